This is an optimization exercise on Yosys and OpenROAD, whose aim is small area, not a production implementation.
RTL that was checked went through simulation tests only; none was proved equivalent to the original.
The runs stand in the order in which they began. Some may have run side by side, so a run need not build on the results above it, and the first need not be the original design.
Some runs may be left out. An edit can pass the tests and still lose a function that they never use.
Only the layout flow was run in run 3; the RTL was not checked for function there.

===== flow/design.v =====
`timescale 1ns/1ps
module VM(		i_clk, 
				i_rst_n,
				i_buy,
				i_product,
				i_money, 
				o_busy,
				o_no_change,
				o_not_enough, 
				o_other_product,
				o_change,
				o_strobe_ch,
				o_product, 
				o_strobe_pr,
				o_empty
				);
parameter   CASH_WIDTH = 10 ;				
parameter   [CASH_WIDTH-1:0]CASH_100   = 100 ;
parameter   [CASH_WIDTH-1:0]CASH_50    = 100 ;
parameter   [CASH_WIDTH-1:0]CASH_20    = 100 ;
parameter   [CASH_WIDTH-1:0]CASH_10    = 100 ;
parameter   [CASH_WIDTH-1:0]CASH_5     = 100 ;
parameter   [CASH_WIDTH-1:0]CASH_2     = 100 ;
parameter   [CASH_WIDTH-1:0]CASH_1     = 100 ;
parameter   [CASH_WIDTH-1:0]CASH_05    = 100 ;
parameter   [CASH_WIDTH-1:0]CASH_025   = 100 ;
parameter   [CASH_WIDTH-1:0]CASH_01    = 100 ;
parameter   [CASH_WIDTH-1:0]CASH_005   = 100 ;
parameter   [CASH_WIDTH-1:0]CASH_001   = 100 ;
parameter   AMOUNT_WIDTH = 6  ;
parameter   [AMOUNT_WIDTH-1:0]AMOUNT_ESPRESSO      = 6 ;
parameter   [AMOUNT_WIDTH-1:0]AMOUNT_AMERICANO     = 6 ;   
parameter   [AMOUNT_WIDTH-1:0]AMOUNT_LATTE         = 6 ;
parameter   [AMOUNT_WIDTH-1:0]AMOUNT_TEA           = 6 ;
parameter   [AMOUNT_WIDTH-1:0]AMOUNT_MILK          = 6 ;
parameter   [AMOUNT_WIDTH-1:0]AMOUNT_HOT_CHOCOLATE = 6 ;
parameter   [AMOUNT_WIDTH-1:0]AMOUNT_NUTS          = 6 ;
parameter   [AMOUNT_WIDTH-1:0]AMOUNT_SNICKERS      = 6 ;
parameter   [AMOUNT_WIDTH-1:0]AMOUNT_BOUNTY        = 6 ; 
parameter   [AMOUNT_WIDTH-1:0]AMOUNT_GUMS          = 8 ;
parameter   PRICE_ESPRESSO      = 1600 ;
parameter   PRICE_AMERICANO     = 1600 ;   
parameter   PRICE_LATTE         = 1600 ;
parameter   PRICE_TEA           = 1200 ;
parameter   PRICE_MILK          = 2100 ;
parameter   PRICE_HOT_CHOCOLATE = 1600 ;
parameter   PRICE_NUTS          = 1000 ;
parameter   PRICE_SNICKERS      = 2100 ;
parameter   PRICE_BOUNTY        = 2100 ; 
parameter   PRICE_GUMS          = 600 ;
localparam  ESPRESSO      = 1 ;
localparam  AMERICANO     = 2 ;   
localparam  LATTE         = 3 ;
localparam  TEA           = 4 ;
localparam  MILK          = 5 ;
localparam  HOT_CHOCOLATE = 6 ;
localparam  NUTS          = 7 ;
localparam  SNICKERS      = 8 ;
localparam  BOUNTY        = 9 ; 
localparam  GUMS          = 10;
localparam  START         = 1 ;
localparam  TAKE_ORDER    = 2 ;
localparam  TAKE_MONEY    = 3 ;
localparam  CHANGE_CALC   = 4 ;
localparam  CHANGE_SEL    = 5 ;
localparam  CASH_SEL      = 6 ;
localparam  GIVE_ORDER    = 7 ;
localparam  GIVE_MONEY    = 8 ;
localparam  EMPTY         = 9;
input			i_clk, i_rst_n, i_buy;
input	[3:0]	i_product;
input	[15:0]	i_money;
output reg			o_busy, o_no_change, o_not_enough, o_other_product,o_empty;
output reg	[3:0]	o_product;
output reg	[15:0]	o_change;
output reg			o_strobe_ch, o_strobe_pr;
reg [CASH_WIDTH-1:0] buf_add;
reg [CASH_WIDTH-1:0] cash_100,next_cash_100;
reg [CASH_WIDTH-1:0] cash_50,next_cash_50;
reg [CASH_WIDTH-1:0] cash_20,next_cash_20;
reg [CASH_WIDTH-1:0] cash_10,next_cash_10;
reg [CASH_WIDTH-1:0] cash_5,next_cash_5;
reg [CASH_WIDTH-1:0] cash_2,next_cash_2;
reg [CASH_WIDTH-1:0] cash_1,next_cash_1;
reg [CASH_WIDTH-1:0] cash_05,next_cash_05;
reg [CASH_WIDTH-1:0] cash_025,next_cash_025;
reg [CASH_WIDTH-1:0] cash_01,next_cash_01;
reg [CASH_WIDTH-1:0] cash_005,next_cash_005;
reg [CASH_WIDTH-1:0] cash_001,next_cash_001;
reg  [AMOUNT_WIDTH-1:0] buf_sub;  
reg  [AMOUNT_WIDTH-1:0] amount_espresso,espresso;
reg  [AMOUNT_WIDTH-1:0] amount_americano,americano;   
reg  [AMOUNT_WIDTH-1:0] amount_latte,latte;
reg  [AMOUNT_WIDTH-1:0] amount_tea,tea;
reg  [AMOUNT_WIDTH-1:0] amount_milk,milk;
reg  [AMOUNT_WIDTH-1:0] amount_hot_chokolate,hot_chokolate;
reg  [AMOUNT_WIDTH-1:0] amount_nuts,nuts;
reg  [AMOUNT_WIDTH-1:0] amount_snickers,snickers;
reg  [AMOUNT_WIDTH-1:0] amount_bounty,bounty; 
reg  [AMOUNT_WIDTH-1:0] amount_gums,gums;
reg	[5:0]	state;
reg			p_busy, p_no_change, p_not_enough, p_other_product,p_empty;
reg	[3:0]	p_product;
reg	[15:0]	p_change;
reg			p_strobe_ch, p_strobe_pr;
reg	[5:0]	next_state;
reg			next_p_busy, next_p_no_change, next_p_not_enough, next_p_other_product,next_p_empty;
reg	[3:0]	next_p_product;
reg	[15:0]	next_p_change;
reg			next_p_strobe_ch, next_p_strobe_pr;
reg	[15:0]    		payment,next_payment;
reg	[15:0]			change,next_change;
reg	[CASH_WIDTH-1:0]	amount, next_amount;
reg	[15:0]			price,next_price;
reg	[15:0]			try,next_try;
reg	[15:0]			change_sel,next_change_sel;
reg	[3:0]			r_product, next_r_product;  
reg	[9:0]			empty,next_empty;  
always @(posedge i_clk, negedge i_rst_n) begin
	if(!i_rst_n)begin
		cash_100	<= CASH_100;
		cash_50   <= CASH_50;
		cash_20   <= CASH_20;
		cash_10   <= CASH_10;
		cash_5    <= CASH_5;
		cash_2    <= CASH_2;
		cash_1    <= CASH_1;
		cash_05   <= CASH_05;
		cash_025  <= CASH_025;
		cash_01   <= CASH_01;
		cash_005  <= CASH_005;
		cash_001  <= CASH_001;
		amount_espresso      <= AMOUNT_ESPRESSO;
		amount_americano     <= AMOUNT_AMERICANO;   
		amount_latte         <= AMOUNT_LATTE;
		amount_tea           <= AMOUNT_TEA;
		amount_milk          <= AMOUNT_MILK;
		amount_hot_chokolate <= AMOUNT_HOT_CHOCOLATE;
		amount_nuts          <= AMOUNT_NUTS;
		amount_snickers      <= AMOUNT_SNICKERS;
		amount_bounty        <= AMOUNT_BOUNTY; 
		amount_gums          <= AMOUNT_GUMS;
		state           <= START;
		p_busy          <=  0;
		p_no_change     <=  0;
		p_not_enough    <=  0;
		p_other_product <=  0;
		p_product       <=  0;
		p_change        <=  0;
		p_strobe_ch     <=  0;
		p_strobe_pr     <=  0;
		p_empty         <=0 ;
		payment       <= 0;
		change        <= 0;
		amount        <= CASH_100;
		price         <= 0;
		try           <= 0;
		change_sel    <= 10000;
		r_product     <= 0;
		empty         <= 10'b11_1111_1111;
	end
	else	begin
		amount_espresso      <= espresso;
		amount_americano     <= americano;   
		amount_latte         <= latte;
		amount_tea           <= tea;
		amount_milk          <= milk;
		amount_hot_chokolate <= hot_chokolate;
		amount_nuts          <= nuts;
		amount_snickers      <= snickers;
		amount_bounty        <= bounty; 
		amount_gums          <= gums;
		cash_100  <= next_cash_100;
		cash_50   <= next_cash_50;
		cash_20   <= next_cash_20;
		cash_10   <= next_cash_10;
		cash_5    <= next_cash_5;
		cash_2    <= next_cash_2;
		cash_1    <= next_cash_1;
		cash_05   <= next_cash_05;
		cash_025  <= next_cash_025;
		cash_01   <= next_cash_01;
		cash_005  <= next_cash_005;
		cash_001  <= next_cash_001;
		state           <= next_state;
		p_busy          <= next_p_busy;
		p_no_change     <= next_p_no_change;
		p_not_enough    <= next_p_not_enough;
		p_other_product <= next_p_other_product;
		p_product       <= next_p_product;
		p_change        <= next_p_change;
		p_strobe_ch     <= next_p_strobe_ch;
		p_strobe_pr     <= next_p_strobe_pr;
		p_empty         <= next_p_empty;
		payment       <= next_payment;
		change        <= next_change;
		amount        <= next_amount;
		price         <= next_price;
		try           <= next_try;
		change_sel    <= next_change_sel;
		r_product     <= next_r_product;
		empty         <= next_empty;
	end
end
always@* begin
	espresso      = amount_espresso;
	americano     = amount_americano;   
	latte         = amount_latte;
	tea           = amount_tea;
	milk          = amount_milk;
	hot_chokolate = amount_hot_chokolate;
	nuts          = amount_nuts;
	snickers      = amount_snickers;
	bounty        = amount_bounty; 
	gums          = amount_gums;
	next_cash_100 = cash_100; 
	next_cash_50  = cash_50;
	next_cash_20  = cash_20;
	next_cash_10  = cash_10;
	next_cash_5   = cash_5;
	next_cash_2   = cash_2;
	next_cash_1   = cash_1;
	next_cash_05  = cash_05;
	next_cash_025 = cash_025;
	next_cash_01  = cash_01;
	next_cash_005 = cash_005;
	next_cash_001 = cash_001;
	next_state		= state;
	next_p_busy         = p_busy;
	next_p_no_change    = p_no_change;
	next_p_not_enough   = p_not_enough;
	next_p_other_product= p_other_product;
	next_p_product      = p_product;
	next_p_change       = p_change;
	next_p_strobe_ch    = p_strobe_ch;
	next_p_strobe_pr    = p_strobe_pr;
	next_p_empty        = p_empty;
	next_payment        = payment;
	next_change         = change;  
	next_amount         = amount;
	next_price          = price;
	next_try            = try;
	next_change_sel     = change_sel;
	next_r_product      = r_product;
	next_empty          = empty;
	buf_sub			=0;
	buf_add			=0;
	case(state)
		START       :	begin			                	       
						if(empty==0) begin 
							next_p_empty=~(|empty); 
							next_state = EMPTY; 
							next_p_busy= 1; 
						end 
						else begin 
							if( i_buy == 1) begin 
								next_state = TAKE_ORDER; 
								next_p_busy  = 1; 
								next_payment = 0; 
							end 
						end 
					end
		TAKE_ORDER  :	begin 
						next_r_product = i_product; 
						case (next_r_product) 
							ESPRESSO      : buf_sub = espresso; 
							AMERICANO     : buf_sub = americano; 
							LATTE         : buf_sub = latte; 
							TEA           : buf_sub = tea; 
							MILK          : buf_sub = milk; 
							HOT_CHOCOLATE : buf_sub = hot_chokolate; 
							NUTS          : buf_sub = nuts; 
							SNICKERS      : buf_sub = snickers; 
							BOUNTY        : buf_sub = bounty; 
							GUMS          : buf_sub = gums; 
							default       : buf_sub = 0; 
						endcase
						if( buf_sub != 0 )	begin 
							buf_sub = buf_sub - 1'b1; 
							next_empty     = empty;
							case (next_r_product) 
							ESPRESSO      :	begin 
												espresso       = buf_sub; 
												next_price     = PRICE_ESPRESSO; 
												next_empty[ESPRESSO-1]  =|buf_sub; 
											end
							AMERICANO     :	begin 
												americano      = buf_sub; 
												next_price     = PRICE_AMERICANO; 
												next_empty[AMERICANO-1]  =|buf_sub; 
											end 
							LATTE         :	begin 
												latte          = buf_sub; 
												next_price     = PRICE_LATTE; 
												next_empty[LATTE-1]  =|buf_sub; 
											end 
							TEA           :	begin 
												tea            = buf_sub; 
												next_price     = PRICE_TEA; 
												next_empty[TEA-1]  =|buf_sub; 
											end 
							MILK          :	begin 
												milk           = buf_sub; 
												next_price     = PRICE_MILK; 
												next_empty[MILK-1]  =|buf_sub; 
											end 
							HOT_CHOCOLATE :	begin 
												hot_chokolate  = buf_sub; 
												next_price     = PRICE_HOT_CHOCOLATE; 
												next_empty[HOT_CHOCOLATE-1]  =|buf_sub; 
											end 
							NUTS          :	begin 
												nuts           = buf_sub; 
												next_price     = PRICE_NUTS; 
												next_empty[NUTS-1]  =|buf_sub; 
											end 
							SNICKERS      :	begin 
												snickers       = buf_sub; 
												next_price     = PRICE_SNICKERS; 
												next_empty[SNICKERS-1]  =|buf_sub; 
											end 
							BOUNTY        :	begin 
												bounty         = buf_sub; 
												next_price     = PRICE_BOUNTY; 
												next_empty[BOUNTY-1]  =|buf_sub; 
												end  
							GUMS          :	begin 
												gums           = buf_sub; 
												next_price     = PRICE_GUMS; 
												next_empty[GUMS-1]  =|buf_sub; 
											end 
							default       :	begin 
												buf_sub        = 0; 
											end
							endcase
							next_state = TAKE_MONEY;
							next_p_other_product = 0;
						end
						else	begin
							next_p_other_product = 1; 
						end
					end
		TAKE_MONEY  :	begin
						next_payment = payment + i_money;
						if( next_payment >= price )	begin
							next_state = CHANGE_CALC;
							next_p_not_enough = 0;
						end
						else	begin
							next_p_not_enough = 1;
						end
						case(i_money)
							10000 :    buf_add = cash_100;
							5000  :    buf_add = cash_50;
							2000  :    buf_add = cash_20;
							1000  :    buf_add = cash_10;
							500   :    buf_add = cash_5;
							200   :    buf_add = cash_2;
							100   :    buf_add = cash_1;
							50    :    buf_add = cash_05;
							25    :    buf_add = cash_025;
							10    :    buf_add = cash_01;
							5     :    buf_add = cash_005;
							1     :    buf_add = cash_001;
							default:	 buf_add=0;
						endcase
						buf_add = buf_add + 1'b1;
						case(i_money)
							10000 :    next_cash_100  = buf_add;
							5000  :    next_cash_50   = buf_add;
							2000  :    next_cash_20   = buf_add;
							1000  :    next_cash_10   = buf_add;
							500   :    next_cash_5    = buf_add;
							200   :    next_cash_2    = buf_add;
							100   :    next_cash_1    = buf_add;
							50    :    next_cash_05   = buf_add;
							25    :    next_cash_025  = buf_add;
							10    :    next_cash_01   = buf_add;
							5     :    next_cash_05   = buf_add;
							1     :    next_cash_001  = buf_add;
							default:	 buf_add=0;						  
						endcase
					end
		CHANGE_CALC :	begin
						next_change = payment - price;
						next_state = CHANGE_SEL;
					end               
		CHANGE_SEL  :	begin
						next_try = change - change_sel; 
                    		if( ( change >= next_try ) && ( amount > 0 ) ) begin 
                    			next_p_change = change_sel; 
                    			next_change = next_try; 
                    			next_amount = amount - 1'b1 ; 
                    		end 
                    		else begin 
                    			next_p_change = 0; 
                    			next_change = change; 
                    			next_amount = amount; 
                    			next_state = CASH_SEL; 
                    		end 
                    	end
		CASH_SEL    :	begin 
                    		case(change_sel) 
                    		10000:	begin 
                    					next_change_sel = 5000; 
                    					if( p_strobe_ch == 1 ) next_cash_100   = amount; 
                    					next_amount     = cash_50; 
                    				end
						5000 :	begin 
                    					next_change_sel = 2000; 
                    					if( p_strobe_ch == 1 ) next_cash_50    = amount; 
                    					next_amount     = cash_20; 
                    				end 
                    		2000 :	begin 
                    					next_change_sel = 1000; 
                    					if( p_strobe_ch == 1 ) next_cash_20    = amount; 
                    					next_amount     = cash_10; 
                    			end
						1000 :	begin 
                    					next_change_sel = 500; 
                    					if( p_strobe_ch == 1 ) next_cash_10    = amount; 
                    					next_amount     = cash_5; 
                    				end
						500  :	begin 
                    					next_change_sel = 200; 
                    					if( p_strobe_ch == 1 ) next_cash_5     = amount; 
                    					next_amount     = cash_2; 
                    				end
						200  :	begin 
                    					next_change_sel = 100; 
                    					if( p_strobe_ch == 1 ) next_cash_2     = amount; 
                    					next_amount     = cash_1; 
                    				end
						100  :	begin 
                    					next_change_sel = 50; 
                    					if( p_strobe_ch == 1 ) next_cash_1     = amount; 
                    					next_amount     = cash_05; 
                    				end 
                    		50   :	begin 
                    					next_change_sel = 25; 
                    					if( p_strobe_ch == 1 ) next_cash_05    = amount; 
                    					next_amount     = cash_025; 
                    				end 
                    		25   :	begin 
                    					next_change_sel = 10; 
                    					if( p_strobe_ch == 1 ) next_cash_025   = amount; 
                    					next_amount     = cash_01; 
                    				end 
                    		10   :	begin 
                    					next_change_sel = 5; 
                    					if( p_strobe_ch == 1 ) next_cash_01    = amount; 
                    					next_amount     = cash_005; 
                    				end 
                    		5    :	begin 
                    					next_change_sel = 1; 
                    					if( p_strobe_ch == 1 ) next_cash_005   = amount; 
                    					next_amount     = cash_001; 
                    				end 
                    		1    :	begin 
                    					next_change_sel = 10000; 
                    					if( p_strobe_ch == 1 ) next_cash_001   = amount; 
                    					next_amount     = cash_100; 
                    				end 
                    		default: 	next_state = START; 
                    		endcase
						if( ( change_sel == 1 ) && ( change != 0 ) ) begin
							next_state = CHANGE_SEL;
							next_change = payment;
							next_p_strobe_ch = 1;
							next_p_no_change = 1;
						end                       
						else begin
							if ( change == 0 ) begin
								next_change_sel = 10000;
								next_amount     = cash_100;
								if( p_strobe_ch == 1 ) begin
									next_state = START;
									next_p_strobe_ch = 0;
									next_p_no_change = 0;
									next_p_busy = 0;
								end
								else	begin
									next_state = GIVE_ORDER;
									next_p_strobe_pr = 1;
									next_p_product = r_product;
								end
							end
							else	begin
								next_state = CHANGE_SEL;
							end
						end
					end
		GIVE_ORDER:	begin
						next_p_strobe_pr = 0;
						next_p_product = 0;                 
						next_state = CHANGE_CALC;
						next_p_strobe_ch = 1;
					end
		EMPTY     :	begin next_state = EMPTY;
					end
	endcase
end				
always@*	begin
	o_busy=p_busy;
	o_no_change=p_no_change;
	o_not_enough=p_not_enough; 
	o_other_product=p_other_product;
	o_change=p_change;
	o_strobe_ch=p_strobe_ch;
	o_product=p_product; 
	o_strobe_pr=p_strobe_pr;
	o_empty = p_empty;
end				
endmodule

===== flow/run.sh =====
#!/bin/bash
# synth_recipe.tcl (not shown) runs the flow's synth.tcl, then flattens the netlist and writes it again
# the make line also repeats each setting of config.mk as NAME=value (left out here)
make -C /OpenROAD-flow-scripts/flow DESIGN_CONFIG=/design/flow/config.mk WORK_HOME=/design/flow/orfs CLKGATE_MAP_FILE= SYNTH_SCRIPT=/design/flow/synth_recipe.tcl finish

===== flow/config.mk =====
export PLATFORM = sky130hd
export DESIGN_NAME = VM
export DESIGN_NICKNAME = VM
export VERILOG_FILES = /design/flow/design.v
export SDC_FILE = /design/flow/constraint.sdc
export NUM_CORES = 4
export LEC_CHECK = 0
export CAP_MARGIN = 20
export CORE_MARGIN = 2
export CORE_UTILIZATION = 40
export SLEW_MARGIN = 20

===== flow/constraint.sdc =====
create_clock -name core_clock -period 8.0 [get_ports {i_clk}]
set_input_delay 1.6000 -clock core_clock [delete_from_list [all_inputs] [get_ports {i_clk}]]
set_output_delay 1.6000 -clock core_clock [all_outputs]
set_load 0.01 [all_outputs]

==> summary.md, run 1 <==
| Metric | Value |
|---|---|
| Post-Synthesis Cells | 1921 |
| GP Congestion | 0.946 |
| Initial antenna violation count | 1 |
| Skew-Pair Late Insertion Delay | 0.56 ns |
| Clock root cell | clkbuf_16 |
| Multi-input gate area | 10100 µm² |
| Grt total ovfl | 0 |
| Main flop type after synthesis | dfrtp_1 |
| Simple-gate share of the synthesized area | 19.0% |
| DR vias | 16.0k |
| Total length of routed met2 wires | 28.6 mm |
| Crit path time final | 5.86 ns |
| FFs w/ async S/R, synth | 100% |
| Vias per Instance | 6.29 |
| Initial Utilization | 40.6% |
| DIE WIDTH | 216 µm |
| Worst setup EP type | flip-flop |
| Clk sinks | 291 |
| Largest family of logic cells by synthesized area | compound AO/OA/AOI/OAI gates |
| Initial DRC Count | 1905 |
| Final wirelength | 63.9 mm |
| Nets | 2022 |
| Worst path slowest cell | clkdlybuf4s50_1 |
| # setup viols final | 0 |
| EDFF count, synth | 0 |
| Max incr delay on CP | 0.74 ns |
| Post-Synth XOR/XNOR Area | 2.50% |
| Post-CTS sizing | 0 |
| Compound-Gate Fraction of Synth Area | 20.4% |
| Top cells by area, synth | dfrtp_1, dfstp_2, mux2_2 |
| Max Cap Viol | 0 |
| Vias in the first global route | 15.6k |
| Yosys Warn Count | 1 |
| H-tree levels | 2 |
| Final TNS setup | 0 ns |
| Cell taking the most area after synthesis | dfrtp_1 |
| First-pass GRT wire length | 97.6 mm |
| Final Hold Vio Count | 0 |
| WP data required | 8.38 ns |
| Count of state elements after synthesis | 291 |
| PortBufs | 49 |
| Initial DRT Pass Iterations | 7 |
| Commonest cells in the netlist | dfrtp_1, nand2_1, nor2_1, a21oi_1, mux2_2 |
| Antenna Nets Post-Route | 0 |
| DRC | 0 |
| DR top layer | met4 |
| Adder-Cell Fraction of Synth Area | 5.24% |
| Non-Filler Instances | 2545 |
| Synth unique cells | 88 |
| Die height | 216 µm |
| GRT Total Usage | 27.3% |
| Dpl cells | 2481 |
| # Post-CTS Setup Buffers | 0 |
| Largest net degree at the start of global routing | 154 |
| Part of the Yosys area used for sequential elements | 40.9% |
| Outcome | complete, no violations |
| Fmax | 171 MHz |
| Register cell area after layout | 7370 µm² |
| # hold bufs at CTS | 0 |
| Crit path max fanout | 11 |
| Synth Cell Area | 18100 µm² |
| Critical path cell sequence | clkdlybuf4s50_1 -> nor3b_1 -> buf_4 -> nand4bb_1 -> a21oi_1 -> a21oi_1 -> and3_1 -> o2111ai_1 -> ha_1 -> inv_1 -> nor4_2 -> buf_4 -> nand3_1 -> xor2_1 -> o221ai_1 |
| Crit Path Class | input port to flip-flop |
| Multiplexer area fraction after synthesis | 8.30% |
| Clock tree from TritonCTS | done |
| Clock transition at path regs | 0.06 ns |
| Layout filler cell count | 4272 |
| DP HPWL | 44.9 mm |
| Core area | 44400 µm² |
| Area share of the largest cell type after synthesis | 30.1% |
| Number of CTS-inserted buffers | 35 |
| Row count | 77 |
| RSZ-0062 raised after global routing | false |
| Area growth, synth to finish | 12.3% |
| I/O pin count | 50 |
| WP data arrival | 6.24 ns |
| Mapped Avg Cell Area | 9.40 µm² |
| Worst-case clock skew | 0.0199 ns |
| Mean routed wirelength per cell | 25.1 µm |
| Worst Tran Pin Value | 1.07 ns |
| Clk buf depth | 3 |
| Met3 routed WL | 5.63 mm |
| Startpoint Class | input port |
| HP Class | flip-flop to flip-flop |
| Top-count cell post-synth | dfrtp_1 |
| Die area | 46800 µm² |
| Headroom to the max-slew limit | 28.7% |
| Metal-1 WL | 27.4 mm |
| Final slew viol count | 0 |
| Layout cells sized above 1 | 16.4% |
| Antenna diode count | 0 |
| Period utilization | 73.2% |
-- layer usage --
metal / vias to the layer above / track usage, %
met1: 7908 / 37.1
met2: 781 / 43.1
met5: - / 0
met3: 147 / 5.49
met4: 0 / 9.95
li1: 7184 / -
-- worst max-delay path, delay by kind of cell --
kind / cells / cell delay (ns)
AO/OA/AOI/OAI: 4 / 0.93
XOR/XNOR: 1 / 0.74
adder cells (fa/ha/maj): 1 / 0.25
buffers and inverters: 4 / 1.25
AND/OR/NAND/NOR: 5 / 1.45
-- cells by family (layout without fill, tap and decap cells) --
group                      count (synthesis)  in the layout
AOI/OAI and AO/OA                        528            528
xor gates and xnor gates                  50             50
buffers and inverters                    172            204
adders and majority gates                 74             74
and+or+nand+nor                          674            674
muxes                                    132            132
DFF                                      291            291
-- path summary, 6_finish.rpt --
path                                   to     startpoint  slack (ns)  cells past startpoint
setup / recovery               cash_10[8]     i_money[2]        2.14                     15
hold / removal               p_change[11]   p_change[11]        0.47                      2
setup reg to reg                amount[1]  change_sel[1]        2.23                     20
hold reg to reg              p_change[11]   p_change[11]        0.47                      2
max in group asynchronous       cash_2[0]        i_rst_n        5.69                      2
min in group asynchronous  amount_milk[3]        i_rst_n        1.01                      1
-- state kept, by name, summed over array words and instances (netlist names), 16 cells and up --
register and flops:
payment 16, change 16, p_change 16, change_sel 16
-- metrics by stage --
stage / area (µm²) / utilization (%) / hold WS [ns] / worst slack [ns]
floorplan: 18100 / - / 0.450 / 3.30
global placement: 19200 / 43.2 / 0.462 / 1.75
detailed placement: 19200 / 43.2 / 0.466 / 1.69
CTS: 20300 / 45.6 / 0.479 / 2.20
global route: 20300 / 45.7 / 0.491 / 1.54
finish: 20300 / 45.7 / 0.472 / 2.14
-- final cells by class --
type / count / share of cell area [%]
multi-input combinational: 1458 / 49.7
sequential: 291 / 36.4
clock buffer: 52 / 4.99
timing repair buffer: 89 / 3.99
tap: 592 / 3.65
inverter: 51 / 0.944
clock inverter: 12 / 0.395
-- layout by cell type, fill, tap and decap left out, types with 17 or more instances in the layout --
cell type,count
nand2_1,202
mux2_2,110
a221oi_1,25
nor2_1,171
a22oi_1,25
o31ai_1,21
clkbuf_16,37
a22o_1,48
clkdlybuf4s50_1,48
and4_1,20
o221ai_1,30
and2_1,28
o21ai_0,83
xor2_1,21
mux2i_1,17
a21oi_1,121
nor3_1,38
dfrtp_1,217
inv_1,50
a31oi_1,28
ha_1,70
nor2b_1,24
xnor2_1,28
buf_4,39
dfstp_2,74
nand3_1,47
Power of run 1 is not shown: the default activity estimate is doubtful for this run.
==> run 2, diff against run 1 <==
==> flow/design.v (replaced) <==
`timescale 1ns/1ps
module VM(i_clk, i_rst_n, i_buy, i_product, i_money,
          o_busy, o_no_change, o_not_enough, o_other_product,
          o_change, o_strobe_ch, o_product, o_strobe_pr, o_empty);
input           i_clk, i_rst_n, i_buy;
input   [3:0]   i_product;
input   [15:0]  i_money;
output          o_busy, o_no_change, o_not_enough, o_other_product, o_empty;
output  [3:0]   o_product;
output  [15:0]  o_change;
output          o_strobe_ch, o_strobe_pr;
localparam [2:0] S_START = 3'd0,
                 S_ORDER = 3'd1,
                 S_MONEY = 3'd2,
                 S_CALC  = 3'd3,
                 S_SEL   = 3'd4,
                 S_CASH  = 3'd5,
                 S_GIVE  = 3'd6,
                 S_EMPTY = 3'd7;
reg [2:0]  st;
reg        ne, op, pcv, sc, nc;
reg [3:0]  idx;             
reg [9:0]  amount;
reg [15:0] x, y;            
reg [3:0]  rp;              
reg [9:0]  c0, c1, c2, c3, c4, c5, c6, c7, c8, c9, c11;
reg [6:0]  c10;             
reg [2:0]  a1, a2, a3, a4, a5, a6, a7, a8, a9;
reg [3:0]  a10;
wire st_start = st == S_START;
wire st_order = st == S_ORDER;
wire st_money = st == S_MONEY;
wire st_calc  = st == S_CALC;
wire st_sel   = st == S_SEL;
wire st_cash  = st == S_CASH;
wire st_give  = st == S_GIVE;
wire st_empty = st == S_EMPTY;
wire [10:1] nz = {|a10, |a9, |a8, |a7, |a6, |a5, |a4, |a3, |a2, |a1};
wire all_zero = ~|nz;
reg  avail;
always @* begin
    case (i_product)
        4'd1: avail = nz[1];
        4'd2: avail = nz[2];
        4'd3: avail = nz[3];
        4'd4: avail = nz[4];
        4'd5: avail = nz[5];
        4'd6: avail = nz[6];
        4'd7: avail = nz[7];
        4'd8: avail = nz[8];
        4'd9: avail = nz[9];
        4'd10: avail = nz[10];
        default: avail = 1'b0;
    endcase
end
wire take = st_order & avail;
reg [15:0] price;
always @* begin
    case (rp)
        4'd4:  price = 16'd1200;
        4'd5, 4'd8, 4'd9: price = 16'd2100;
        4'd7:  price = 16'd1000;
        4'd10: price = 16'd600;
        default: price = 16'd1600;
    endcase
end
reg [15:0] denom;
always @* begin
    case (idx)
        4'd0:  denom = 16'd10000;
        4'd1:  denom = 16'd5000;
        4'd2:  denom = 16'd2000;
        4'd3:  denom = 16'd1000;
        4'd4:  denom = 16'd500;
        4'd5:  denom = 16'd200;
        4'd6:  denom = 16'd100;
        4'd7:  denom = 16'd50;
        4'd8:  denom = 16'd25;
        4'd9:  denom = 16'd10;
        4'd10: denom = 16'd5;
        default: denom = 16'd1;
    endcase
end
wire [15:0] k  = st_calc ? price : denom;
wire [15:0] b  = st_money ? i_money : ~k;
wire [16:0] s  = {1'b0, x} + {1'b0, b} + {16'd0, ~st_money};
wire        ge_price = s[15:0] >= price;
wire        amt_nz = |amount;
wire        succ = s[16] & amt_nz;            
wire        z = ~|x;                          
wire [11:0] ihot;
genvar gi;
generate for (gi = 0; gi < 12; gi = gi + 1) begin : g_ih
    assign ihot[gi] = idx == gi;
end endgenerate
wire last = ihot[11];
wire [11:0] nhot = {ihot[10:0] & {11{~z}}, last | z};
wire [11:0] mhot;
assign mhot[0]  = i_money == 16'd10000;
assign mhot[1]  = i_money == 16'd5000;
assign mhot[2]  = i_money == 16'd2000;
assign mhot[3]  = i_money == 16'd1000;
assign mhot[4]  = i_money == 16'd500;
assign mhot[5]  = i_money == 16'd200;
assign mhot[6]  = i_money == 16'd100;
assign mhot[7]  = i_money == 16'd50;
assign mhot[8]  = i_money == 16'd25;
assign mhot[9]  = i_money == 16'd10;
assign mhot[10] = i_money == 16'd5;
assign mhot[11] = i_money == 16'd1;
wire [11:0] whot = {mhot[11], 1'b0, mhot[9:8], mhot[7] | mhot[10], mhot[6:0]};
wire [11:0] rs = st_money ? mhot : nhot;
wire [9:0] r = ({10{rs[0]}}  & c0)  | ({10{rs[1]}}  & c1)  | ({10{rs[2]}}  & c2)  |
               ({10{rs[3]}}  & c3)  | ({10{rs[4]}}  & c4)  | ({10{rs[5]}}  & c5)  |
               ({10{rs[6]}}  & c6)  | ({10{rs[7]}}  & c7)  | ({10{rs[8]}}  & c8)  |
               ({10{rs[9]}}  & c9)  | ({10{rs[10]}} & {3'd0, c10}) | ({10{rs[11]}} & c11);
wire [9:0] w = st_money ? r + 10'd1 : amount;
wire [11:0] we = ({12{st_money}} & whot) | ({12{st_cash & sc}} & ihot);
always @(posedge i_clk, negedge i_rst_n) begin
    if (!i_rst_n) begin
        c0 <= 10'd100; c1 <= 10'd100; c2 <= 10'd100; c3 <= 10'd100;
        c4 <= 10'd100; c5 <= 10'd100; c6 <= 10'd100; c7 <= 10'd100;
        c8 <= 10'd100; c9 <= 10'd100; c10 <= 7'd100; c11 <= 10'd100;
    end else begin
        if (we[0])  c0  <= w;
        if (we[1])  c1  <= w;
        if (we[2])  c2  <= w;
        if (we[3])  c3  <= w;
        if (we[4])  c4  <= w;
        if (we[5])  c5  <= w;
        if (we[6])  c6  <= w;
        if (we[7])  c7  <= w;
        if (we[8])  c8  <= w;
        if (we[9])  c9  <= w;
        if (we[10]) c10 <= w[6:0];
        if (we[11]) c11 <= w;
    end
end
always @(posedge i_clk, negedge i_rst_n) begin
    if (!i_rst_n) begin
        a1 <= 3'd6; a2 <= 3'd6; a3 <= 3'd6; a4 <= 3'd6; a5 <= 3'd6;
        a6 <= 3'd6; a7 <= 3'd6; a8 <= 3'd6; a9 <= 3'd6; a10 <= 4'd8;
    end else if (take) begin
        case (i_product)
            4'd1: a1 <= a1 - 3'd1;
            4'd2: a2 <= a2 - 3'd1;
            4'd3: a3 <= a3 - 3'd1;
            4'd4: a4 <= a4 - 3'd1;
            4'd5: a5 <= a5 - 3'd1;
            4'd6: a6 <= a6 - 3'd1;
            4'd7: a7 <= a7 - 3'd1;
            4'd8: a8 <= a8 - 3'd1;
            4'd9: a9 <= a9 - 3'd1;
            4'd10: a10 <= a10 - 4'd1;
            default: ;
        endcase
    end
end
always @(posedge i_clk, negedge i_rst_n) begin
    if (!i_rst_n) begin
        amount <= 10'd100;
        idx    <= 4'd0;
    end else begin
        if (st_cash) begin
            amount <= r;
            idx    <= (last | z) ? 4'd0 : idx + 4'd1;
        end else if (st_sel & succ)
            amount <= amount - 10'd1;
    end
end
always @(posedge i_clk) begin
    if (st_order) rp <= i_product;
    if (st_money) y <= s[15:0];
    if (st_order)
        x <= 16'd0;
    else if (st_money | st_calc | (st_sel & succ))
        x <= s[15:0];
    else if (st_cash & nhot[0])
        x <= y;
end
always @(posedge i_clk, negedge i_rst_n) begin
    if (!i_rst_n) begin
        st  <= S_START;
        ne  <= 1'b0;
        op  <= 1'b0;
        pcv <= 1'b0;
        sc  <= 1'b0;
        nc  <= 1'b0;
    end else begin
        ne  <= st_money & ~ge_price;
        op  <= st_order & ~avail;
        pcv <= st_sel & succ;
        case (st)
            S_START: if (all_zero) st <= S_EMPTY;
                     else if (i_buy) st <= S_ORDER;
            S_ORDER: if (avail) st <= S_MONEY;
            S_MONEY: if (ge_price) st <= S_CALC;
            S_CALC:  st <= S_SEL;
            S_SEL:   if (~succ) st <= S_CASH;
            S_CASH:  begin
                if (last & ~z) begin
                    st <= S_SEL; sc <= 1'b1; nc <= 1'b1;
                end else if (z) begin
                    if (sc) begin
                        st <= S_START; sc <= 1'b0; nc <= 1'b0;
                    end else
                        st <= S_GIVE;
                end else
                    st <= S_SEL;
            end
            S_GIVE:  begin st <= S_CALC; sc <= 1'b1; end
            default: ;
        endcase
    end
end
assign o_busy          = ~st_start;
assign o_empty         = st_empty;
assign o_strobe_pr     = st_give;
assign o_product       = {4{st_give}} & rp;
assign o_change        = {16{pcv}} & denom;
assign o_strobe_ch     = sc;
assign o_no_change     = nc;
assign o_not_enough    = ne;
assign o_other_product = op;
endmodule
==> summary.md, run 2 <==
| Metric | Value |
|---|---|
| HP Class | flip-flop to flip-flop (unchanged) |
| Flop2flop setup slack | 1.96 ns (was 2.23 ns) |
| Cell taking the most area after synthesis | dfrtp_1 (unchanged) |
| DR vias | 9559 (was 16.0k) |
| Commonest non-fill, non-tap cells in the layout | o21ai_0, nor2_1, dfrtp_1 (was dfrtp_1, nand2_1, nor2_1) |
| Top flop regs | x x16, y x16 |
| Multi-input gate area | 6010 µm² (was 10100 µm²) |
| Clock tree from TritonCTS | done (unchanged) |
| Row count | 62 (was 77) |
| Crit Path Class | flip-flop to flip-flop (was input port to flip-flop) |
| Post-Synthesis Cells | 1243 (was 1921) |
| Count of state elements after synthesis | 206 (was 291) |
| Largest net degree at the start of global routing | 96 (was 154) |
| EDFF count, synth | 20 (was 0) |
| Outcome | complete, no violations (unchanged) |
| Non-Filler Instances | 1674 (was 2545) |
| Startpoint Class | flip-flop (was input port) |
| Antenna Nets Post-Route | 0 (unchanged) |
| H-tree levels | 1 (was 2) |
| Layout filler cell count | 2654 (was 4272) |
| Die height | 175 µm (was 216 µm) |
| Setup slack at placement | 1.28 ns (was 1.69 ns) |
| Final TNS setup | 0 ns (unchanged) |
| Nets | 1351 (was 2022) |
| Worst Tran Pin Value | 1.14 ns (was 1.07 ns) |
| Vias per Instance | 5.71 (was 6.29) |
| Clock root cell | clkbuf_16 (unchanged) |
| Main flop type after synthesis | dfrtp_1 (unchanged) |
| Area share of the largest cell type after synthesis | 23.9% (was 30.1%) |
| Synth Cell Area | 11700 µm² (was 18100 µm²) |
| Clk sinks | 206 (was 291) |
| Commonest cells in the netlist | o21ai_0, nor2_1, dfrtp_1, nand2_1, a21oi_1 (was dfrtp_1, nand2_1, nor2_1, a21oi_1, mux2_2) |
| Worst setup EP type | flip-flop (unchanged) |
| # hold bufs at CTS | 0 (unchanged) |
| Initial DRC Count | 976 (was 1905) |
| DIE WIDTH | 175 µm (was 216 µm) |
| PortBufs | 46 (was 49) |
| Final slew viol count | 0 (unchanged) |
| DP HPWL | 23.5 mm (was 44.9 mm) |
| Max Cap Viol | 0 (unchanged) |
| Core area | 28800 µm² (was 44400 µm²) |
| Mapped Avg Cell Area | 9.43 µm² (was 9.40 µm²) |
| Clk buf depth | 3 (unchanged) |
| Crit path max fanout | 35 (was 11) |
| Dpl cells | 1628 (was 2481) |
| Number of CTS-inserted buffers | 25 (was 35) |
| Synth unique cells | 71 (was 88) |
| I/O pin count | 50 (unchanged) |
| Top cells by area, synth | dfrtp_1, dfstp_2, ha_1 (was dfrtp_1, dfstp_2, mux2_2) |
| GP Congestion | 0.905 (was 0.946) |
| Clock transition at path regs | 0.06 ns (about the same) |
| Initial antenna violation count | 0 (was 1) |
| # Post-CTS Setup Buffers | 0 (unchanged) |
| Post-CTS sizing | 0 (unchanged) |
| Yosys Warn Count | 1 (unchanged) |
| RSZ-0062 raised after global routing | false (unchanged) |
| Grt total ovfl | 0 (unchanged) |
| Commonest non-fill, non-tap cell in the layout | o21ai_0 (was dfrtp_1) |
| First-pass GRT wire length | 52.9 mm (was 97.6 mm) |
| FFs w/ async S/R, synth | 82.5% (was 100%) |
| Antenna diode count | 0 (unchanged) |
| Register cell area after layout | 5250 µm² (was 7370 µm²) |
| Part of the Yosys area used for sequential elements | 44.7% (was 40.9%) |
| Headroom to the max-slew limit | 23.1% (was 28.7%) |
| Top-count cell post-synth | o21ai_0 (was dfrtp_1) |
| # setup viols final | 0 (unchanged) |
| WP data arrival | 6.50 ns (was 6.24 ns) |
| WP data required | 8.46 ns (was 8.38 ns) |
| Vias in the first global route | 9270 (was 15.6k) |
| Layout cells sized above 1 | 16.1% (was 16.4%) |
| Crit path time final | 6.04 ns (was 5.86 ns) |
| Initial DRT Pass Iterations | 6 (was 7) |
| Area growth, synth to finish | 15.3% (was 12.3%) |
| DRC | 0 (unchanged) |
| Die area | 30700 µm² (was 46800 µm²) |
| Worst-case clock skew | 0.0114 ns (was 0.0199 ns) |
| Fmax | 165 MHz (was 171 MHz) |
| GRT Total Usage | 21.6% (was 27.3%) |
| Fin worst setup slack | 1.96 ns (was 2.14 ns) |
| Final wirelength | 33.0 mm (was 63.9 mm) |
| Skew-Pair Late Insertion Delay | 0.54 ns (was 0.56 ns) |
| Mean routed wirelength per cell | 19.7 µm (was 25.1 µm) |
| Initial Utilization | 40.7% (was 40.6%) |
| Period utilization | 75.5% (was 73.2%) |
| Final Hold Vio Count | 0 (unchanged) |
run 2: changes by cell type after synthesis, sizes merged, moves of 19 or more:
cell    before  now
nand3       47   21
nand2      203   93
o21ai       90  129
and4        20    1
o221ai      30    1
edfxtp       0   20
mux2       111   59
nor2       172  121
a21oi      121   75
a22o        48    9
a221oi      25    0
buf         39   13
dfrtp      217  112
clkbuf      82   54
run 2: area by class of cell:
class                   count  area share, %
multi-input cells         911           44.4
flip-flops and latches    206           38.8
clock buffers              35           5.67
repair buffers             67           4.73
well taps                 384           3.55
inverters                  61           1.69
clock inverters            10           1.08
run 2: worst max-delay path, stage by stage (launching register included):
cell     delay [ns]
dfrtp_1        0.90
or3b_1         0.21
buf_4          0.33
inv_2          0.41
fa_1           0.56
fa_1           0.42
nor2b_1        0.12
o21ai_0        0.11
a21o_1         0.24
a21oi_1        0.21
a21o_1         0.15
a21oi_1        0.07
xnor2_1        0.28
ha_1           0.31
a21o_1         0.18
a211o_1        0.27
or3_1          0.40
o41ai_1        0.53
mux2i_1        0.26
run 2: cell families after synthesis:
group	count (synthesis)	synth area share (%)
multiplexers	75	7.03
XOR/XNOR	44	3.29
AND/OR/NAND/NOR	414	18.0
adder cells (fa/ha/maj)	56	6.10
buffers and inverters	128	4.26
other	1	0.0320
flip-flops	206	44.7
AO/OA/AOI/OAI	319	16.5
run 2: metrics by stage:
| stage | area [µm²] | hold WS [ns] | util, % |
|---|---|---|---|
| final | 13500 | 0.478 | 47.0 |
| after CTS | 13500 | 0.479 | 46.8 |
| after global placement | 12600 | 0.455 | 43.6 |
| after detailed placement | 12600 | 0.466 | 43.7 |
| after global routing | 13500 | 0.482 | 47.0 |
| after floorplan | 11700 | 0.436 | - |
run 2: path summary, 6_finish.rpt:
| check | from | to | depth (start not counted) |
|---|---|---|---|
| min reg2reg | y[2] | x[2] | 1 |
| min | y[2] | x[2] | 1 |
| max in group asynchronous | i_rst_n | c0[6] | 3 |
| max | st[0] | st[2] | 18 |
| min in group asynchronous | i_rst_n | a3[0] | 1 |
| max reg2reg | st[0] | st[2] | 18 |
run 2: routing by layer:
| metal | track usage (%) | share of wire [%] |
|---|---|---|
| met5 | 0 | 0 |
| met4 | 5.56 | 1.9 |
| met3 | 3.11 | 6.3 |
| met2 | 33.9 | 46 |
| met1 | 31.4 | 46 |
Power of run 2 is not shown: the default activity estimate is doubtful for this run.
==> run 3, diff against run 2 <==
--- a/flow/design.v
+++ b/flow/design.v
@@ -23,2 +23,3 @@
 reg [9:0]  amount;
+wire [9:0] ab = {ab[8:0] & ~amount[8:0], 1'b1};
 reg [15:0] x, y;            
@@ -27,4 +28,2 @@
 reg [6:0]  c10;             
-reg [2:0]  a1, a2, a3, a4, a5, a6, a7, a8, a9;
-reg [3:0]  a10;
 wire st_start = st == S_START;
@@ -37,21 +36,5 @@
 wire st_empty = st == S_EMPTY;
-wire [10:1] nz = {|a10, |a9, |a8, |a7, |a6, |a5, |a4, |a3, |a2, |a1};
-wire all_zero = ~|nz;
-reg  avail;
-always @* begin
-    case (i_product)
-        4'd1: avail = nz[1];
-        4'd2: avail = nz[2];
-        4'd3: avail = nz[3];
-        4'd4: avail = nz[4];
-        4'd5: avail = nz[5];
-        4'd6: avail = nz[6];
-        4'd7: avail = nz[7];
-        4'd8: avail = nz[8];
-        4'd9: avail = nz[9];
-        4'd10: avail = nz[10];
-        default: avail = 1'b0;
-    endcase
-end
+wire avail, all_zero;
 wire take = st_order & avail;
+vm_stock u_stock(.i_clk(i_clk), .i_rst_n(i_rst_n), .take(take), .i_product(i_product), .avail(avail), .all_zero(all_zero));
 reg [15:0] price;
@@ -85,4 +68,18 @@
 wire [15:0] b  = st_money ? i_money : ~k;
-wire [16:0] s  = {1'b0, x} + {1'b0, b} + {16'd0, ~st_money};
-wire        ge_price = s[15:0] >= price;
+wire [16:0] cy;
+wire [15:0] s0 = x ^ b;
+assign cy[0] = ~st_money;
+genvar ai;
+generate for (ai = 0; ai < 16; ai = ai + 1) begin : g_add
+    assign cy[ai+1] = (x[ai] & b[ai]) | (cy[ai] & s0[ai]);
+end endgenerate
+wire [16:0] s = {cy[16], s0 ^ cy[15:0]};
+reg         ge_lo;
+integer gj;
+always @* begin
+    ge_lo = 1'b1;
+    for (gj = 0; gj < 12; gj = gj + 1)
+        ge_lo = (s[gj] & ~price[gj]) | (~(s[gj] ^ price[gj]) & ge_lo);
+end
+wire        ge_price = (|s[15:12]) | ge_lo;
 wire        amt_nz = |amount;
@@ -116,3 +113,4 @@
                ({10{rs[9]}}  & c9)  | ({10{rs[10]}} & {3'd0, c10}) | ({10{rs[11]}} & c11);
-wire [9:0] w = st_money ? r + 10'd1 : amount;
+wire [9:0] rc = {rc[8:0] & r[8:0], 1'b1};
+wire [9:0] w = st_money ? r ^ rc : amount;
 wire [11:0] we = ({12{st_money}} & whot) | ({12{st_cash & sc}} & ihot);
@@ -140,22 +138,2 @@
     if (!i_rst_n) begin
-        a1 <= 3'd6; a2 <= 3'd6; a3 <= 3'd6; a4 <= 3'd6; a5 <= 3'd6;
-        a6 <= 3'd6; a7 <= 3'd6; a8 <= 3'd6; a9 <= 3'd6; a10 <= 4'd8;
-    end else if (take) begin
-        case (i_product)
-            4'd1: a1 <= a1 - 3'd1;
-            4'd2: a2 <= a2 - 3'd1;
-            4'd3: a3 <= a3 - 3'd1;
-            4'd4: a4 <= a4 - 3'd1;
-            4'd5: a5 <= a5 - 3'd1;
-            4'd6: a6 <= a6 - 3'd1;
-            4'd7: a7 <= a7 - 3'd1;
-            4'd8: a8 <= a8 - 3'd1;
-            4'd9: a9 <= a9 - 3'd1;
-            4'd10: a10 <= a10 - 4'd1;
-            default: ;
-        endcase
-    end
-end
-always @(posedge i_clk, negedge i_rst_n) begin
-    if (!i_rst_n) begin
         amount <= 10'd100;
@@ -165,5 +143,5 @@
             amount <= r;
-            idx    <= (last | z) ? 4'd0 : idx + 4'd1;
+            idx    <= (last | z) ? 4'd0 : idx ^ {&idx[2:0], &idx[1:0], idx[0], 1'b1};
         end else if (st_sel & succ)
-            amount <= amount - 10'd1;
+            amount <= amount ^ ab;
     end
@@ -225 +203,45 @@
 endmodule
+module vm_stock(input i_clk, input i_rst_n, input take, input [3:0] i_product, output reg avail, output all_zero);
+reg [2:0]  u1, u2, u3, u4, u5, u6, u7, u8, u9;
+reg [3:0]  u10;
+wire [10:1] nz = {~u10[3], ~(u9[2]&u9[1]), ~(u8[2]&u8[1]), ~(u7[2]&u7[1]), ~(u6[2]&u6[1]),
+                  ~(u5[2]&u5[1]), ~(u4[2]&u4[1]), ~(u3[2]&u3[1]), ~(u2[2]&u2[1]), ~(u1[2]&u1[1])};
+assign all_zero = ~|nz;
+always @* begin
+    case (i_product)
+        4'd1: avail = nz[1];
+        4'd2: avail = nz[2];
+        4'd3: avail = nz[3];
+        4'd4: avail = nz[4];
+        4'd5: avail = nz[5];
+        4'd6: avail = nz[6];
+        4'd7: avail = nz[7];
+        4'd8: avail = nz[8];
+        4'd9: avail = nz[9];
+        4'd10: avail = nz[10];
+        default: avail = 1'b0;
+    endcase
+end
+wire [10:1] e;
+genvar i;
+generate for (i = 1; i <= 10; i = i + 1) begin : g_e
+    assign e[i] = take & (i_product == i);
+end endgenerate
+always @(posedge i_clk, negedge i_rst_n) begin
+    if (!i_rst_n) begin
+        u1 <= 0; u2 <= 0; u3 <= 0; u4 <= 0; u5 <= 0;
+        u6 <= 0; u7 <= 0; u8 <= 0; u9 <= 0; u10 <= 0;
+    end else begin
+        u1 <= u1 ^ ({u1[1]&u1[0], u1[0], 1'b1} & {3{e[1]}});
+        u2 <= u2 ^ ({u2[1]&u2[0], u2[0], 1'b1} & {3{e[2]}});
+        u3 <= u3 ^ ({u3[1]&u3[0], u3[0], 1'b1} & {3{e[3]}});
+        u4 <= u4 ^ ({u4[1]&u4[0], u4[0], 1'b1} & {3{e[4]}});
+        u5 <= u5 ^ ({u5[1]&u5[0], u5[0], 1'b1} & {3{e[5]}});
+        u6 <= u6 ^ ({u6[1]&u6[0], u6[0], 1'b1} & {3{e[6]}});
+        u7 <= u7 ^ ({u7[1]&u7[0], u7[0], 1'b1} & {3{e[7]}});
+        u8 <= u8 ^ ({u8[1]&u8[0], u8[0], 1'b1} & {3{e[8]}});
+        u9 <= u9 ^ ({u9[1]&u9[0], u9[0], 1'b1} & {3{e[9]}});
+        u10 <= u10 ^ ({u10[2]&u10[1]&u10[0], u10[1]&u10[0], u10[0], 1'b1} & {4{e[10]}});
+    end
+end
+endmodule
==> summary.md, run 3 <==
| Metric | Value |
|---|---|
| Non-Filler Instances | 1486 (was 1674) |
| Main flop type after synthesis | dfrtp_1 (unchanged) |
| Commonest cells in the netlist | nor2_1, dfrtp_1, a21oi_1, nand2_1, clkbuf_1 (was o21ai_0, nor2_1, dfrtp_1, nand2_1, a21oi_1) |
| Cell taking the most area after synthesis | dfrtp_1 (unchanged) |
| Row count | 59 (was 62) |
| Max Cap Viol | 0 (unchanged) |
| GP Congestion | 0.862 (was 0.905) |
| Core area | 26200 µm² (was 28800 µm²) |
| Antenna Nets Post-Route | 0 (unchanged) |
| Final TNS setup | 0 ns (unchanged) |
| Max incr delay on CP | 0.39 ns (was 0.90 ns) |
| HP Class | flip-flop to flip-flop (unchanged) |
| Area growth, synth to finish | 17.5% (was 15.3%) |
| Largest net degree at the start of global routing | 71 (was 96) |
| Multi-input gate area | 5270 µm² (was 6010 µm²) |
| Grt total ovfl | 0 (unchanged) |
| Startpoint Class | input port (was flip-flop) |
| Clock transition at path regs | 0.06 ns (about the same) |
| Clock tree from TritonCTS | done (unchanged) |
| FFs w/ async S/R, synth | 82.5% (unchanged) |
| First-pass GRT wire length | 47.5 mm (was 52.9 mm) |
| Area share of the largest cell type after synthesis | 30.5% (was 23.9%) |
| Final Hold Vio Count | 0 (unchanged) |
| # setup viols final | 0 (unchanged) |
| Die area | 28200 µm² (was 30700 µm²) |
| I/O pin count | 50 (unchanged) |
| Layout cells sized above 1 | 18.3% (was 16.1%) |
| Register cell area after layout | 5220 µm² (was 5250 µm²) |
| Nets | 1215 (was 1351) |
| Final slew viol count | 0 (unchanged) |
| Initial Utilization | 41.0% (was 40.7%) |
| Clk buf depth | 3 (unchanged) |
| Skew-Pair Late Insertion Delay | 0.51 ns (was 0.54 ns) |
| Mapped Avg Cell Area | 9.99 µm² (was 9.43 µm²) |
| WP data arrival | 8.11 ns (was 6.50 ns) |
| Commonest non-fill, non-tap cells in the layout | nor2_1, dfrtp_1, a21oi_1 (was o21ai_0, nor2_1, dfrtp_1) |
| Crit path time final | 7.72 ns (was 6.04 ns) |
| EDFF count, synth | 20 (unchanged) |
| Worst path bufs/invs | 8 (was 2) |
| Number of CTS-inserted buffers | 22 (was 25) |
| Headroom to the max-slew limit | 28.6% (was 23.1%) |
| DIE WIDTH | 168 µm (was 175 µm) |
| GRT Total Usage | 21.3% (was 21.6%) |
| Part of the Yosys area used for sequential elements | 48.6% (was 44.7%) |
| Synth Cell Area | 10700 µm² (was 11700 µm²) |
| Layout filler cell count | 2402 (was 2654) |
| Crit path max-delay family | adder cells (was compound AO/OA/AOI/OAI gates) |
| Final wirelength | 30.0 mm (was 33.0 mm) |
| Vias in the first global route | 8266 (was 9270) |
| DP HPWL | 20.6 mm (was 23.5 mm) |
| WP data required | 8.39 ns (was 8.46 ns) |
| DRC | 0 (unchanged) |
| H-tree levels | 1 (unchanged) |
| Hold WS | 0.455 ns (was 0.478 ns) |
| Worst Tran Pin Value | 1.06 ns (was 1.14 ns) |
| Worst path slowest cell | fa_2 (was dfrtp_1) |
| Fin worst setup slack | 0.279 ns (was 1.96 ns) |
| Top flop regs | x x16, y x16 (unchanged) |
| Mean routed wirelength per cell | 20.2 µm (was 19.7 µm) |
| Setup slack at placement | -0.656 ns (was 1.28 ns) |
| Worst-case clock skew | 0.0260 ns (was 0.0114 ns) |
| Initial DRT Pass Iterations | 6 (unchanged) |
| Top-count cell post-synth | nor2_1 (was o21ai_0) |
| Vias per Instance | 5.79 (was 5.71) |
| Dpl cells | 1438 (was 1628) |
| Most used cell along the critical path | fa_2 (was a21o_1) |
| Crit path max fanout | 9 (was 35) |
| Period utilization | 96.5% (was 75.5%) |
| Crit Path Class | input port to flip-flop (was flip-flop to flip-flop) |
| Outcome | complete, no violations (unchanged) |
| Initial antenna violation count | 0 (unchanged) |
| Top cells by area, synth | dfrtp_1, dfstp_2, edfxtp_1 (was dfrtp_1, dfstp_2, ha_1) |
| Yosys Warn Count | 2 (was 1) |
| Commonest non-fill, non-tap cell in the layout | nor2_1 (was o21ai_0) |
| Clk sinks | 206 (unchanged) |
| PortBufs | 46 (unchanged) |
| Clock root cell | clkbuf_16 (unchanged) |
| Initial DRC Count | 927 (was 976) |
| Post-Synthesis Cells | 1075 (was 1243) |
| Die height | 168 µm (was 175 µm) |
| Fmax | 130 MHz (was 165 MHz) |
| Count of state elements after synthesis | 206 (unchanged) |
| DR vias | 8610 (was 9559) |
| Antenna diode count | 0 (unchanged) |
| Worst setup EP type | flip-flop (unchanged) |
| Synth unique cells | 79 (was 71) |
[run 3: cell count changes in the layout (fill, tap and decap cells not counted), moves of 18 or more]
| cell | before | now |
|---|---|---|
| dfstp_2 | 58 | 39 |
| nor2_1 | 121 | 139 |
| buf_4 | 20 | 45 |
| inv_1 | 60 | 33 |
| nand4_1 | 28 | 9 |
| o21ai_0 | 129 | 41 |
| dfrtp_1 | 112 | 131 |
| a21oi_1 | 73 | 101 |
| mux2_2 | 59 | 25 |
| xnor2_1 | 33 | 1 |
[run 3: logic make-up (layout without fill, tap and decap cells)]
| group | after synthesis | after routing | synth area share, % |
|---|---|---|---|
| xor gates and xnor gates | 14 | 14 | 1.14 |
| buffers and inverters | 101 | 174 | 3.82 |
| DFF | 206 | 206 | 48.6 |
| other | 1 | 3 | 0.0349 |
| adders and majority gates | 57 | 57 | 7.76 |
| muxes | 41 | 41 | 4.23 |
| and+or+nand+nor | 369 | 370 | 16.5 |
| AOI/OAI and AO/OA | 286 | 286 | 17.9 |
[run 3: timing repair]
action                                  CTS  global route
endpoints found under the setup margin   26            29
hold buffers                              0             0
pin swaps                                29            13
buffers inserted                          5             2
hold endpoints to repair                  0             0
cloned                                    1             0
resized for setup                        32             5
[run 3: worst paths after layout]
path / from / to / slack [ns] / cells past startpoint
worst max-delay path: i_money[0] / amount[1] / 0.28 / 29
worst min-delay path: u_stock.u10[1] / u_stock.u10[1] / 0.46 / 1
max in group asynchronous: i_rst_n / u_stock.u6[2] / 5.82 / 2
worst min register to register: u_stock.u10[1] / u_stock.u10[1] / 0.46 / 1
worst max register to register: st[0] / amount[1] / 0.53 / 29
min in group asynchronous: i_rst_n / nc / 1.01 / 1
[run 3: final cells by class]
type	count	area share [%]
inverters	39	1.16
clock buffers	35	5.22
clock inverters	5	0.327
multi-input cells	771	41.8
repair buffers	95	6.81
flip-flops and latches	206	41.4
well taps	335	3.32
[run 3: through the flow]
step / area (µm²) / utilization [%]
final: 12600 / 48.2
after global routing: 12600 / 48.2
after CTS: 12600 / 48.0
after detailed placement: 11700 / 44.7
after global placement: 11700 / 44.7
after floorplan: 10800 / -
[run 3: layer usage]
| layer | vias to the layer above | routed length [µm] | GRT usage, % |
|---|---|---|---|
| met5 | - | 0 | 0 |
| met4 | 0 | 584 | 5.14 |
| met3 | 44 | 2030 | 3.31 |
| met2 | 282 | 13500 | 32.9 |
| met1 | 4262 | 14000 | 31.4 |
| li1 | 4022 | - | - |
Power of run 3 is not shown: the default activity estimate is doubtful for this run.
==> run 4, diff against run 3 <==
--- a/flow/design.v
+++ b/flow/design.v
@@ -36,5 +36,46 @@
 wire st_empty = st == S_EMPTY;
-wire avail, all_zero;
+reg [2:0]  u1, u2, u3, u4, u5, u6, u7, u8, u9;
+reg [3:0]  u10;
+wire [10:1] nz = {~u10[3], ~(u9[2]&u9[1]), ~(u8[2]&u8[1]), ~(u7[2]&u7[1]), ~(u6[2]&u6[1]),
+                  ~(u5[2]&u5[1]), ~(u4[2]&u4[1]), ~(u3[2]&u3[1]), ~(u2[2]&u2[1]), ~(u1[2]&u1[1])};
+wire all_zero = ~|nz;
+reg  avail;
+always @* begin
+    case (i_product)
+        4'd1: avail = nz[1];
+        4'd2: avail = nz[2];
+        4'd3: avail = nz[3];
+        4'd4: avail = nz[4];
+        4'd5: avail = nz[5];
+        4'd6: avail = nz[6];
+        4'd7: avail = nz[7];
+        4'd8: avail = nz[8];
+        4'd9: avail = nz[9];
+        4'd10: avail = nz[10];
+        default: avail = 1'b0;
+    endcase
+end
 wire take = st_order & avail;
-vm_stock u_stock(.i_clk(i_clk), .i_rst_n(i_rst_n), .take(take), .i_product(i_product), .avail(avail), .all_zero(all_zero));
+wire [10:1] e;
+genvar i;
+generate for (i = 1; i <= 10; i = i + 1) begin : g_e
+    assign e[i] = take & (i_product == i);
+end endgenerate
+always @(posedge i_clk, negedge i_rst_n) begin
+    if (!i_rst_n) begin
+        u1 <= 0; u2 <= 0; u3 <= 0; u4 <= 0; u5 <= 0;
+        u6 <= 0; u7 <= 0; u8 <= 0; u9 <= 0; u10 <= 0;
+    end else begin
+        u1 <= u1 ^ ({u1[1]&u1[0], u1[0], 1'b1} & {3{e[1]}});
+        u2 <= u2 ^ ({u2[1]&u2[0], u2[0], 1'b1} & {3{e[2]}});
+        u3 <= u3 ^ ({u3[1]&u3[0], u3[0], 1'b1} & {3{e[3]}});
+        u4 <= u4 ^ ({u4[1]&u4[0], u4[0], 1'b1} & {3{e[4]}});
+        u5 <= u5 ^ ({u5[1]&u5[0], u5[0], 1'b1} & {3{e[5]}});
+        u6 <= u6 ^ ({u6[1]&u6[0], u6[0], 1'b1} & {3{e[6]}});
+        u7 <= u7 ^ ({u7[1]&u7[0], u7[0], 1'b1} & {3{e[7]}});
+        u8 <= u8 ^ ({u8[1]&u8[0], u8[0], 1'b1} & {3{e[8]}});
+        u9 <= u9 ^ ({u9[1]&u9[0], u9[0], 1'b1} & {3{e[9]}});
+        u10 <= u10 ^ ({u10[2]&u10[1]&u10[0], u10[1]&u10[0], u10[0], 1'b1} & {4{e[10]}});
+    end
+end
 reg [15:0] price;
@@ -203,45 +244 @@
 endmodule
-module vm_stock(input i_clk, input i_rst_n, input take, input [3:0] i_product, output reg avail, output all_zero);
-reg [2:0]  u1, u2, u3, u4, u5, u6, u7, u8, u9;
-reg [3:0]  u10;
-wire [10:1] nz = {~u10[3], ~(u9[2]&u9[1]), ~(u8[2]&u8[1]), ~(u7[2]&u7[1]), ~(u6[2]&u6[1]),
-                  ~(u5[2]&u5[1]), ~(u4[2]&u4[1]), ~(u3[2]&u3[1]), ~(u2[2]&u2[1]), ~(u1[2]&u1[1])};
-assign all_zero = ~|nz;
-always @* begin
-    case (i_product)
-        4'd1: avail = nz[1];
-        4'd2: avail = nz[2];
-        4'd3: avail = nz[3];
-        4'd4: avail = nz[4];
-        4'd5: avail = nz[5];
-        4'd6: avail = nz[6];
-        4'd7: avail = nz[7];
-        4'd8: avail = nz[8];
-        4'd9: avail = nz[9];
-        4'd10: avail = nz[10];
-        default: avail = 1'b0;
-    endcase
-end
-wire [10:1] e;
-genvar i;
-generate for (i = 1; i <= 10; i = i + 1) begin : g_e
-    assign e[i] = take & (i_product == i);
-end endgenerate
-always @(posedge i_clk, negedge i_rst_n) begin
-    if (!i_rst_n) begin
-        u1 <= 0; u2 <= 0; u3 <= 0; u4 <= 0; u5 <= 0;
-        u6 <= 0; u7 <= 0; u8 <= 0; u9 <= 0; u10 <= 0;
-    end else begin
-        u1 <= u1 ^ ({u1[1]&u1[0], u1[0], 1'b1} & {3{e[1]}});
-        u2 <= u2 ^ ({u2[1]&u2[0], u2[0], 1'b1} & {3{e[2]}});
-        u3 <= u3 ^ ({u3[1]&u3[0], u3[0], 1'b1} & {3{e[3]}});
-        u4 <= u4 ^ ({u4[1]&u4[0], u4[0], 1'b1} & {3{e[4]}});
-        u5 <= u5 ^ ({u5[1]&u5[0], u5[0], 1'b1} & {3{e[5]}});
-        u6 <= u6 ^ ({u6[1]&u6[0], u6[0], 1'b1} & {3{e[6]}});
-        u7 <= u7 ^ ({u7[1]&u7[0], u7[0], 1'b1} & {3{e[7]}});
-        u8 <= u8 ^ ({u8[1]&u8[0], u8[0], 1'b1} & {3{e[8]}});
-        u9 <= u9 ^ ({u9[1]&u9[0], u9[0], 1'b1} & {3{e[9]}});
-        u10 <= u10 ^ ({u10[2]&u10[1]&u10[0], u10[1]&u10[0], u10[0], 1'b1} & {4{e[10]}});
-    end
-end
-endmodule
--- a/flow/config.mk
+++ b/flow/config.mk
@@ -9,3 +9,6 @@
 export CORE_MARGIN = 2
-export CORE_UTILIZATION = 40
+export CORE_UTILIZATION = 60
+export CTS_BUF_LIST = sky130_fd_sc_hd__clkbuf_8
+export CTS_CLUSTER_DIAMETER = 50
+export CTS_CLUSTER_SIZE = 20
 export SLEW_MARGIN = 20
==> summary.md, run 4 <==
| Metric | Value |
|---|---|
| Skew-Pair Late Insertion Delay | 0.55 ns (was 0.51 ns) |
| WP data arrival | 8.56 ns (was 8.11 ns) |
| Top flop regs | x x16, y x16 (unchanged) |
| Antenna diode count | 0 (unchanged) |
| Area share of the largest cell type after synthesis | 30.2% (was 30.5%) |
| DR vias | 8775 (was 8610) |
| Commonest cells in the netlist | nor2_1, dfrtp_1, a21oi_1, nand2_1, clkbuf_1 (unchanged) |
| Largest net degree at the start of global routing | 94 (was 71) |
| Period utilization | 101% (was 96.5%) |
| Synth unique cells | 80 (was 79) |
| HP Class | flip-flop to flip-flop (unchanged) |
| Crit path max fanout | 4 (was 9) |
| Die area | 19200 µm² (was 28200 µm²) |
| Vias per Instance | 6.25 (was 5.79) |
| # hold bufs at CTS | 0 (unchanged) |
| Startpoint Class | input port (unchanged) |
| Final Hold Vio Count | 0 (unchanged) |
| Crit path max-delay family | adder cells (unchanged) |
| Worst path slowest cell | or4_4 (was fa_2) |
| Vias in the first global route | 8412 (was 8266) |
| Worst setup EP type | flip-flop (unchanged) |
| Synth Cell Area | 10900 µm² (was 10700 µm²) |
| FFs w/ async S/R, synth | 82.5% (unchanged) |
| Fmax | 123 MHz (was 130 MHz) |
| Clock tree from TritonCTS | done (unchanged) |
| Initial Utilization | 60.8% (was 41.0%) |
| Initial DRC Count | 725 (was 927) |
| Row count | 49 (was 59) |
| Crit path time final | 8.11 ns (was 7.72 ns) |
| Commonest non-fill, non-tap cell in the layout | nor2_1 (unchanged) |
| Top-count cell post-synth | nor2_1 (unchanged) |
| Clock root cell | clkbuf_8 (was clkbuf_16) |
| Cell taking the most area after synthesis | dfrtp_1 (unchanged) |
| Layout filler cell count | 1400 (was 2402) |
| Part of the Yosys area used for sequential elements | 48.1% (was 48.6%) |
| Worst path bufs/invs | 5 (was 8) |
| DP HPWL | 20.4 mm (was 20.6 mm) |
| Max Cap Viol | 0 (unchanged) |
| GRT Total Usage | 30.5% (was 21.3%) |
| EDFF count, synth | 20 (unchanged) |
| Initial antenna violation count | 0 (unchanged) |
| Number of CTS-inserted buffers | 22 (unchanged) |
| Nets | 1238 (was 1215) |
| Crit Path Class | input port to flip-flop (unchanged) |
| WP data required | 8.45 ns (was 8.39 ns) |
| Hold WS | 0.468 ns (was 0.455 ns) |
| Mapped Avg Cell Area | 9.76 µm² (was 9.99 µm²) |
| Main flop type after synthesis | dfrtp_1 (unchanged) |
| Top cells by area, synth | dfrtp_1, dfstp_2, nor2_1 (was dfrtp_1, dfstp_2, edfxtp_1) |
| Yosys Warn Count | 1 (was 2) |
| PortBufs | 46 (unchanged) |
| GP Congestion | 0.918 (was 0.862) |
| Outcome | failed layout checks (was complete, no violations) |
| Clock transition at path regs | 0.10 ns (was 0.06 ns) |
| RSZ-0062 raised after global routing | true |
| Commonest non-fill, non-tap cells in the layout | nor2_1, dfrtp_1, a21oi_1 (unchanged) |
| Max incr delay on CP | 0.45 ns (was 0.39 ns) |
| Worst Tran Pin Value | 1.09 ns (was 1.06 ns) |
| Core area | 17800 µm² (was 26200 µm²) |
| DIE WIDTH | 138 µm (was 168 µm) |
| Count of state elements after synthesis | 206 (unchanged) |
| Die height | 138 µm (was 168 µm) |
| Grt total ovfl | 0 (unchanged) |
| Most used cell along the critical path | fa_2 (unchanged) |
| I/O pin count | 50 (unchanged) |
| # setup viols final | 12 (was 0) |
| Final wirelength | 29.6 mm (was 30.0 mm) |
| Fin worst setup slack | -0.111 ns (was 0.279 ns) |
| Worst-case clock skew | 0.0172 ns (was 0.0260 ns) |
| Mean routed wirelength per cell | 21.1 µm (was 20.2 µm) |
| Antenna Nets Post-Route | 0 (unchanged) |
| Final slew viol count | 0 (unchanged) |
| Layout cells sized above 1 | 18.0% (was 18.3%) |
| Flop2flop setup slack | 0.34 ns (was 0.53 ns) |
| Area growth, synth to finish | 13.8% (was 17.5%) |
| DRC | 0 (unchanged) |
| Initial DRT Pass Iterations | 5 (was 6) |
| Post-Synthesis Cells | 1112 (was 1075) |
| Headroom to the max-slew limit | 27.3% (was 28.6%) |
| Clk sinks | 206 (unchanged) |
| First-pass GRT wire length | 46.6 mm (was 47.5 mm) |
| Clk buf depth | 3 (unchanged) |
| H-tree levels | 1 (unchanged) |
| Fail Reasons | setup timing |
[run 4: cell count changes in the layout (fill, tap and decap cells not counted), moves of 7 or more]
cell	previous run	this run
a21o_1	17	10
buf_4	45	35
clkbuf_8	6	23
clkbuf_16	22	1
clkbuf_1	7	0
a22oi_1	22	37
nor2b_1	7	14
nand3_1	22	31
a222oi_1	20	6
a21oi_1	101	115
nor2_1	139	157
mux2_2	25	11
[run 4: kinds of logic after synthesis]
family,count (synthesis),share of synthesized area [%]
simple gates,403,18.0
compound gates,297,18.3
flops,206,48.1
buf+inv,110,4.17
fa+ha+maj,57,7.68
mux,25,2.43
xor+xnor,13,1.22
other cells,1,0.0346
[run 4: layout make-up]
cell class / instances / area, µm² / area share, %
flip-flops and latches: 206 / 5220 / 42.3
clock buffers: 23 / 317 / 2.56
well taps: 229 / 287 / 2.32
repair buffers: 88 / 851 / 6.89
multi-input cells: 798 / 5370 / 43.5
inverters: 42 / 160 / 1.30
clock inverters: 17 / 138 / 1.11
[run 4: stage by stage]
step | setup WS [ns] | TNS, ns | area, µm² | util (%) | instances
2_1_floorplan | -0.174 | -1.04 | 11000 | - | 1114
4_1_cts | -0.147 | -0.435 | 12200 | 68.2 | 1397
3_5_place_dp | -1.07 | -28.24 | 11700 | 65.5 | 1355
6_report | -0.111 | -0.535 | 12300 | 69.2 | 1403
3_3_place_gp | -0.974 | -25.23 | 11700 | 65.5 | 1355
5_1_grt | -0.370 | -6.20 | 12300 | 69.2 | 1403
[run 4: path summary, 6_finish.rpt]
kind                                  from         to  depth (start not counted)
worst max register to register      idx[0]      st[0]                         27
max in group asynchronous          i_rst_n      u8[0]                          3
min in group asynchronous          i_rst_n  amount[3]                          1
worst max-delay path            i_money[0]      st[0]                         27
worst min register to register      u10[1]     u10[1]                          1
worst min-delay path                u10[1]     u10[1]                          1
[run 4: repair_timing]
item                       in CTS  in global routing
setup endpoints to repair      30                 30
cloned                          0                  2
gates resized for setup        10                 20
pin swaps                       3                 17
buffers inserted                2                  4
[run 4: routing by layer]
layer	up-vias	wire length [µm]	track usage, %	share of wire (%)
met4	0	849	8.16	2.9
li1	4095	-	-	-
met2	344	13200	45.7	45
met3	76	2330	6.30	7.9
met1	4260	13200	45.7	45
met5	-	0	0	0
Power of run 4 is not shown: the default activity estimate is doubtful for this run.
==> run 5, diff against run 4 <==
--- a/flow/design.v
+++ b/flow/design.v
@@ -109,10 +109,18 @@
 wire [15:0] b  = st_money ? i_money : ~k;
-wire [16:0] cy;
 wire [15:0] s0 = x ^ b;
-assign cy[0] = ~st_money;
+wire [15:0] g0 = x & b;
+wire [8:0]  cl;                   
+wire [8:0]  ch0, ch1;             
+assign cl[0]  = ~st_money;
+assign ch0[0] = 1'b0;
+assign ch1[0] = 1'b1;
 genvar ai;
-generate for (ai = 0; ai < 16; ai = ai + 1) begin : g_add
-    assign cy[ai+1] = (x[ai] & b[ai]) | (cy[ai] & s0[ai]);
+generate for (ai = 0; ai < 8; ai = ai + 1) begin : g_add
+    assign cl[ai+1]  = g0[ai]   | (cl[ai]  & s0[ai]);
+    assign ch0[ai+1] = g0[ai+8] | (ch0[ai] & s0[ai+8]);
+    assign ch1[ai+1] = g0[ai+8] | (ch1[ai] & s0[ai+8]);
 end endgenerate
-wire [16:0] s = {cy[16], s0 ^ cy[15:0]};
+wire [7:0]  sh = cl[8] ? s0[15:8] ^ ch1[7:0] : s0[15:8] ^ ch0[7:0];
+wire        co = cl[8] ? ch1[8] : ch0[8];
+wire [16:0] s = {co, sh, s0[7:0] ^ cl[7:0]};
 reg         ge_lo;
==> flow/flow/run.sh (new file) <==
#!/bin/bash
set -euo pipefail
W=$(cd "$(dirname "$0")/.." && pwd)
mkdir -p "$W/own"

# synthesis script: ORFS's synth.tcl with the ABC script swapped
sed "s|log_cmd abc {\*}\$abc_args|log_cmd abc -script $W/flow/abc.script {*}[lrange \$abc_args 2 end]|" \
  "$FLOW_HOME/scripts/synth.tcl" > "$W/own/synth.tcl"
grep -q "abc -script $W/flow/abc.script" "$W/own/synth.tcl"
sed "s|source \$::env(SCRIPTS_DIR)/synth.tcl|source $W/own/synth.tcl|" \
  "$W/synth_recipe.tcl" > "$W/own/synth_recipe.tcl"
grep -q "source $W/own/synth.tcl" "$W/own/synth_recipe.tcl"
sed "s|SYNTH_SCRIPT=[^ ]*|SYNTH_SCRIPT=$W/own/synth_recipe.tcl|" "$W/standard.sh" > "$W/own/standard.sh"
grep -q "SYNTH_SCRIPT=$W/own/synth_recipe.tcl" "$W/own/standard.sh"

cd "$W"
bash "$W/own/standard.sh" \
  "BUFFER_PORTS_ARGS=-buffer_cell sky130_fd_sc_hd__buf_2" \
  "CTS_ARGS=-sink_clustering_enable -repair_clock_nets -sink_clustering_size 20 -sink_clustering_max_diameter 50 -buf_list sky130_fd_sc_hd__clkbuf_8 -dont_use_dummy_load" \
  finish > "$W/flow.log" 2>&1
test -s "$W/out/final.def"
==> flow/flow/abc.script (new file) <==
strash
&get -n
&st
&dch
&nf -p
&put
topo
==> flow/standard.sh (new file) <==
#!/bin/bash
# synth_recipe.tcl (not shown) runs the flow's synth.tcl, then flattens the netlist and writes it again
# the make line also repeats each setting of config.mk as NAME=value (left out here)
make -C /OpenROAD-flow-scripts/flow DESIGN_CONFIG=/design/flow/config.mk WORK_HOME=/design/flow/orfs CLKGATE_MAP_FILE= SYNTH_SCRIPT=/design/flow/synth_recipe.tcl "${@:-finish}"
--- a/flow/config.mk
+++ b/flow/config.mk
@@ -10,5 +10,2 @@
 export CORE_UTILIZATION = 60
-export CTS_BUF_LIST = sky130_fd_sc_hd__clkbuf_8
-export CTS_CLUSTER_DIAMETER = 50
-export CTS_CLUSTER_SIZE = 20
 export SLEW_MARGIN = 20
removed: flow/run.sh
==> summary.md, run 5 <==
| Metric | Value |
|---|---|
| Outcome | complete, no violations (was failed layout checks) |
| Antenna diode count | 0 (unchanged) |
| Row count | 47 (was 49) |
| Count of state elements after synthesis | 206 (unchanged) |
| Worst setup EP type | flip-flop (unchanged) |
| Number of CTS-inserted buffers | 23 (was 22) |
| Initial Utilization | 61.4% (was 60.8%) |
| RSZ-0062 raised after global routing | false (was true) |
| Worst path bufs/invs | 4 (was 5) |
| Layout cells sized above 1 | 15.8% (was 18.0%) |
| Main flop type after synthesis | dfrtp_1 (unchanged) |
| Max Cap Viol | 0 (unchanged) |
| Skew-Pair Late Insertion Delay | 0.55 ns (about the same) |
| Max incr delay on CP | 0.55 ns (was 0.45 ns) |
| Final TNS setup | 0 ns (was -0.535 ns) |
| Core area | 16500 µm² (was 17800 µm²) |
| Crit path from | i_money[0] (unchanged) |
| Vias in the first global route | 8222 (was 8412) |
| Clk sinks | 206 (unchanged) |
| Period utilization | 95.6% (was 101%) |
| DR vias | 8601 (was 8775) |
| DRC | 0 (unchanged) |
| GP Congestion | 0.920 (was 0.918) |
| RR Endpoint | st[1] (was st[0]) |
| First-pass GRT wire length | 45.4 mm (was 46.6 mm) |
| DIE WIDTH | 134 µm (was 138 µm) |
| Crit path time final | 7.64 ns (was 8.11 ns) |
| GRT Total Usage | 32.6% (was 30.5%) |
| Worst Tran Pin Value | 1.15 ns (was 1.09 ns) |
| WP data required | 8.39 ns (was 8.45 ns) |
| Synth unique cells | 60 (was 80) |
| EDFF count, synth | 20 (unchanged) |
| Grt total ovfl | 0 (unchanged) |
| Clock transition at path regs | 0.08 ns (was 0.10 ns) |
| Die area | 18000 µm² (was 19200 µm²) |
| Mean routed wirelength per cell | 20.8 µm (was 21.1 µm) |
| Clock root cell | clkbuf_8 (unchanged) |
| Top cells by area, synth | dfrtp_1, dfstp_2, ha_1 (was dfrtp_1, dfstp_2, nor2_1) |
| Final slew viol count | 0 (unchanged) |
| Initial antenna violation count | 0 (unchanged) |
| Fmax | 131 MHz (was 123 MHz) |
| Yosys Warn Count | 1 (unchanged) |
| WP data arrival | 8.03 ns (was 8.56 ns) |
| Final Hold Vio Count | 0 (unchanged) |
| I/O pin count | 50 (unchanged) |
| Post-Synthesis Cells | 1015 (was 1112) |
| Crit path max-delay family | adder cells (unchanged) |
| Clk buf depth | 3 (unchanged) |
| Largest net degree at the start of global routing | 65 (was 94) |
| Commonest cells in the netlist | nor2_1, dfrtp_1, a21oi_1, nand2_1, o21ai_0 (was nor2_1, dfrtp_1, a21oi_1, nand2_1, clkbuf_1) |
| Worst path slowest cell | fa_1 (was or4_4) |
| H-tree levels | 1 (unchanged) |
| PortBufs | 46 (unchanged) |
| Crit path max fanout | 3 (was 4) |
| Synth Cell Area | 10100 µm² (was 10900 µm²) |
| HP Class | flip-flop to flip-flop (unchanged) |
| Antenna Nets Post-Route | 0 (unchanged) |
| # setup viols final | 0 (was 12) |
| Clock tree from TritonCTS | done (unchanged) |
| Nets | 1225 (was 1238) |
| Top flop regs | x x16, y x16 (unchanged) |
| Startpoint Class | input port (unchanged) |
| Part of the Yosys area used for sequential elements | 51.5% (was 48.1%) |
| Area share of the largest cell type after synthesis | 32.3% (was 30.2%) |
| Cells on worst reg2reg path | 30 (was 27) |
| Top-count cell post-synth | nor2_1 (unchanged) |
| Die height | 134 µm (was 138 µm) |
| Headroom to the max-slew limit | 22.7% (was 27.3%) |
| Vias per Instance | 6.31 (was 6.25) |
| Levels on crit path | 27 (unchanged) |
| FFs w/ async S/R, synth | 82.5% (unchanged) |
| Cell taking the most area after synthesis | dfrtp_1 (unchanged) |
| Mapped Avg Cell Area | 9.99 µm² (was 9.76 µm²) |
| Flop2flop setup slack | 0.48 ns (was 0.34 ns) |
| Initial DRT Pass Iterations | 7 (was 5) |
| Most used cell along the critical path | fa_1 (was fa_2) |
| Area growth, synth to finish | 13.1% (was 13.8%) |
| Worst R2R Start | idx[1] (was idx[0]) |
| Capture point of the critical path | st[1] (was st[0]) |
| Final wirelength | 28.4 mm (was 29.6 mm) |
| Worst-case clock skew | 0.0661 ns (was 0.0172 ns) |
| DP HPWL | 19.6 mm (was 20.4 mm) |
| Initial DRC Count | 840 (was 725) |
| Crit Path Class | input port to flip-flop (unchanged) |
| Commonest non-fill, non-tap cells in the layout | nor2_1, dfrtp_1, a21oi_1 (unchanged) |
run 5: cell count changes after synthesis, moves of 10 or more:
| cell | previous run | this run |
|---|---|---|
| clkbuf_1 | 45 | 0 |
| inv_1 | 41 | 0 |
| nand2_1 | 77 | 110 |
| clkinv_1 | 0 | 32 |
| nor2_1 | 163 | 132 |
| o21ai_0 | 36 | 62 |
| nor3_1 | 27 | 12 |
| a31o_2 | 14 | 0 |
| mux2i_1 | 14 | 0 |
| a222oi_1 | 6 | 18 |
| buf_2 | 12 | 0 |
| mux2_2 | 11 | 0 |
| nand3_1 | 31 | 20 |
| and2_1 | 10 | 0 |
run 5: through the flow:
step,setup WS [ns],area [µm²],hold WS [ns],cells,utilization [%]
final,0.356,11500,0.477,1362,69.4
after global routing,0.0000373,11500,0.508,1362,69.4
after CTS,0.221,11400,0.483,1359,69.1
after detailed placement,-0.306,11100,0.464,1336,67.2
after global placement,-0.165,11100,0.456,1336,67.2
after floorplan,0.0315,10100,0.437,1017,-
run 5: routing by layer:
metal | global-route usage (%) | wire length (µm)
met1 | 49.9 | 12400
met2 | 48.7 | 12500
met3 | 5.37 | 2770
met4 | 8.45 | 753
met5 | 0 | 0
run 5: final cells by class:
class / instances / area (µm²)
flip-flops and latches: 206 / 5220
fillers: 1345 / 5060
multi-input cells: 776 / 4840
repair buffers: 105 / 687
clock buffers: 23 / 317
well taps: 220 / 275
inverters: 32 / 120
run 5: how the worst min path moves through the flow:
stage                     slack (ns)  cells past startpoint    from  endpoint
after floorplan                 0.44                      2   x[10]     x[10]
after global placement          0.46                      2   x[10]     x[10]
after detailed placement        0.46                      1  u10[2]    u10[2]
after CTS                       0.48                      1  u10[2]    u10[2]
after global routing            0.51                      1  u10[2]    u10[2]
final                           0.48                      1  u10[2]    u10[2]
run 5: logic make-up after synthesis:
logic type / share of synthesized area [%]
xor gates and xnor gates: 1.81
adders and majority gates: 7.82
other: 0.0370
AOI/OAI and AO/OA: 19.8
DFF: 51.5
buffers and inverters: 1.41
and+or+nand+nor: 17.4
muxes: 0.222
run 5: timing repair:
| item | 4_1_cts | 5_1_grt |
|---|---|---|
| buffers inserted | 0 | 1 |
| hold buffers | 0 | 0 |
| gates resized for setup | 0 | 5 |
| endpoints found under the setup margin | 0 | 14 |
Power of run 5 is not shown: the default activity estimate is doubtful for this run.
==> run 6, diff against run 5 <==
--- a/flow/flow/run.sh
+++ b/flow/flow/run.sh
@@ -18,3 +18,4 @@
   "BUFFER_PORTS_ARGS=-buffer_cell sky130_fd_sc_hd__buf_2" \
-  "CTS_ARGS=-sink_clustering_enable -repair_clock_nets -sink_clustering_size 20 -sink_clustering_max_diameter 50 -buf_list sky130_fd_sc_hd__clkbuf_8 -dont_use_dummy_load" \
+  "CTS_ARGS=-sink_clustering_enable -repair_clock_nets -sink_clustering_size 20 -sink_clustering_max_diameter 60 -buf_list sky130_fd_sc_hd__clkbuf_8 -dont_use_dummy_load" \
+  RECOVER_POWER=100 \
   finish > "$W/flow.log" 2>&1
--- a/flow/config.mk
+++ b/flow/config.mk
@@ -9,3 +9,3 @@
 export CORE_MARGIN = 2
-export CORE_UTILIZATION = 60
+export CORE_UTILIZATION = 75
 export SLEW_MARGIN = 20
==> summary.md, run 6 <==
| Metric | Value |
|---|---|
| Cell taking the most area after synthesis | dfrtp_1 (unchanged) |
| Antenna Nets Post-Route | 0 (unchanged) |
| Count of state elements after synthesis | 206 (unchanged) |
| Hold WS | 0.476 ns (was 0.477 ns) |
| WP data required | 8.38 ns (was 8.39 ns) |
| Final Hold Vio Count | 0 (unchanged) |
| Die area | 14500 µm² (was 18000 µm²) |
| PortBufs | 46 (unchanged) |
| HP Class | flip-flop to flip-flop (unchanged) |
| Vias per Instance | 6.83 (was 6.31) |
| Outcome | failed layout checks (was complete, no violations) |
| Largest net degree at the start of global routing | 88 (was 65) |
| Most used cell along the critical path | fa_1 (unchanged) |
| Layout filler cell count | 812 (was 1345) |
| GRT Total Usage | 37.9% (was 32.6%) |
| Synth unique cells | 60 (unchanged) |
| GP Congestion | 1.01 (was 0.920) |
| FFs w/ async S/R, synth | 82.5% (unchanged) |
| Core area | 13200 µm² (was 16500 µm²) |
| Fmax | 131 MHz (about the same) |
| Grt total ovfl | 0 (unchanged) |
| DR vias | 8892 (was 8601) |
| Commonest cells in the netlist | nor2_1, dfrtp_1, a21oi_1, nand2_1, o21ai_0 (unchanged) |
| Crit Path Class | input port to flip-flop (unchanged) |
| Worst-case clock skew | 0.0398 ns (was 0.0661 ns) |
| Crit path max-delay family | adder cells (unchanged) |
| Clock tree from TritonCTS | done (unchanged) |
| Main flop type after synthesis | dfrtp_1 (unchanged) |
| DP HPWL | 18.5 mm (was 19.6 mm) |
| Mean routed wirelength per cell | 20.8 µm (about the same) |
| Part of the Yosys area used for sequential elements | 51.5% (unchanged) |
| Initial DRT Pass Iterations | 6 (was 7) |
| Top-count cell post-synth | nor2_1 (unchanged) |
| RSZ-0062 raised after global routing | false (unchanged) |
| Nets | 1208 (was 1225) |
| Commonest non-fill, non-tap cell in the layout | dfrtp_1 |
| Worst path bufs/invs | 4 (unchanged) |
| Top cells by area, synth | dfrtp_1, dfstp_2, ha_1 (unchanged) |
| Row count | 42 (was 47) |
| Clk sinks | 206 (unchanged) |
| Antenna diode count | 0 (unchanged) |
| Max incr delay on CP | 0.55 ns (about the same) |
| Mapped Avg Cell Area | 9.99 µm² (unchanged) |
| Period utilization | 95.4% (was 95.6%) |
| First-pass GRT wire length | 43.1 mm (was 45.4 mm) |
| Area share of the largest cell type after synthesis | 32.3% (unchanged) |
| Post-Synthesis Cells | 1015 (unchanged) |
| Area growth, synth to finish | 9.77% (was 13.1%) |
| Crit path max fanout | 3 (unchanged) |
| Clock root cell | clkbuf_8 (unchanged) |
| Initial Utilization | 76.6% (was 61.4%) |
| Synth Cell Area | 10100 µm² (unchanged) |
| Clk buf depth | 3 (unchanged) |
| Clock transition at path regs | 0.10 ns (was 0.08 ns) |
| Max Cap Viol | 3 (was 0) |
| DIE WIDTH | 120 µm (was 134 µm) |
| Fail Reasons | capacitance limit, slew limit |
| Startpoint Class | input port (unchanged) |
| Vias in the first global route | 8286 (was 8222) |
| Commonest non-fill, non-tap cells in the layout | dfrtp_1, nor2_1, a21oi_1 (was nor2_1, dfrtp_1, a21oi_1) |
| Number of CTS-inserted buffers | 15 (was 23) |
| Die height | 120 µm (was 134 µm) |
| H-tree levels | 1 (unchanged) |
| Layout cells sized above 1 | 10.9% (was 15.8%) |
| Final slew viol count | 207 (was 0) |
| Initial antenna violation count | 0 (unchanged) |
| Yosys Warn Count | 1 (unchanged) |
| Non-Filler Instances | 1301 (was 1362) |
| Crit path time final | 7.63 ns (was 7.64 ns) |
| Worst setup EP type | flip-flop (unchanged) |
| Initial DRC Count | 1174 (was 840) |
| Final wirelength | 27.1 mm (was 28.4 mm) |
| # hold bufs at CTS | 0 (unchanged) |
| WP data arrival | 8.01 ns (was 8.03 ns) |
| DRC | 0 (unchanged) |
| Headroom to the max-slew limit | -209% (was 22.7%) |
| Dpl cells | 1285 (was 1336) |
| EDFF count, synth | 20 (unchanged) |
| # setup viols final | 0 (unchanged) |
| Top flop regs | x x16, y x16 (unchanged) |
| Worst Tran Pin Value | 4.63 ns (was 1.15 ns) |
| I/O pin count | 50 (unchanged) |
| Worst path slowest cell | fa_1 (unchanged) |
| Skew-Pair Late Insertion Delay | 0.51 ns (was 0.55 ns) |
## run 6: cell counts after synthesis
No cell type changed its count.
## run 6: cell families after synthesis
group	Yosys count	share of synthesized area (%)
simple gates	377	17.4
fa+ha+maj	58	7.82
flops	206	51.5
compound gates	315	19.8
xor+xnor	21	1.81
buf+inv	35	1.41
mux	2	0.222
other cells	1	0.0370
## run 6: layer usage
metal	routed length (µm)	vias up	GRT usage, %
li1	-	3967	-
met4	1020	0	12.6
met3	3410	96	7.88
met5	0	-	0
met1	10500	4231	56.9
met2	12100	598	56.2
## run 6: what timing repair did
action | CTS | global route
setup endpoints to repair | 0 | 13
gates resized for setup | 0 | 7
setup buffers | 0 | 1
## run 6: cell type report
type / count / area, µm² / area share (%)
Sequential cell: 206 / 5220 / 46.9
Multi-Input combinational cell: 776 / 4840 / 43.4
Timing Repair Buffer: 96 / 524 / 4.71
Tap cell: 176 / 220 / 1.98
Clock buffer: 15 / 206 / 1.85
Inverter: 32 / 120 / 1.08
## run 6: path summary, 6_finish.rpt
| path | startpoint | endpoint | slack (ns) | cells after the start |
|---|---|---|---|---|
| setup / recovery | i_money[0] | st[1] | 0.37 | 27 |
| hold / removal | x[9] | x[9] | 0.48 | 2 |
| setup reg to reg | st[1] | st[1] | 0.49 | 28 |
| hold reg to reg | x[9] | x[9] | 0.48 | 2 |
| max in group asynchronous | i_rst_n | c10[0] | 1.50 | 2 |
| min in group asynchronous | i_rst_n | c10[4] | 2.75 | 1 |
## run 6: tightest hold or removal path, cell delays in order (launching register included)
cell	delay (ns)
dfxtp_1	0.34
clkinv_1	0.05
a21oi_1	0.05
## run 6: stage by stage
| step | TNS [ns] | instance area (µm²) | utilization [%] | worst slack [ns] |
|---|---|---|---|---|
| CTS | 0 | 11200 | 84.4 | 0.196 |
| floorplan | 0 | 10100 | - | 0.0315 |
| global route | 0 | 11100 | 84.1 | 0.0155 |
| detailed placement | -3.40 | 11000 | 82.9 | -0.291 |
| global placement | -0.414 | 11000 | 82.9 | -0.148 |
| finish | 0 | 11100 | 84.1 | 0.372 |
Power of run 6 is not shown: the default activity estimate is doubtful for this run.
==> run 7, diff against run 6 <==
--- a/flow/design.v
+++ b/flow/design.v
@@ -22,3 +22,5 @@
 reg [3:0]  idx;             
-reg [9:0]  amount;
+localparam [9:0] K100 = 10'd100;    
+reg [9:0]  amount_n;
+wire [9:0] amount = amount_n ^ K100;
 wire [9:0] ab = {ab[8:0] & ~amount[8:0], 1'b1};
@@ -158,8 +160,8 @@
 wire [11:0] rs = st_money ? mhot : nhot;
-wire [9:0] r = ({10{rs[0]}}  & c0)  | ({10{rs[1]}}  & c1)  | ({10{rs[2]}}  & c2)  |
+wire [9:0] r = K100 ^ (({10{rs[0]}}  & c0)  | ({10{rs[1]}}  & c1)  | ({10{rs[2]}}  & c2)  |
                ({10{rs[3]}}  & c3)  | ({10{rs[4]}}  & c4)  | ({10{rs[5]}}  & c5)  |
                ({10{rs[6]}}  & c6)  | ({10{rs[7]}}  & c7)  | ({10{rs[8]}}  & c8)  |
-               ({10{rs[9]}}  & c9)  | ({10{rs[10]}} & {3'd0, c10}) | ({10{rs[11]}} & c11);
+               ({10{rs[9]}}  & c9)  | ({10{rs[10]}} & {3'd0, c10}) | ({10{rs[11]}} & c11));
 wire [9:0] rc = {rc[8:0] & r[8:0], 1'b1};
-wire [9:0] w = st_money ? r ^ rc : amount;
+wire [9:0] w = st_money ? r ^ rc ^ K100 : amount_n;    
 wire [11:0] we = ({12{st_money}} & whot) | ({12{st_cash & sc}} & ihot);
@@ -167,5 +169,5 @@
     if (!i_rst_n) begin
-        c0 <= 10'd100; c1 <= 10'd100; c2 <= 10'd100; c3 <= 10'd100;
-        c4 <= 10'd100; c5 <= 10'd100; c6 <= 10'd100; c7 <= 10'd100;
-        c8 <= 10'd100; c9 <= 10'd100; c10 <= 7'd100; c11 <= 10'd100;
+        c0 <= 10'd0; c1 <= 10'd0; c2 <= 10'd0; c3 <= 10'd0;
+        c4 <= 10'd0; c5 <= 10'd0; c6 <= 10'd0; c7 <= 10'd0;
+        c8 <= 10'd0; c9 <= 10'd0; c10 <= 7'd0; c11 <= 10'd0;
     end else begin
@@ -187,3 +189,3 @@
     if (!i_rst_n) begin
-        amount <= 10'd100;
+        amount_n <= 10'd0;
         idx    <= 4'd0;
@@ -191,6 +193,6 @@
         if (st_cash) begin
-            amount <= r;
+            amount_n <= r ^ K100;
             idx    <= (last | z) ? 4'd0 : idx ^ {&idx[2:0], &idx[1:0], idx[0], 1'b1};
         end else if (st_sel & succ)
-            amount <= amount ^ ab;
+            amount_n <= amount_n ^ ab;
     end
--- a/flow/flow/run.sh
+++ b/flow/flow/run.sh
@@ -19,3 +19,2 @@
   "CTS_ARGS=-sink_clustering_enable -repair_clock_nets -sink_clustering_size 20 -sink_clustering_max_diameter 60 -buf_list sky130_fd_sc_hd__clkbuf_8 -dont_use_dummy_load" \
-  RECOVER_POWER=100 \
   finish > "$W/flow.log" 2>&1
==> summary.md, run 7 <==
| Metric | Value |
|---|---|
| Outcome | complete, no violations (was failed layout checks) |
| Layout filler cell count | 795 (was 812) |
| Most used cell along the critical path | fa_1 (unchanged) |
| Number of CTS-inserted buffers | 15 (unchanged) |
| Clock tree from TritonCTS | done (unchanged) |
| Crit path from | i_money[0] (unchanged) |
| Worst-case clock skew | 0.0394 ns (was 0.0398 ns) |
| # hold bufs at CTS | 0 (unchanged) |
| Largest family of logic cells by synthesized area | compound AO/OA/AOI/OAI gates (unchanged) |
| Crit path time final | 7.75 ns (was 7.63 ns) |
| Simple-gate share of the synthesized area | 17.7% (was 17.4%) |
| Flop2flop setup slack | 0.37 ns (was 0.49 ns) |
| Compound-Gate Fraction of Synth Area | 19.5% (was 19.8%) |
| Initial antenna violation count | 0 (unchanged) |
| Final slew viol count | 0 (was 207) |
| Top cells by area, synth | dfrtp_1, ha_1, edfxtp_1 (was dfrtp_1, dfstp_2, ha_1) |
| Skew-Pair Late Insertion Delay | 0.51 ns (about the same) |
| Vias in the first global route | 8651 (was 8286) |
| Worst setup EP type | flip-flop (unchanged) |
| Die height | 120 µm (about the same) |
| Commonest non-fill, non-tap cell in the layout | dfrtp_1 (unchanged) |
| Vias per Instance | 6.90 (was 6.83) |
| Hold WS | 0.473 ns (was 0.476 ns) |
| Yosys Warn Count | 1 (unchanged) |
| Mapped Avg Cell Area | 9.95 µm² (was 9.99 µm²) |
| DRC | 0 (unchanged) |
| Worst R2R Start | st[1] (unchanged) |
| Post-CTS sizing | 0 (unchanged) |
| Crit path max-delay family | adder cells (unchanged) |
| Capture point of the critical path | st[1] (unchanged) |
| DIE WIDTH | 120 µm (about the same) |
| Top flop regs | x x16, y x16 (unchanged) |
| Antenna Nets Post-Route | 0 (unchanged) |
| Area share of the largest cell type after synthesis | 42.3% (was 32.3%) |
| Clk buf depth | 3 (unchanged) |
| Row count | 42 (unchanged) |
| GP Congestion | 0.948 (was 1.01) |
| Nets | 1191 (was 1208) |
| Area growth, synth to finish | 9.79% (was 9.77%) |
| Post-Synthesis Cells | 1011 (was 1015) |
| Largest net degree at the start of global routing | 76 (was 88) |
| Max Cap Viol | 0 (was 3) |
| Synth Cell Area | 10100 µm² (about the same) |
| Final Cell Area | 11000 µm² (was 11100 µm²) |
| # Post-CTS Setup Buffers | 0 (unchanged) |
| WP data arrival | 8.15 ns (was 8.01 ns) |
| Post-Synth XOR/XNOR Area | 1.83% (was 1.81%) |
| Multiplexer area fraction after synthesis | 0.323% (was 0.222%) |
| Worst Tran Pin Value | 1.13 ns (was 4.63 ns) |
| Grt total ovfl | 0 (unchanged) |
| DP HPWL | 19.6 mm (was 18.5 mm) |
| Headroom to the max-slew limit | 24.4% (was -209%) |
| Layout cells sized above 1 | 9.93% (was 10.9%) |
| Placed Area | 10800 µm² (was 11000 µm²) |
| Crit Path Class | input port to flip-flop (unchanged) |
| I/O pin count | 50 (unchanged) |
| Synth unique cells | 59 (was 60) |
| Levels on crit path | 26 (was 27) |
| Register cell area after layout | 5170 µm² (was 5220 µm²) |
| Initial DRC Count | 1342 (was 1174) |
| RR Endpoint | st[1] (unchanged) |
| Commonest non-fill, non-tap cells in the layout | dfrtp_1, nor2_1, nand2_1 (was dfrtp_1, nor2_1, a21oi_1) |
| HP Class | flip-flop to flip-flop (unchanged) |
| Max incr delay on CP | 0.59 ns (was 0.55 ns) |
| Final TNS setup | 0 ns (unchanged) |
| Clock transition at path regs | 0.12 ns (was 0.10 ns) |
| Antenna diode count | 0 (unchanged) |
| Top-count cell post-synth | dfrtp_1 (was nor2_1) |
| Crit path max fanout | 4 (was 3) |
| Mean routed wirelength per cell | 21.9 µm (was 20.8 µm) |
| Core area | 13200 µm² (about the same) |
| WP data required | 8.40 ns (was 8.38 ns) |
| H-tree levels | 1 (unchanged) |
| Commonest cells in the netlist | dfrtp_1, nor2_1, nand2_1, a21oi_1, o21ai_0 (was nor2_1, dfrtp_1, a21oi_1, nand2_1, o21ai_0) |
| Cells on worst reg2reg path | 28 (unchanged) |
| Die area | 14400 µm² (was 14500 µm²) |
| EDFF count, synth | 20 (unchanged) |
| Clk sinks | 206 (unchanged) |
| Count of state elements after synthesis | 206 (unchanged) |
| Final Hold Vio Count | 0 (unchanged) |
| Adder-Cell Fraction of Synth Area | 7.88% (was 7.82%) |
| Startpoint Class | input port (unchanged) |
| Worst path slowest cell | or4_1 (was fa_1) |
| Initial Utilization | 76.3% (was 76.6%) |
| Main flop type after synthesis | dfrtp_1 (unchanged) |
| Period utilization | 96.8% (was 95.4%) |
| DR vias | 8863 (was 8892) |
| RSZ-0062 raised after global routing | false (unchanged) |
| Final wirelength | 28.1 mm (was 27.1 mm) |
| Fmax | 129 MHz (was 131 MHz) |
| FFs w/ async S/R, synth | 82.5% (unchanged) |
| PortBufs | 46 (unchanged) |
| Worst path bufs/invs | 4 (unchanged) |
| GRT Total Usage | 40.4% (was 37.9%) |
| Multi-input gate area | 4830 µm² (was 4840 µm²) |
| First-pass GRT wire length | 45.3 mm (was 43.1 mm) |
| Clock root cell | clkbuf_8 (unchanged) |
| Cell taking the most area after synthesis | dfrtp_1 (unchanged) |
| Initial DRT Pass Iterations | 6 (unchanged) |
| Part of the Yosys area used for sequential elements | 51.4% (was 51.5%) |
| # setup viols final | 0 (unchanged) |
## run 7: changes by cell type in the layout (fill, tap and decap cells not counted), sizes merged, moves of 13 or more
cell,before,now
clkbuf,60,15
buf,51,83
a21oi,116,103
dfstp,39,0
nor2,132,152
dfrtp,131,170
## run 7: layout make-up
class / instances / area share (%)
flip-flops and latches: 206 / 46.9
multi-input cells: 777 / 43.7
repair buffers: 83 / 4.66
well taps: 176 / 1.99
clock buffers: 15 / 1.87
inverters: 27 / 0.918
## run 7: cell families after synthesis
group	Yosys count
buf+inv	30
mux	3
fa+ha+maj	58
compound gates	302
simple gates	390
flops	206
xor+xnor	21
other cells	1
## run 7: per-stage QoR
| step | std cells | utilization, % | setup WS [ns] |
|---|---|---|---|
| finish | 1284 | 83.7 | 0.254 |
| global route | 1284 | 83.7 | 0.000518 |
| CTS | 1284 | 83.5 | 0.0425 |
| detailed placement | 1269 | 82.0 | -0.406 |
| global placement | 1269 | 82.0 | -0.151 |
| floorplan | 1013 | - | 0.0247 |
## run 7: layer usage
layer	routed length, µm	GRT usage (%)
met5	0	0
met4	883	12.3
met3	3160	10.2
met2	13200	63.5
met1	10900	56.2
## run 7: worst min-delay path by stage
stage | start | slack (ns) | depth (start not counted) | end
3_3_place_gp | c2[8] | 0.46 | 2 | c2[8]
3_5_place_dp | c2[8] | 0.47 | 2 | c2[8]
4_1_cts | y[8] | 0.47 | 2 | x[8]
6_report | y[8] | 0.47 | 2 | x[8]
5_1_grt | y[8] | 0.49 | 2 | x[8]
2_1_floorplan | u10[2] | 0.45 | 1 | u10[2]
## run 7: worst reg2reg max path, delay by kind of cell (launching register included)
| kind | cells | cell delay [ns] |
|---|---|---|
| flops | 1 | 0.48 |
| compound gates | 9 | 1.42 |
| buf+inv | 3 | 0.22 |
| fa+ha+maj | 9 | 3.65 |
| mux | 1 | 0.31 |
| simple gates | 6 | 1.46 |
Power of run 7 is not shown: the default activity estimate is doubtful for this run.
==> run 8, diff against run 7 <==
--- a/flow/flow/run.sh
+++ b/flow/flow/run.sh
@@ -19,2 +19,4 @@
   "CTS_ARGS=-sink_clustering_enable -repair_clock_nets -sink_clustering_size 20 -sink_clustering_max_diameter 60 -buf_list sky130_fd_sc_hd__clkbuf_8 -dont_use_dummy_load" \
+  RECOVER_POWER=100 \
+  "POST_GLOBAL_ROUTE_TCL=$W/flow/post_grt.tcl" \
   finish > "$W/flow.log" 2>&1
==> flow/flow/post_grt.tcl (new file) <==
# After the power recovery: repair the slew and capacitance violations it left,
# then setup timing, each followed by legalization and incremental routing.
global_route -start_incremental
repair_design_helper
detailed_placement
global_route -end_incremental
estimate_parasitics -global_routing
global_route -start_incremental
repair_timing_helper
detailed_placement
global_route -end_incremental
estimate_parasitics -global_routing
==> summary.md, run 8 <==
| Metric | Value |
|---|---|
| Outcome | complete, no violations (unchanged) |
| HP Class | flip-flop to flip-flop (unchanged) |
| WP data required | 8.41 ns (was 8.40 ns) |
| Crit Path Class | input port to flip-flop (unchanged) |
| DR vias | 8862 (was 8863) |
| H-tree levels | 1 (unchanged) |
| Final wirelength | 28.2 mm (was 28.1 mm) |
| DIE WIDTH | 120 µm (unchanged) |
| Fmax | 129 MHz (about the same) |
| DRC | 0 (unchanged) |
| Top cells by area, synth | dfrtp_1, ha_1, edfxtp_1 (unchanged) |
| Worst-case clock skew | 0.0434 ns (was 0.0394 ns) |
| Worst Tran Pin Value | 1.08 ns (was 1.13 ns) |
| Initial DRC Count | 1252 (was 1342) |
| Nets | 1192 (was 1191) |
| Layout filler cell count | 816 (was 795) |
| Antenna Nets Post-Route | 0 (unchanged) |
| WP data arrival | 8.13 ns (was 8.15 ns) |
| Die area | 14400 µm² (unchanged) |
| Number of CTS-inserted buffers | 15 (unchanged) |
| Count of state elements after synthesis | 206 (unchanged) |
| Mapped Avg Cell Area | 9.95 µm² (unchanged) |
| # setup viols final | 0 (unchanged) |
| Clk sinks | 206 (unchanged) |
| EDFF count, synth | 20 (unchanged) |
| Max Cap Viol | 0 (unchanged) |
| Clk buf depth | 3 (unchanged) |
| Post-CTS sizing | 0 (unchanged) |
| Worst path slowest cell | or4_1 (unchanged) |
| Die height | 120 µm (unchanged) |
| Commonest cells in the netlist | dfrtp_1, nor2_1, nand2_1, a21oi_1, o21ai_0 (unchanged) |
| Post-Synthesis Cells | 1011 (unchanged) |
| Mean routed wirelength per cell | 21.9 µm (about the same) |
| Clock tree from TritonCTS | done (unchanged) |
| Final Cell Area | 11000 µm² (about the same) |
| PortBufs | 46 (unchanged) |
| Top-count cell post-synth | dfrtp_1 (unchanged) |
| RR Endpoint | st[1] (unchanged) |
| Commonest non-fill, non-tap cells in the layout | dfrtp_1, nor2_1, nand2_1 (unchanged) |
| Global routing met3 resource utilization | 10.2% (unchanged) |
| # hold bufs at CTS | 0 (unchanged) |
| Top flop regs | x x16, y x16 (unchanged) |
| Vias in the first global route | 8651 (unchanged) |
| Cells on worst reg2reg path | 28 (unchanged) |
| Antenna diode count | 0 (unchanged) |
| Core area | 13200 µm² (unchanged) |
| Initial Utilization | 76.3% (unchanged) |
| Synth unique cells | 59 (unchanged) |
| First-pass GRT wire length | 45.3 mm (unchanged) |
| Initial antenna violation count | 0 (unchanged) |
| Yosys Warn Count | 1 (unchanged) |
| Grt total ovfl | 0 (unchanged) |
| Initial DRT Pass Iterations | 6 (unchanged) |
| Startpoint Class | input port (unchanged) |
| Period utilization | 96.6% (was 96.8%) |
| Synth Cell Area | 10100 µm² (unchanged) |
| Clock root cell | clkbuf_8 (unchanged) |
| Part of the Yosys area used for sequential elements | 51.4% (unchanged) |
| Met2 Usage GRT | 63.5% (unchanged) |
| FFs w/ async S/R, synth | 82.5% (unchanged) |
| # Post-CTS Setup Buffers | 0 (unchanged) |
| Placed Area | 10800 µm² (unchanged) |
| Largest net degree at the start of global routing | 76 (unchanged) |
| Area share of the largest cell type after synthesis | 42.3% (unchanged) |
| Crit path time final | 7.73 ns (was 7.75 ns) |
| Met1 global-route usage | 56.2% (unchanged) |
| Flop2flop setup slack | 0.36 ns (was 0.37 ns) |
| Cell taking the most area after synthesis | dfrtp_1 (unchanged) |
| Row count | 42 (unchanged) |
| Skew-Pair Late Insertion Delay | 0.52 ns (was 0.51 ns) |
| Worst R2R Start | st[1] (unchanged) |
| Vias per Instance | 6.90 (about the same) |
| GP Congestion | 0.948 (unchanged) |
| Capture point of the critical path | st[1] (unchanged) |
| Crit path max fanout | 4 (unchanged) |
| Hold path depth | 2 (unchanged) |
| Area growth, synth to finish | 9.58% (was 9.79%) |
| Most Crowded Layer GR | met2 (unchanged) |
| Commonest non-fill, non-tap cell in the layout | dfrtp_1 (unchanged) |
| Clock transition at path regs | 0.12 ns (about the same) |
| I/O pin count | 50 (unchanged) |
| Layout cells sized above 1 | 7.30% (was 9.93%) |
| Worst setup EP type | flip-flop (unchanged) |
| Headroom to the max-slew limit | 28.2% (was 24.4%) |
| Final TNS setup | 0 ns (unchanged) |
| GRT Total Usage | 40.4% (unchanged) |
| DP HPWL | 19.6 mm (unchanged) |
| Main flop type after synthesis | dfrtp_1 (unchanged) |
| Final slew viol count | 0 (unchanged) |
| Most used cell along the critical path | fa_1 (unchanged) |
| Max incr delay on CP | 0.58 ns (was 0.59 ns) |
| Crit path from | i_money[0] (unchanged) |
| Final Hold Vio Count | 0 (unchanged) |
## run 8: cell counts after synthesis
Identical to the previous run, type by type.
## run 8: cell type report
| type | instances | area (µm²) | share of cell area (%) |
|---|---|---|---|
| clock buffer | 15 | 206 | 1.87 |
| tap | 176 | 220 | 2.00 |
| inverter | 27 | 101 | 0.919 |
| timing repair buffer | 84 | 493 | 4.47 |
| sequential | 206 | 5170 | 46.9 |
| multi-input combinational | 777 | 4830 | 43.8 |
## run 8: critical path, delay by kind of cell
family	cells	cell delay, ns
compound gates	9	1.40
simple gates	3	0.83
fa+ha+maj	9	3.65
mux	1	0.31
buf+inv	4	0.31
## run 8: kinds of logic after synthesis
family          after synthesis  synth area share, %
compound gates              302                 19.5
mux                           3                0.323
buf+inv                      30                 1.23
xor+xnor                     21                 1.83
flops                       206                 51.4
fa+ha+maj                    58                 7.88
simple gates                390                 17.7
other cells                   1               0.0373
## run 8: worst min-delay path by stage
| stage | startpoint | endpoint | slack [ns] |
|---|---|---|---|
| after CTS | y[8] | x[8] | 0.47 |
| after floorplan | u10[2] | u10[2] | 0.45 |
| final | y[8] | x[8] | 0.47 |
| after detailed placement | c2[8] | c2[8] | 0.47 |
| after global placement | c2[8] | c2[8] | 0.46 |
## run 8: through the flow
stage | std cells | setup WS [ns] | utilization, % | hold slack, ns
after detailed placement | 1269 | -0.406 | 82.0 | 0.470
final | 1285 | 0.275 | 83.6 | 0.470
after global placement | 1269 | -0.151 | 82.0 | 0.460
after floorplan | 1013 | 0.0247 | - | 0.446
after CTS | 1284 | 0.0425 | 83.5 | 0.467
## run 8: layer usage
metal / share of wire (%) / up-vias
met2: 47 / 548
met3: 11 / 87
met5: 0 / -
met4: 3.2 / 0
met1: 39 / 4282
li1: - / 3945
Power of run 8 is not shown: the default activity estimate is doubtful for this run.
==> run 9, diff against run 8 <==
--- a/flow/flow/run.sh
+++ b/flow/flow/run.sh
@@ -18,3 +18,3 @@
   "BUFFER_PORTS_ARGS=-buffer_cell sky130_fd_sc_hd__buf_2" \
-  "CTS_ARGS=-sink_clustering_enable -repair_clock_nets -sink_clustering_size 20 -sink_clustering_max_diameter 60 -buf_list sky130_fd_sc_hd__clkbuf_8 -dont_use_dummy_load" \
+  "CTS_ARGS=-sink_clustering_enable -repair_clock_nets -sink_clustering_size 16 -sink_clustering_max_diameter 60 -buf_list sky130_fd_sc_hd__clkbuf_8 -dont_use_dummy_load" \
   RECOVER_POWER=100 \
==> summary.md, run 9 <==
| Metric | Value |
|---|---|
| Clk sinks | 206 (unchanged) |
| Crit path max fanout | 4 (unchanged) |
| Outcome | complete, no violations (unchanged) |
| Initial antenna violation count | 0 (unchanged) |
| Number of CTS-inserted buffers | 17 (was 15) |
| Placed Area | 10800 µm² (unchanged) |
| Final slew viol count | 0 (unchanged) |
| Worst setup EP type | flip-flop (unchanged) |
| Row count | 42 (unchanged) |
| Worst R2R Start | st[1] (unchanged) |
| Crit Path Class | input port to flip-flop (unchanged) |
| Nets | 1194 (was 1192) |
| Synth Cell Area | 10100 µm² (unchanged) |
| Synth unique cells | 59 (unchanged) |
| EDFF count, synth | 20 (unchanged) |
| Worst-case clock skew | 0.0463 ns (was 0.0434 ns) |
| Area growth, synth to finish | 9.75% (was 9.58%) |
| DRC | 0 (unchanged) |
| Fmax | 130 MHz (was 129 MHz) |
| WP data arrival | 8.10 ns (was 8.13 ns) |
| I/O pin count | 50 (unchanged) |
| Clk buf depth | 3 (unchanged) |
| Top cells by area, synth | dfrtp_1, ha_1, edfxtp_1 (unchanged) |
| Final TNS setup | 0 ns (unchanged) |
| Max Cap Viol | 0 (unchanged) |
| Part of the Yosys area used for sequential elements | 51.4% (unchanged) |
| # setup viols final | 0 (unchanged) |
| Antenna diode count | 0 (unchanged) |
| # hold bufs at CTS | 0 (unchanged) |
| Layout cells sized above 1 | 7.29% (was 7.30%) |
| Commonest cells in the netlist | dfrtp_1, nor2_1, nand2_1, a21oi_1, o21ai_0 (unchanged) |
| Headroom to the max-slew limit | 27.7% (was 28.2%) |
| Crit path time final | 7.70 ns (was 7.73 ns) |
| Vias in the first global route | 8714 (was 8651) |
| Grt total ovfl | 0 (unchanged) |
| Layout filler cell count | 810 (was 816) |
| Die area | 14400 µm² (unchanged) |
| Post-Synthesis Cells | 1011 (unchanged) |
| DR vias | 8886 (was 8862) |
| Die height | 120 µm (unchanged) |
| Mapped Avg Cell Area | 9.95 µm² (unchanged) |
| FFs w/ async S/R, synth | 82.5% (unchanged) |
| Hold path start | y[8] (unchanged) |
| Startpoint Class | input port (unchanged) |
| Clock transition at path regs | 0.10 ns (was 0.12 ns) |
| PortBufs | 46 (unchanged) |
| Commonest non-fill, non-tap cell in the layout | dfrtp_1 (unchanged) |
| GRT Total Usage | 40.5% (was 40.4%) |
| Area share of the largest cell type after synthesis | 42.3% (unchanged) |
| # Post-CTS Setup Buffers | 0 (unchanged) |
| Largest net degree at the start of global routing | 76 (unchanged) |
| Vias per Instance | 6.90 (about the same) |
| Non-Filler Instances | 1287 (was 1285) |
| Main flop type after synthesis | dfrtp_1 (unchanged) |
| Hold WS | 0.473 ns (was 0.470 ns) |
| DP HPWL | 19.6 mm (unchanged) |
| WP data required | 8.40 ns (was 8.41 ns) |
| Top-count cell post-synth | dfrtp_1 (unchanged) |
| Post-CTS sizing | 0 (unchanged) |
| GP Congestion | 0.948 (unchanged) |
| Clock tree from TritonCTS | done (unchanged) |
| Mean routed wirelength per cell | 21.9 µm (about the same) |
| Initial DRT Pass Iterations | 8 (was 6) |
| Crit path from | i_money[0] (unchanged) |
| Initial DRC Count | 1328 (was 1252) |
| Cell taking the most area after synthesis | dfrtp_1 (unchanged) |
| Clock root cell | clkbuf_8 (unchanged) |
| Core area | 13200 µm² (unchanged) |
| Top flop regs | x x16, y x16 (unchanged) |
| Final Hold Vio Count | 0 (unchanged) |
| Antenna Nets Post-Route | 0 (unchanged) |
| Yosys Warn Count | 1 (unchanged) |
| Dpl cells | 1269 (unchanged) |
| DIE WIDTH | 120 µm (unchanged) |
| Period utilization | 96.2% (was 96.6%) |
| HP Class | flip-flop to flip-flop (unchanged) |
| Count of state elements after synthesis | 206 (unchanged) |
| Commonest non-fill, non-tap cells in the layout | dfrtp_1, nor2_1, nand2_1 (unchanged) |
| First-pass GRT wire length | 45.5 mm (was 45.3 mm) |
| H-tree levels | 1 (unchanged) |
| Final wirelength | 28.1 mm (was 28.2 mm) |
| Initial Utilization | 76.3% (unchanged) |
| Skew-Pair Late Insertion Delay | 0.52 ns (about the same) |
| Worst Tran Pin Value | 1.09 ns (was 1.08 ns) |
| Final Cell Area | 11000 µm² (about the same) |
-- run 9: cell counts after synthesis --
No cell type changed its count.
-- run 9: worst paths after layout --
kind                            endpoint  slack [ns]  depth (start not counted)
worst min register to register      x[8]        0.47                          2
min in group asynchronous             op        1.01                          1
worst max register to register     st[1]        0.41                         28
worst max-delay path               st[1]        0.30                         26
max in group asynchronous            pcv        5.67                          3
worst min-delay path                x[8]        0.47                          2
-- run 9: logic make-up (layout without fill, tap and decap cells) --
kind of cell | Yosys count | count (layout) | share of synthesized area [%]
AOI/OAI and AO/OA | 302 | 302 | 19.5
buffers and inverters | 30 | 128 | 1.23
DFF | 206 | 206 | 51.4
other | 1 | 3 | 0.0373
xor gates and xnor gates | 21 | 21 | 1.83
and+or+nand+nor | 390 | 390 | 17.7
adders and majority gates | 58 | 58 | 7.88
muxes | 3 | 3 | 0.323
-- run 9: layout make-up --
cell class | instances | area (µm²) | area share, %
Clock buffer | 17 | 234 | 2.12
Inverter | 27 | 101 | 0.918
Multi-Input combinational cell | 777 | 4820 | 43.7
Sequential cell | 206 | 5170 | 46.9
Tap cell | 176 | 220 | 1.99
Timing Repair Buffer | 84 | 487 | 4.41
-- run 9: per-stage QoR --
stage          setup WS, ns  util, %
6_report              0.304     83.7
4_1_cts              0.0974     83.7
3_5_place_dp         -0.406     82.0
3_3_place_gp         -0.151     82.0
2_1_floorplan        0.0247        -
-- run 9: critical path: stages --
cell       delay (ns)
clkbuf_1         0.10
o22a_1           0.23
fa_1             0.43
fa_1             0.44
fa_1             0.45
fa_1             0.44
fa_2             0.39
fa_2             0.37
fa_1             0.40
clkinv_1         0.07
fa_2             0.21
nand2_1          0.05
o21ai_0          0.12
a21oi_1          0.13
o21bai_1         0.20
a21o_1           0.17
a21o_1           0.15
a21oi_2          0.07
clkinv_1         0.06
a21oi_2          0.06
fa_1             0.55
clkinv_1         0.08
or4_1            0.58
a2111oi_4        0.24
or4_1            0.19
mux2_1           0.32
-- run 9: metal layers --
metal  track usage, %  wire (µm)
met4             12.4        855
met1             56.3      10700
met2             63.7      13200
met3             10.3       3300
met5                0          0
Power of run 9 is not shown: the default activity estimate is doubtful for this run.

## re-timing with driven ports
The results above use ideal ports. As a check the final layouts listed here were re-extracted and re-timed, cells and wires unchanged. Step 1: set_driving_cell puts a clkbuf_16 on i_clk and a buf_2 on each other input, an assumption about the parent block. Step 2 times the ports against the registers' clock, not the clock port: input delays grow and output delays shrink by t, the midpoint of the rising clock arrivals with the driver on. a / b / c = ideal ports / drivers / drivers and shift; a / b = the first two.
| run | shift t [ns] | slack for setup (ns) | clock arrival spread, ns |
|---|---|---|---|
| run 1 | 0.605 | 2.141 / 2.172 / 1.567 | 0.023 / 0.023 |
| run 2 | 0.580 | 1.956 / 1.956 / 1.451 | 0.011 / 0.012 |
| run 3 | 0.544 | 0.279 / 0.298 / -0.245 | 0.027 / 0.027 |
| run 4 | 0.583 | -0.111 / -0.106 / -0.688 | 0.017 / 0.017 |
| run 5 | 0.556 | 0.356 / 0.377 / -0.179 | 0.066 / 0.066 |
| run 6 | 0.525 | 0.372 / 0.390 / -0.135 | 0.040 / 0.040 |
| run 7 | 0.530 | 0.254 / 0.275 / -0.255 | 0.039 / 0.039 |
| run 8 | 0.534 | 0.275 / 0.296 / -0.238 | 0.043 / 0.044 |
| run 9 | 0.530 | 0.304 / 0.324 / -0.207 | 0.046 / 0.047 |
For run 4, which loses most, drivers alone change the setup slack by +0.005 ns; drivers and shift together by -0.577 ns.
